What follows belongs to an exercise in optimizing a design on an open flow for small area and a short achievable clock period; a production flow would make more cautious choices. Where RTL was checked, it was by simulation tests only, not by an equivalence proof against the original. The runs stand in the order in which they began. Some may have run side by side, so a run need not build on the results above it, and the first need not be the original design. Some runs may be left out. An edit can pass the tests and still lose a function that they never use. Function not checked in runs 2 to 4: the RTL went through the layout flow alone. Power is estimated from default activity; no workload was simulated.

==> design/flow/design.v <==
`timescale 1ns / 1ps
module adder_32(
    input [31:0] value1,
    input [31:0] value2,
    output reg [31:0] out_value
    );
    always @(*) begin
        out_value = value1 + value2;
    end
endmodule
module or2to1_1bit(
    input in1,
    input in2,
    output out
    );
    assign out = in1 | in2;
endmodule
module mux4to1_32(
    input [1:0] switch,
    input [31:0] input00,
    input [31:0] input01,
    input [31:0] input10,
    input [31:0] input11,
    output reg [31:0] out
    );
    always @(*) begin
        case(switch)
            2'b00: out = input00;
            2'b01: out = input01;
            2'b10: out = input10;
            2'b11: out = input11;
        endcase
        end
endmodule
module mux2to1_32(
    input switch,
    input [31:0] input0,
    input [31:0] input1,
    output reg [31:0] out
    );
    always @(*) begin
        if(switch) out = input1;
        else out = input0;
    end
endmodule
`timescale 1ns / 1ps
module program_counter(
    input [31:0] pc_in,
    input rst,
    input clk,
    output reg [31:0] pc_out  
    );
    always @(posedge clk) begin
        if(rst) pc_out <= 32'h00010000;  
        else pc_out <= pc_in;
    end
endmodule
`timescale 1ns / 1ps
module decoder_core(
    input [31:0] inst,
    output reg rd_e,
    output reg [4:0] rd,
    output reg rs1_e,
    output reg [4:0] rs1,
    output reg rs2_e,
    output reg [4:0] rs2,
    output reg imm_e,  
    output reg [31:0] imm,
    output reg pc_e,  
    output reg jump_e,  
    output reg [16:0] full_inst  
    );
    always @(*) begin
        case(inst[6:0])
            7'b0110011: begin  
                full_inst = {inst[31:25], inst[14:12], inst[6:0]};  
                rd_e = 1;
                rd = inst[11:7];
                rs1_e = 1;
                rs1 = inst[19:15];
                rs2_e = 1;
                rs2 = inst[24:20];
                imm_e = 0;
                imm = 32'b0;
                pc_e = 0;
                jump_e = 0;
            end
            7'b0010011,  
            7'b0000011,  
            7'b1110011,  
            7'b0001111: begin  
                full_inst = {7'b0, inst[14:12], inst[6:0]};  
                rd_e = 1;
                rd = inst[11:7];
                rs1_e = 1;
                rs1 = inst[19:15];
                rs2_e = 0;
                rs2 = 5'b0;
                imm_e = 1;
                imm = {{20{inst[31]}}, inst[31:20]};
                pc_e = 0;
                jump_e = 0;
            end
            7'b0100011: begin  
                full_inst = {7'b0, inst[14:12], inst[6:0]};  
                rd_e = 0;
                rd = 5'b0;
                rs1_e = 1;
                rs1 = inst[19:15];
                rs2_e = 1;
                rs2 = inst[24:20];
                imm_e = 1;
                imm = {{20{inst[31]}}, inst[31:25], inst[11:7]};
                pc_e = 0;
                jump_e = 0;
            end
            7'b1100011: begin  
                full_inst = {7'b0, inst[14:12], inst[6:0]};  
                rd_e = 0;
                rd = 5'b0;
                rs1_e = 1;
                rs1 = inst[19:15];
                rs2_e = 1;
                rs2 = inst[24:20];
                imm_e = 1;
                imm = {{20{inst[31]}}, inst[7], inst[30:25], inst[11:8], 1'b0};
                pc_e = 1;
                jump_e = 0;
            end
            7'b0110111 : begin  
                full_inst = {10'b0, inst[6:0]};  
                rd_e = 1;
                rd = inst[11:7];
                rs1_e = 1;
                rs1 = 5'b0;  
                rs2_e = 0;
                rs2 = 5'b0;
                imm_e = 1;
                imm = {inst[31:12], 12'b0};
                pc_e = 0;  
                jump_e = 0;
            end
            7'b0010111 : begin  
                full_inst = {10'b0, inst[6:0]};  
                rd_e = 1;
                rd = inst[11:7];
                rs1_e = 0;
                rs1 = 5'b0;
                rs2_e = 0;
                rs2 = 5'b0;
                imm_e = 1;
                imm = {inst[31:12], 12'b0};
                pc_e = 1;
                jump_e = 0;
            end
            7'b1101111: begin  
                full_inst = {10'b0, inst[6:0]};  
                rd_e = 1;
                rd = inst[11:7];
                rs1_e = 0;
                rs1 = 5'b0;
                rs2_e = 0;
                rs2 = 5'b0;
                imm_e = 1;
                imm = {{12{inst[31]}}, inst[19:12], inst[20], inst[30:21], 1'b0};
                pc_e = 1;
                jump_e = 1;
            end
             7'b1100111: begin  
                full_inst = {10'b0, inst[6:0]};  
                rd_e = 1;
                rd = inst[11:7];
                rs1_e = 1;
                rs1 = inst[19:15];
                rs2_e = 0;
                rs2 = 5'b0;
                imm_e = 1;
                imm = {{20{inst[31]}}, inst[31:20]};
                pc_e = 0;
                jump_e = 1;
            end
            default: begin  
                full_inst = 17'b0;
                rd_e = 0;
                rd = 5'b0;
                rs1_e = 0;
                rs1 = 5'b0;
                rs2_e = 0;
                rs2 = 5'b0;
                imm_e = 0;
                imm = 32'b0;
                pc_e = 0;
                jump_e = 0;
            end
        endcase
    end
endmodule
`timescale 1ns / 1ps
module register(
    input rd_e,
    input [4:0] rd,
    input [31:0] rd_v,
    input rs1_e,
    input [4:0] rs1,
    input rs2_e,
    input [4:0] rs2,
    input clk,
    output reg [31:0] rs1_v,
    output reg [31:0] rs2_v 
    );
    reg [31:0] registers[31:1];  
    always @(posedge clk) begin
        if (rd_e && (rd != 5'b0)) begin
            registers[rd] <= rd_v;
        end
    end
    always @(*) begin
        rs1_v = 32'b0;
        rs2_v = 32'b0;
        if (rs1_e && (rs1 != 5'b0)) rs1_v = registers[rs1];
        if (rs2_e && (rs2 != 5'b0)) rs2_v = registers[rs2];
    end
endmodule
`timescale 1ns / 1ps
module alu(
    input [16:0] full_op,
    input [31:0] in_value1,
    input [31:0] in_value2,
    output reg [31:0] out_value
    );
    always @(*) begin
        out_value = 32'b0;
        case(full_op[6:0])
            7'b0110011,  
            7'b0010011:  
                case(full_op[9:7])
                    3'b000:  
                        if(full_op[16:10]==7'b0000000) out_value = in_value1 + in_value2;
                        else if(full_op[6:0]==7'b0110011 && full_op[16:10]==7'b0100000) out_value = in_value1 - in_value2;
                    3'b001:  
                        if(full_op[16:10]==7'b0000000) out_value = in_value1 << in_value2[4:0];
                    3'b010:  
                        if(full_op[16:10]==7'b0000000) out_value = $signed(in_value1) < $signed(in_value2);
                    3'b011:  
                        if(full_op[16:10]==7'b0000000) out_value = in_value1 < in_value2;
                    3'b100:  
                        if(full_op[16:10]==7'b0000000) out_value = in_value1 ^ in_value2;
                    3'b101:  
                        if(full_op[16:10]==7'b0000000) out_value = in_value1 >> in_value2[4:0];
                        else if(full_op[16:10]==7'b0100000) out_value = $signed(in_value1) >>> in_value2[4:0];
                    3'b110:  
                        if(full_op[16:10]==7'b0000000) out_value = in_value1 | in_value2;
                    3'b111:  
                        if(full_op[16:10]==7'b0000000) out_value = in_value1 & in_value2;
                endcase
            7'b1101111,  
            7'b1100111,  
            7'b0110111,  
            7'b0010111,  
            7'b1100011: begin  
                out_value = in_value1 + in_value2;
            end
            default:
                out_value = 32'hdeadbeef;
        endcase
    end
endmodule
`timescale 1ns / 1ps
module branch(
    input [9:0] branch_inst,
    input [31:0] rs1_v,
    input [31:0] rs2_v,
    output reg branch_e
    );
    always @(*) begin
        case(branch_inst[6:0])
            7'b1100011: begin  
                case(branch_inst[9:7])
                    3'b000:  
                        branch_e = (rs1_v == rs2_v) ? 1 : 0;
                    3'b001:  
                        branch_e = (rs1_v == rs2_v) ? 0 : 1;
                    3'b100:  
                        branch_e = ($signed(rs1_v) < $signed(rs2_v)) ? 1 : 0;
                    3'b101:  
                        branch_e = ($signed(rs1_v) < $signed(rs2_v)) ? 0 : 1;
                    3'b110:  
                        branch_e = (rs1_v < rs2_v) ? 1 : 0;
                    3'b111:  
                        branch_e = (rs1_v < rs2_v) ? 0 : 1;
                    default:
                        branch_e = 0;
                endcase
            end
            default:
                branch_e = 0;
        endcase
    end
endmodule
`timescale 1ns / 1ps
module cpu(
        input clk,
        input reset,
        input [31:0] op_code,  
        output reg [31:0] im_addr  
    );
    wire branch_e, jump_e, jumpmux_e;
    wire [31:0] pc_in, pc_out, next_pc;
    wire rd_e, rs1_e, rs2_e, imm_e, pc_e;
    wire [4:0] rd, rs1, rs2;
    wire [16:0] full_inst;  
    wire [31:0] rd_v, rs1_v, rs2_v, imm;
    wire [31:0] value_1, value_2;
    wire [31:0] alu_out;
    or2to1_1bit _jumpsw(branch_e, jump_e, jumpmux_e);  
    mux2to1_32 _jumpmux(jumpmux_e, next_pc, alu_out, pc_in);  
    adder_32 _pcadd(32'd4, pc_out, next_pc);  
    program_counter _pc(pc_in, reset, clk, pc_out);  
    decoder_core _dc(op_code, rd_e, rd, rs1_e, rs1, rs2_e, rs2, imm_e, imm, pc_e, jump_e, full_inst);
    register _re(rd_e, rd, rd_v, rs1_e, rs1, rs2_e, rs2, clk, rs1_v, rs2_v);
    mux2to1_32 _pcsw(pc_e, rs1_v, pc_out, value_1);  
    mux2to1_32 _immsw(imm_e, rs2_v, imm, value_2);  
    alu _alu(full_inst, value_1, value_2, alu_out);
    branch _branch(full_inst[9:0], rs1_v, rs2_v, branch_e);
    mux4to1_32 _rdsw({1'b0, jump_e}, alu_out, next_pc, 32'b0, 32'b0, rd_v);  
    always @(posedge clk) begin
        im_addr <= pc_out;
    end
endmodule
==> design/flow/run.sh <==
#!/bin/bash
# synth_recipe.tcl (not shown) runs the flow's synth.tcl, then flattens the netlist and writes it again
# the make line also repeats each setting of config.mk as NAME=value (left out here)
make -C /OpenROAD-flow-scripts/flow DESIGN_CONFIG=/design/flow/config.mk WORK_HOME=/design/flow/orfs CLKGATE_MAP_FILE= SYNTH_SCRIPT=/design/flow/synth_recipe.tcl finish
==> design/flow/config.mk <==
export PLATFORM = sky130hd
export DESIGN_NAME = cpu
export DESIGN_NICKNAME = cpu
export VERILOG_FILES = /design/flow/design.v
export SDC_FILE = /design/flow/constraint.sdc
export NUM_CORES = 4
export LEC_CHECK = 0
export CAP_MARGIN = 20
export CORE_MARGIN = 2
export CORE_UTILIZATION = 40
export SLEW_MARGIN = 20
==> design/flow/constraint.sdc <==
create_clock -name core_clock -period 10.0 [get_ports {clk}]
set_input_delay 2.0000 -clock core_clock [delete_from_list [all_inputs] [get_ports {clk}]]
set_output_delay 2.0000 -clock core_clock [all_outputs]
set_load 0.01 [all_outputs]
==> results of run 1 <==
## worst min-delay path by stage
stage,endpoint,slack [ns],cells past startpoint
2_1_floorplan,im_addr[0]$_DFF_P_,0.36,0
3_3_place_gp,im_addr[21]$_DFF_P_,0.45,0
3_5_place_dp,im_addr[31]$_DFF_P_,0.44,0
4_1_cts,im_addr[31]$_DFF_P_,0.45,0
5_1_grt,im_addr[3]$_DFF_P_,0.46,0
6_report,im_addr[31]$_DFF_P_,0.45,0
## state kept, by name, summed over array words and instances, names as in the netlist
register,flops
im_addr,32
_pc.pc_out,32
_re.registers,992
## cell families after synthesis
kind of cell	Yosys count	synth area share
compound gates	1729	0.1917
simple gates	1919	0.1374
buf+inv	636	0.04423
flops	1056	0.4895
xor+xnor	70	0.009658
mux	572	0.1012
fa+ha+maj	132	0.02626
## power by group
group	switching, W	internal [W]	leakage [nW]
Sequential	0.0000120	0.00482	11.1
Clock	0.00195	0.00252	1.86
Combinational	0.000771	0.000317	12.7
Total	0.00273	0.00765	25.7
## area by class of cell
type	count	area share
Clock inverter	78	0.01203
Multi-Input combinational cell	4422	0.4176
Timing Repair Buffer	438	0.05435
Inverter	161	0.008395
Antenna cell	10	0.0003462
Sequential cell	1056	0.4298
Clock buffer	137	0.04154
Tap cell	2072	0.03587
## cell usage in the layout (no fill, tap or decap), types with 64 or more instances in the layout
master | netlist | layout
sky130_fd_sc_hd__nor2_1 | 416 | 375
sky130_fd_sc_hd__dfxtp_1 | 64 | 64
sky130_fd_sc_hd__a31oi_1 | 95 | 87
sky130_fd_sc_hd__o211ai_1 | 80 | 80
sky130_fd_sc_hd__nor4_1 | 67 | 67
sky130_fd_sc_hd__ha_1 | 130 | 130
sky130_fd_sc_hd__clkbuf_16 | 0 | 117
sky130_fd_sc_hd__inv_1 | 151 | 149
sky130_fd_sc_hd__a221oi_1 | 76 | 76
sky130_fd_sc_hd__a211oi_1 | 193 | 193
sky130_fd_sc_hd__a221o_1 | 79 | 79
sky130_fd_sc_hd__mux2i_1 | 394 | 392
sky130_fd_sc_hd__mux2_2 | 130 | 130
sky130_fd_sc_hd__o21ai_0 | 298 | 296
sky130_fd_sc_hd__edfxtp_1 | 992 | 992
sky130_fd_sc_hd__nor3_1 | 126 | 122
sky130_fd_sc_hd__nand3_1 | 238 | 233
sky130_fd_sc_hd__nor2b_1 | 67 | 67
sky130_fd_sc_hd__nand2_1 | 785 | 784
sky130_fd_sc_hd__a21oi_1 | 310 | 302
sky130_fd_sc_hd__buf_4 | 32 | 338
sky130_fd_sc_hd__o22ai_1 | 95 | 95
## layer usage
layer	vias up	share of wire
met5	-	0.00072
met4	24	0.083
met3	1325	0.14
met2	5057	0.41
met1	28850	0.37
li1	23700	-
## synthesized netlist by cell type, drive strengths merged, types with 12 or more instances
cell type	number
edfxtp	992
nand2	786
nor2	420
mux2i	398
o21ai	324
a21oi	315
clkbuf	265
nand3	239
buf	210
a211oi	200
inv	158
mux2	134
nor3	131
ha	130
a31oi	96
o22ai	95
o211ai	85
a221o	80
a221oi	79
nor4	69
nor2b	68
dfxtp	64
xnor2	50
a2111oi	40
and3	40
mux4	40
a21o	37
o221ai	37
o21a	34
nand4	31
o31ai	27
a22oi	26
a211o	23
and2	23
o21bai	23
nand2b	21
xor2	20
or2	18
or4	17
or3	16
o2111ai	15
o41ai	14
a32oi	12
## repair_timing
item	4_1_cts	5_1_grt
resized for setup	0	1
hold endpoints to repair	0	0
setup endpoints to repair	0	26
## stage by stage
stage / total power, W / setup TNS, ns
6_report: 0.01038 / 0
5_1_grt: 0.01057 / 0
3_5_place_dp: 0.005951 / -7.036
4_1_cts: 0.01033 / 0
2_1_floorplan: 0.005499 / 0
3_3_place_gp: 0.005953 / -9.273
## worst max-delay path: cells and delay by family
kind,cells,cell delay [ns]
compound gates,13,3.65
buf+inv,7,2.26
simple gates,6,1.76
fa+ha+maj,1,0.30
xor+xnor,1,0.12
mux,1,0.11
==> flow_summary.toml, run 1 <==
[yosys]
synth.avg_cell_area_um2 = 10.38
synth_async_sr_flop_share = 0
syn_inst = 6114
synth_seq_cells = 1056
synth-edff-count = 992
cell_accounting_for_the_most_synthesized_area = "sky130_fd_sc_hd__edfxtp_1"
dominantRegCellSynth = "sky130_fd_sc_hd__edfxtp_1"
synth_cell_type_count = 125
synthDominantCellAreaShare = 0.4693
synthesis.area_mm2 = 0.06348
synth_area_leaders = "sky130_fd_sc_hd__edfxtp_1, sky130_fd_sc_hd__mux2i_1, sky130_fd_sc_hd__nand2_1, sky130_fd_sc_hd__ha_1, sky130_fd_sc_hd__nor2_1"
synth_nets = 6280
ys.warnings.count = 9
synth_seq_area_share = 0.4895

[worst_setup_path]
critPathCaptureType = "register"
crit_path_start_kind = "primary input"
critPathKind = "primary input to register"
setup.reg_to_reg.worst_slack_ns = 3.03
cp_slowest_stage_delay_ns = 0.82
required_ns = 10.62
ff2ff_path_depth = 20
crit_arrival_ns = 10.31
reg2reg_from = "_re.registers[26][7]$_DFFE_PP_"
path_max_fanout = 40
most_frequent_cp_cell = "sky130_fd_sc_hd__buf_12"
crit_path_end = "_re.registers[4][31]$_DFFE_PP_"
r2r_end = "_re.registers[4][31]$_DFFE_PP_"
master_of_the_slowest_instance_on_the_critical_path = "sky130_fd_sc_hd__nor3_1"
timing.critical_path.from = "op_code[3]"

[pwr]
vdd_drop_max_mv = 0.1684
static-leakage-power_nw = 25.67
cellPowerDensity_mw_per_mm2 = 143.6

[clock_tree]
cts_buffers = 117
ctsLongestPathBuffers = 3
cts-htree-levels = 3
cts_root_buffer = "sky130_fd_sc_hd__clkbuf_16"
cts_tree = "yes"
clk_latency_ns = 0.79
post_cts.repair.setup_buffers = 0
clock-sinks = 1056
clk_pin_slew_ns = 0.06
cts_hold_buffers = 0

[cells_and_area]
n_fill_cell = 14520
final_util = 0.4575
syn2layout_area_growth_pct = 13.87
layoutNonFillerInstCount = 8374
postLayoutCellArea_mm2 = 0.07228
share_of_post_route_cells_with_drive_strength_above_1 = 0.1457
total_area_of_multi_input_combinational_cells_mm2 = 0.03019
regArea_mm2 = 0.03107
layout.nets = 6362

[die]
design.die.area_mm2 = 0.1619
core.rowCount = 146
chipWidth_um = 402.4
dieHeight_um = 402.4
count_of_boundary_i_o_pins = 66
core-area_mm2 = 0.1580
initial_core_util = 0.4017

[worst_hold_path]
min_from = "_pc.pc_out[31]$_SDFF_PP0_"
min_path_type = "register to register"

[placed_design]
place.gp.congestion = 1.090
detailed_place_hpwl_um = 213700
place_area_mm2 = 0.06836
portBuffers = 65
dp_slack_ns = -0.1955
dpl.cell_count = 8148

[route]
avgRoutedWirePerCell_um = 37.98
drt_first_pass_iters = 8
drt-initial-drc-count = 10350
post_drt_via_cell_ratio = 7.041
drt_drc_violations_left = 0
wl_um = 318100
ant_nets = 0
dr_total_vias = 58960

[global_route]
globalRouteMet1Util = 0.4918
busiest_layer = "met2"
grt_antenna_before_repair = 20
met2_use_gr = 0.5413
met3_track_usage_gr = 0.1231
grt_first_pass_wirelength_um = 436400
number_of_global_route_vias_before_repair = 55220
grtUsageTotal = 0.3807
globalRouteOverflowTotal = 0
grt_start_max_net_pins = 114

[timing]
final_setup_violation_count = 0
worstMarginPinSlew_ns = 1.251
final_min_period_over_clock_period = 0.9692
max_clock_freq_mhz = 103.2
final_period_minus_worst_setup_slack_ns = 9.692
timing.final.hold_violations = 0
rsz0062_at_grt = "false"
finalMaxSlewViolations = 0
maxSlewHeadroom = 0.1581
final_hold_slack_ns = 0.4477
setup_ws_final_ns = 0.3077
fin_worst_skew_ns = 0.04368

[flow_run]
cap_viol_max_count = 0

[outcome]
run_status = "complete, no violations"
==> run 2: changes to the inputs <==
==> design/flow/design.v (replaced) <==
module cpu(
        input clk,
        input reset,
        input [31:0] op_code,
        output reg [31:0] im_addr
    );
    wire [6:0] opc = op_code[6:0];
    wire [2:0] f3  = op_code[14:12];
    wire [6:0] f7  = op_code[31:25];
    wire [4:0] rd  = op_code[11:7];
    wire [4:0] rs1 = op_code[19:15];
    wire [4:0] rs2 = op_code[24:20];
    wire is_op    = opc == 7'b0110011;
    wire is_imm   = opc == 7'b0010011;
    wire is_lui   = opc == 7'b0110111;
    wire is_auipc = opc == 7'b0010111;
    wire is_jal   = opc == 7'b1101111;
    wire is_jalr  = opc == 7'b1100111;
    wire is_br    = opc == 7'b1100011;
    wire is_sys   = opc == 7'b0000011 || opc == 7'b1110011 || opc == 7'b0001111;
    wire f7_0  = f7 == 7'b0000000;
    wire f7_32 = f7 == 7'b0100000;
    wire arith = is_imm || (is_op && (f7_0 || (f7_32 && (f3 == 3'd0 || f3 == 3'd5))));
    wire rd_e  = is_op || is_imm || is_lui || is_auipc || is_jal || is_jalr || is_sys;
    wire we    = rd_e && rd != 5'd0;
    wire use2  = is_op || is_br;
    reg [31:0] imm;
    always @(*) begin
        if (is_imm || is_jalr)
            imm = {{20{op_code[31]}}, op_code[31:20]};
        else if (is_br)
            imm = {{20{op_code[31]}}, op_code[7], op_code[30:25], op_code[11:8], 1'b0};
        else if (is_jal)
            imm = {{12{op_code[31]}}, op_code[19:12], op_code[20], op_code[30:21], 1'b0};
        else
            imm = {op_code[31:12], 12'b0};
    end
    reg        rst_q;
    reg [31:0] imm_q;
    reg [31:1] s1_q, s2_q;      
    reg        f1_q, f2_q;      
    reg        imm2_q;          
    reg [4:0]  rd_q;
    reg        we_q;
    reg        add_q, sll_q, slt_q, sltu_q, xor_q, sr_q, or_q, and_q;
    reg        lui_q, auipc_q, link_q, dead_q, sub_q, sra_q;
    reg        jal_q, jalr_q, beq_q, blt_q, bltu_q, binv_q;
    reg [31:0] res_q;
    reg [4:0]  wrd_q;
    reg        wwe_q;
    wire fwd1 = we_q && rs1 == rd_q;
    wire fwd2 = we_q && rs2 == rd_q && use2;
    integer k;
    always @(posedge clk) begin
        rst_q  <= reset;
        imm_q  <= imm;
        for (k = 1; k < 32; k = k + 1) begin
            s1_q[k] <= rs1 == k && !fwd1;
            s2_q[k] <= rs2 == k && use2 && !fwd2;
        end
        f1_q   <= fwd1;
        f2_q   <= fwd2;
        imm2_q <= is_imm || is_jalr;
        rd_q   <= rd;
        we_q   <= we;
        add_q  <= arith && f3 == 3'd0;
        sll_q  <= arith && f3 == 3'd1;
        slt_q  <= arith && f3 == 3'd2;
        sltu_q <= arith && f3 == 3'd3;
        xor_q  <= arith && f3 == 3'd4;
        sr_q   <= arith && f3 == 3'd5;
        or_q   <= arith && f3 == 3'd6;
        and_q  <= arith && f3 == 3'd7;
        lui_q  <= is_lui;
        auipc_q <= is_auipc;
        link_q <= is_jal || is_jalr;
        dead_q <= is_sys;
        sub_q  <= (is_op && f7_32 && f3 == 3'd0) || (arith && (f3 == 3'd2 || f3 == 3'd3)) || is_br;
        sra_q  <= is_op && f7_32 && f3 == 3'd5;
        jal_q  <= is_jal;
        jalr_q <= is_jalr;
        beq_q  <= is_br && f3[2:1] == 2'b00;
        blt_q  <= is_br && f3[2:1] == 2'b10;
        bltu_q <= is_br && f3[2:1] == 2'b11;
        binv_q <= f3[0];
    end
    reg [31:0] rf [1:31];
    always @(posedge clk) begin
        if (wwe_q) rf[wrd_q] <= res_q;
    end
    reg [31:0] a, b;
    integer i;
    always @(*) begin
        a = {32{f1_q}} & res_q;
        b = ({32{f2_q}} & res_q) | ({32{imm2_q}} & imm_q);
        for (i = 1; i < 32; i = i + 1) begin
            a = a | ({32{s1_q[i]}} & rf[i]);
            b = b | ({32{s2_q[i]}} & rf[i]);
        end
    end
    wire [31:0] bx = b ^ {32{sub_q}};
    wire [32:0] sum = {1'b0, a} + {1'b0, bx} + {32'b0, sub_q};
    wire ltu = !sum[32];
    wire lt  = (a[31] ^ b[31]) ? a[31] : sum[31];
    wire eq  = a == b;
    reg [31:0] a_rev, shl;
    always @(*) for (i = 0; i < 32; i = i + 1) a_rev[i] = a[31 - i];
    wire [31:0] sh_in = sll_q ? a_rev : a;
    wire [31:0] shr = $signed({sra_q & a[31], sh_in}) >>> b[4:0];
    always @(*) for (i = 0; i < 32; i = i + 1) shl[i] = shr[31 - i];
    wire [31:0] pc4   = im_addr + 32'd4;
    wire [31:0] pcimm = im_addr + imm_q;
    wire [31:0] res =
          ({32{add_q}}   & sum[31:0])
        | ({32{slt_q}}   & {31'b0, lt})
        | ({32{sltu_q}}  & {31'b0, ltu})
        | ({32{xor_q}}   & (a ^ b))
        | ({32{or_q}}    & (a | b))
        | ({32{and_q}}   & (a & b))
        | ({32{sll_q}}   & shl)
        | ({32{sr_q}}    & shr)
        | ({32{lui_q}}   & imm_q)
        | ({32{auipc_q}} & pcimm)
        | ({32{link_q}}  & pc4)
        | ({32{dead_q}}  & 32'hdeadbeef);
    wire taken = (beq_q && (eq ^ binv_q)) || (blt_q && (lt ^ binv_q)) || (bltu_q && (ltu ^ binv_q));
    always @(posedge clk) begin
        res_q <= res;
        wrd_q <= rd_q;
        wwe_q <= we_q;
        if (rst_q)       im_addr <= 32'h00010000;
        else if (jalr_q) im_addr <= sum[31:0];
        else if (jal_q || taken) im_addr <= pcimm;
        else             im_addr <= pc4;
    end
endmodule
==> run 2 against run 1 <==
Area after synthesis decreased by 13%. Synthesized cell count decreased by 29%. Design area decreased by 13%. Non-clock buffer count decreased by 191. Critical path depth decreased by 9. Highest routed layer unchanged. First-iteration DRC count increased by 6.3%. Sequential power increased by 12%. Register-to-register slack got worse by 0.35 ns. Total power increased by 3.7%. Combinational power decreased by 23%. Largest cell class unchanged.
==> flow_summary.toml, run 2 <==
[route]
dr_total_vias = 48410
wl_um = 283500
drt-initial-drc-count = 11000
avgRoutedWirePerCell_um = 44.61
drt_drc_violations_left = 0
drt_first_pass_iters = 12
post_drt_via_cell_ratio = 7.619
ant_nets = 0

[timing]
timing.setup.tns_ns = 0
rsz0062_at_grt = "false"
max_clock_freq_mhz = 136.7
final_min_period_over_clock_period = 0.7316
finalMaxSlewViolations = 0
fin_worst_skew_ns = 0.1013
maxSlewHeadroom = 0.1048
final_period_minus_worst_setup_slack_ns = 7.316
setup_ws_final_ns = 2.684
final_setup_violation_count = 0
worstMarginPinSlew_ns = 1.343
timing.final.hold_violations = 0

[placed_design]
portBuffers = 65
place.gp.congestion = 0.9773
dp_slack_ns = 2.967
detailed_place_hpwl_um = 159500

[die]
chipWidth_um = 376.1
dieHeight_um = 376.1
core-area_mm2 = 0.1375
count_of_boundary_i_o_pins = 66
core.rowCount = 136
initial_core_util = 0.4027
design.die.area_mm2 = 0.1414

[pwr]
cell_internal_pwr_w = 0.008097
power_frac_clock = 0.419
cellPowerDensity_mw_per_mm2 = 171.5
switching_share = 0.2479
power.net_switching_w = 0.002670
p_seq_frac = 0.503
power.share.combinational = 0.078
static-leakage-power_nw = 21.16
vdd_drop_max_mv = 0.1742

[clock_tree]
clk_latency_ns = 0.80
clk_pin_slew_ns = 0.06
cts_root_buffer = "sky130_fd_sc_hd__clkbuf_16"
cts_buffers = 120
clock-sinks = 1186
post_cts_resize_count = 0
cts_hold_buffers = 0
cts_tree = "yes"
cts-htree-levels = 3
ctsLongestPathBuffers = 3
post_cts.repair.setup_buffers = 0

[yosys]
ys.warnings.count = 1
synthesis.area_mm2 = 0.05537
syn_inst = 4368
cell_accounting_for_the_most_synthesized_area = "sky130_fd_sc_hd__edfxtp_1"
synth_seq_cells = 1186
synth_area_leaders = "sky130_fd_sc_hd__edfxtp_1, sky130_fd_sc_hd__a22oi_1, sky130_fd_sc_hd__dfxtp_1, sky130_fd_sc_hd__ha_1, sky130_fd_sc_hd__a221oi_1"
yosysMostFrequentCell = "sky130_fd_sc_hd__edfxtp_1"
synth-edff-count = 992
synth_async_sr_flop_share = 0
synth_top_cells_by_count = "sky130_fd_sc_hd__edfxtp_1, sky130_fd_sc_hd__a22oi_1, sky130_fd_sc_hd__clkbuf_1"
synth.avg_cell_area_um2 = 12.68
dominantRegCellSynth = "sky130_fd_sc_hd__edfxtp_1"
synth_seq_area_share = 0.6081
synth_nets = 4531
synthDominantCellAreaShare = 0.5380
synth_cell_type_count = 84

[worst_setup_path]
cp_slowest_stage_delay_ns = 0.79
required_ns = 10.59
crit_arrival_ns = 7.90
cp.buffers_inverters = 3
critPathCaptureType = "register"
path_max_fanout = 40
crit_path_cell_trace = "buf_4 -> a221oi_1 -> nand3_1 -> nor3_1 -> nand3_1 -> inv_1 -> xnor2_1 -> ha_1 -> and2_1 -> a221oi_2 -> a311oi_1 -> a311oi_2 -> o2111ai_2 -> a311oi_2 -> o211a_1 -> o21bai_1 -> a311oi_4 -> buf_4 -> nor3_1 -> a2111oi_1"
critPathTopFamily = "compound AO/OA/AOI/OAI gates"
crit_path_start_kind = "register"
master_of_the_slowest_instance_on_the_critical_path = "sky130_fd_sc_hd__nand3_1"
critPathKind = "register to register"

[cells_and_area]
regArea_mm2 = 0.03376
layout.cells.most_common = "sky130_fd_sc_hd__edfxtp_1"
largest_register = "rf"
syn2layout_area_growth_pct = 13.40
largest_register_ffs = 992
n_fill_cell = 12390
share_of_post_route_cells_with_drive_strength_above_1 = 0.1167
total_area_of_multi_input_combinational_cells_mm2 = 0.02050
layout.nets = 4609
mostFrequentLayoutCells = "sky130_fd_sc_hd__edfxtp_1, sky130_fd_sc_hd__a22oi_1, sky130_fd_sc_hd__nand4_1"

[flow_run]
cap_viol_max_count = 0

[global_route]
grt_antenna_before_repair = 11
globalRouteOverflowTotal = 0
grt_start_max_net_pins = 41
grt_first_pass_wirelength_um = 377800
grtUsageTotal = 0.3886
number_of_global_route_vias_before_repair = 45170

[outcome]
run_status = "complete, no violations"

[worst_hold_path]
min_path_type = "register to register"
==> run 2: path summary, 6_finish.rpt <==
| kind | startpoint | to | slack (ns) | cells past startpoint |
|---|---|---|---|---|
| hold / removal | we_q$_DFF_P_ | wwe_q$_DFF_P_ | 0.36 | 0 |
| setup / recovery | s2_q[20]$_DFF_P_ | im_addr[11]$_SDFF_PP0_ | 2.68 | 20 |
| hold reg to reg | we_q$_DFF_P_ | wwe_q$_DFF_P_ | 0.36 | 0 |
| setup reg to reg | s2_q[20]$_DFF_P_ | im_addr[11]$_SDFF_PP0_ | 2.68 | 20 |
==> run 2: metrics by stage <==
stage | utilization | area, µm² | hold WS [ns] | std cells | power (W)
after floorplan | - | 55370 | 0.3363 | 4368 | 0.005917
after global placement | 0.4280 | 58850 | 0.4233 | 6118 | 0.006310
after detailed placement | 0.4280 | 58850 | 0.4094 | 6118 | 0.006310
after CTS | 0.4565 | 62770 | 0.3864 | 6344 | 0.01072
after global routing | 0.4566 | 62770 | 0.3974 | 6346 | 0.01098
final | 0.4567 | 62790 | 0.3638 | 6354 | 0.01077
==> run 2: kinds of logic after synthesis <==
| kind of cell | after synthesis | synth area share |
|---|---|---|
| xor+xnor | 129 | 0.02065 |
| buf+inv | 380 | 0.02644 |
| flops | 1186 | 0.6081 |
| mux | 83 | 0.02142 |
| simple gates | 955 | 0.08704 |
| compound gates | 1506 | 0.2069 |
| fa+ha+maj | 129 | 0.02942 |
==> run 2: area by class of cell <==
type                            count  share of cell area
Timing Repair Buffer              247             0.03212
Tap cell                         1794             0.03575
Antenna cell                       10           0.0003985
Inverter                           89            0.005320
Sequential cell                  1186              0.5376
Multi-Input combinational cell   2802              0.3265
Clock buffer                      167             0.05274
Clock inverter                     59            0.009624
==> run 2: power groups by stage <==
stage	clock network [W]	registers, W	logic [W]
2_1_floorplan	0	0.00548	0.000433
3_3_place_gp	0	0.00551	0.000797
3_5_place_dp	0	0.00551	0.000797
4_1_cts	0.00451	0.00541	0.000802
5_1_grt	0.00470	0.00541	0.000870
6_report	0.00451	0.00541	0.000843
==> run 2: worst register-to-register path: stages, from the launching register on <==
cell and delay [ns]:
sky130_fd_sc_hd__dfxtp_2 0.31, sky130_fd_sc_hd__buf_4 0.36, sky130_fd_sc_hd__a221oi_1 0.39, sky130_fd_sc_hd__nand3_1 0.15, sky130_fd_sc_hd__nor3_1 0.27, sky130_fd_sc_hd__nand3_1 0.79, sky130_fd_sc_hd__inv_1 0.76, sky130_fd_sc_hd__xnor2_1 0.13
sky130_fd_sc_hd__ha_1 0.36, sky130_fd_sc_hd__and2_1 0.20, sky130_fd_sc_hd__a221oi_2 0.41, sky130_fd_sc_hd__a311oi_1 0.19, sky130_fd_sc_hd__a311oi_2 0.47, sky130_fd_sc_hd__o2111ai_2 0.23, sky130_fd_sc_hd__a311oi_2 0.33, sky130_fd_sc_hd__o211a_1 0.18
sky130_fd_sc_hd__o21bai_1 0.10, sky130_fd_sc_hd__a311oi_4 0.53, sky130_fd_sc_hd__buf_4 0.48, sky130_fd_sc_hd__nor3_1 0.11, sky130_fd_sc_hd__a2111oi_1 0.36
==> run 2: metal layers <==
metal | vias up | wire (µm) | GRT usage
met5 | - | 223 | 0.005832
met4 | 18 | 23230 | 0.2432
met3 | 1543 | 49340 | 0.1828
met2 | 5309 | 115500 | 0.5535
met1 | 23380 | 95200 | 0.4730
li1 | 18160 | - | -
==> run 3: changes to the inputs <==
--- a/design/flow/config.mk
+++ b/design/flow/config.mk
@@ -8,4 +8,5 @@
 export CAP_MARGIN = 20
 export CORE_MARGIN = 2
 export CORE_UTILIZATION = 40
+export SETUP_SLACK_MARGIN = 5
 export SLEW_MARGIN = 20
==> run 3 against run 2 <==
Critical endpoint is now im_addr[24]$_SDFF_PP0_. Still clean on timing, DRC and antenna. Global-route usage up 1.2 points. Critical path depth up 2. Count of clock-buffer cells in the layout unchanged. Hold slack better by 0.0097 ns. Register-to-register slack better by 2.1 ns. Worst setup slack better by 2.1 ns. Critical path type unchanged. Total power up 0.82%. Clock skew up 0.0044 ns. Sequential cell count unchanged. Clock power about the same.
==> flow_summary.toml, run 3 <==
[clock_tree]
cts-htree-levels = 3
clk_pin_slew_ns = 0.06
clk_latency_ns = 0.81
cts_buffers = 120
clock-sinks = 1186
cts_root_buffer = "sky130_fd_sc_hd__clkbuf_16"
ctsLongestPathBuffers = 3
cts_tree = "yes"

[worst_setup_path]
reg2reg_from = "s1_q[24]$_DFF_P_"
r2r_end = "im_addr[24]$_SDFF_PP0_"
crit_arrival_ns = 5.82
crit_path_start_kind = "register"
ff2ff_path_depth = 22
critPathKind = "register to register"
master_of_the_slowest_instance_on_the_critical_path = "sky130_fd_sc_hd__nor4_1"
crit_path_cell_trace = "buf_6 -> a22oi_1 -> nand4_1 -> nor4_1 -> buf_4 -> inv_1 -> ha_1 -> and4_4 -> nand2_1 -> a311oi_2 -> a311oi_2 -> buf_4 -> o2111ai_4 -> a311oi_4 -> o211a_1 -> o21bai_2 -> a311oi_4 -> buf_6 -> buf_12 -> clkbuf_16 -> or2_2 -> a311oi_1"
cp_slowest_stage_delay_ns = 0.45
critPathCaptureType = "register"
setup.reg_to_reg.worst_slack_ns = 4.81
cp.buffers_inverters = 7
required_ns = 10.63
timing.critical_path.from = "s1_q[24]$_DFF_P_"
path_max_fanout = 32
critPathTopFamily = "compound AO/OA/AOI/OAI gates"

[cells_and_area]
layout.cells.most_common = "sky130_fd_sc_hd__edfxtp_1"
mostFrequentLayoutCells = "sky130_fd_sc_hd__edfxtp_1, sky130_fd_sc_hd__a22oi_1, sky130_fd_sc_hd__buf_4"
largest_register_ffs = 992
share_of_post_route_cells_with_drive_strength_above_1 = 0.1822
n_fill_cell = 12110
layoutNonFillerInstCount = 6543
syn2layout_area_growth_pct = 19.76
layout.nets = 4778
largest_register = "rf"

[pwr]
switching_share = 0.2500
vdd_drop_max_mv = 0.1786
cellPowerDensity_mw_per_mm2 = 163.7
cell_internal_pwr_w = 0.008141
static-leakage-power_nw = 22.60
power_frac_clock = 0.417
power.share.combinational = 0.085
p_seq_frac = 0.498
power.net_switching_w = 0.002714

[timing]
maxSlewHeadroom = 0.2147
timing.setup.tns_ns = 0
final_setup_violation_count = 0
final_hold_slack_ns = 0.3735
finalMaxSlewViolations = 0
timing.final.hold_violations = 0
final_period_minus_worst_setup_slack_ns = 5.193
final_min_period_over_clock_period = 0.5193
worstMarginPinSlew_ns = 1.178
fin_worst_skew_ns = 0.1058
rsz0062_at_grt = "true"
max_clock_freq_mhz = 192.6
setup_ws_final_ns = 4.807

[die]
count_of_boundary_i_o_pins = 66
initial_core_util = 0.4027
core.rowCount = 136
core-area_mm2 = 0.1375
dieHeight_um = 376.1
design.die.area_mm2 = 0.1414
chipWidth_um = 376.1

[global_route]
globalRouteOverflowTotal = 0
grtUsageTotal = 0.4008
grt_first_pass_wirelength_um = 388400
grt_start_max_net_pins = 39
number_of_global_route_vias_before_repair = 46030
grt_antenna_before_repair = 22

[worst_hold_path]
min_from = "rd_q[2]$_DFF_P_"
min_path_type = "register to register"
hold_end = "wrd_q[2]$_DFF_P_"
hold_path_depth = 0

[yosys]
synth_seq_area_share = 0.6081
synth_top_cells_by_count = "sky130_fd_sc_hd__edfxtp_1, sky130_fd_sc_hd__a22oi_1, sky130_fd_sc_hd__clkbuf_1"
synth_seq_cells = 1186
synth_async_sr_flop_share = 0
synth_cell_type_count = 84
synth-edff-count = 992
synth_nets = 4531
dominantRegCellSynth = "sky130_fd_sc_hd__edfxtp_1"
synth.avg_cell_area_um2 = 12.68
cell_accounting_for_the_most_synthesized_area = "sky130_fd_sc_hd__edfxtp_1"
syn_inst = 4368
ys.warnings.count = 1
synth_area_leaders = "sky130_fd_sc_hd__edfxtp_1, sky130_fd_sc_hd__a22oi_1, sky130_fd_sc_hd__dfxtp_1, sky130_fd_sc_hd__ha_1, sky130_fd_sc_hd__a221oi_1"
yosysMostFrequentCell = "sky130_fd_sc_hd__edfxtp_1"
synthDominantCellAreaShare = 0.5380
synthesis.area_mm2 = 0.05537

[flow_run]
cap_viol_max_count = 0

[placed_design]
place.gp.congestion = 0.9773
detailed_place_hpwl_um = 159500
dp_slack_ns = 2.967
portBuffers = 65
dpl.cell_count = 6118

[route]
drt_drc_violations_left = 0
avgRoutedWirePerCell_um = 45.11
drt_first_pass_iters = 14
wl_um = 295100
dr_total_vias = 50430
drt-initial-drc-count = 11740
post_drt_via_cell_ratio = 7.707
ant_nets = 0

[outcome]
run_status = "complete, no violations"
==> run 3: changes by cell type in the layout (fill, tap and decap cells not counted), moves of 19 or more <==
cell,change
sky130_fd_sc_hd__buf_4,+60
sky130_fd_sc_hd__a221oi_1,-21
sky130_fd_sc_hd__nor3_2,+23
sky130_fd_sc_hd__dfxtp_4,+21
sky130_fd_sc_hd__dfxtp_2,-19
sky130_fd_sc_hd__nor3_1,-24
sky130_fd_sc_hd__buf_6,+29
sky130_fd_sc_hd__diode_2,+20
sky130_fd_sc_hd__a221oi_2,+19
sky130_fd_sc_hd__nand2_2,+24
sky130_fd_sc_hd__buf_12,+46
sky130_fd_sc_hd__nand2_1,-29
==> run 3: worst max path at each step <==
stage                        endpoint  slack [ns]  cells after the start
2_1_floorplan  im_addr[11]$_SDFF_PP0_        5.21                     22
3_3_place_gp   im_addr[11]$_SDFF_PP0_        2.90                     20
3_5_place_dp   im_addr[11]$_SDFF_PP0_        2.97                     20
4_1_cts        im_addr[11]$_SDFF_PP0_        4.97                     23
5_1_grt        im_addr[11]$_SDFF_PP0_        4.77                     22
6_report       im_addr[24]$_SDFF_PP0_        4.81                     22
==> run 3: layer usage <==
layer	track usage	up-vias	wire length (µm)
met1	0.4789	24010	97470
met2	0.5624	5981	117400
li1	-	18550	-
met3	0.1957	1866	51420
met4	0.2799	26	28430
met5	0.007547	-	419
==> run 3: cell type report <==
class,instances,area [µm²],share of cell area
diodes,30,75.07,0.001132
clock buffers,167,3312,0.04994
clock inverters,59,604.3,0.009113
inverters,89,350.3,0.005283
multi-input cells,2803,21460,0.3236
flip-flops and latches,1186,33810,0.5099
well taps,1794,2245,0.03385
repair buffers,415,4456,0.06719
==> run 3: stage by stage <==
step                instance area (µm²)  power (W)  utilization
floorplan                         55370   0.005917            -
global route                      66250    0.01105       0.4818
detailed placement                58850   0.006310       0.4280
CTS                               65280    0.01077       0.4748
global placement                  58850   0.006310       0.4280
finish                            66310    0.01086       0.4823
==> run 3: what timing repair did <==
| action | in CTS | in global routing |
|---|---|---|
| gates resized for setup | 307 | 74 |
| hold buffers | 0 | 0 |
| pin swaps | 51 | 55 |
| setup endpoints to repair | 59 | 42 |
| setup buffers | 106 | 45 |
| cloned | 11 | 7 |
==> run 3: kinds of logic (layout without fill, tap and decap cells) <==
logic type	after synthesis	in the layout	share of synthesized area
AOI/OAI and AO/OA	1506	1506	0.2069
muxes	83	83	0.02142
xor gates and xnor gates	129	129	0.02065
adders and majority gates	129	129	0.02942
and+or+nand+nor	955	956	0.08704
other	0	30	0
DFF	1186	1186	0.6081
buffers and inverters	380	730	0.02644
==> run 3: worst reg2reg max path: stages, from the launching register on <==
cell                        delay (ns)
sky130_fd_sc_hd__dfxtp_2          0.32
sky130_fd_sc_hd__buf_6            0.27
sky130_fd_sc_hd__a22oi_1          0.46
sky130_fd_sc_hd__nand4_1          0.15
sky130_fd_sc_hd__nor4_1           0.45
sky130_fd_sc_hd__buf_4            0.27
sky130_fd_sc_hd__inv_1            0.09
sky130_fd_sc_hd__ha_1             0.32
sky130_fd_sc_hd__and4_4           0.29
sky130_fd_sc_hd__nand2_1          0.08
sky130_fd_sc_hd__a311oi_2         0.28
sky130_fd_sc_hd__a311oi_2         0.07
sky130_fd_sc_hd__buf_4            0.18
sky130_fd_sc_hd__o2111ai_4        0.23
sky130_fd_sc_hd__a311oi_4         0.15
sky130_fd_sc_hd__o211a_1          0.25
sky130_fd_sc_hd__o21bai_2         0.18
sky130_fd_sc_hd__a311oi_4         0.05
sky130_fd_sc_hd__buf_6            0.15
sky130_fd_sc_hd__buf_12           0.12
sky130_fd_sc_hd__clkbuf_16        0.15
sky130_fd_sc_hd__or2_2            0.26
sky130_fd_sc_hd__a311oi_1         0.25
==> run 3: power groups by stage <==
stage	registers (W)	clock network [W]	logic (W)
after CTS	0.00540	0.00451	0.000854
after detailed placement	0.00551	0	0.000797
after global routing	0.00540	0.00470	0.000951
after global placement	0.00551	0	0.000797
final	0.00540	0.00452	0.000927
after floorplan	0.00548	0	0.000433
==> run 4: changes to the inputs <==
==> design/flow/flow/run.sh (new file) <==
#!/bin/bash
# Standard ORFS layout, with repair_timing aiming for more setup slack than the
# period needs (the SDC and clock period are the standard flow's, unchanged).
set -euo pipefail
bash standard.sh SETUP_SLACK_MARGIN=6.5 finish > standard.log 2>&1
==> design/flow/standard.sh (new file) <==
#!/bin/bash
# synth_recipe.tcl (not shown) runs the flow's synth.tcl, then flattens the netlist and writes it again
# the make line also repeats each setting of config.mk as NAME=value (left out here)
make -C /OpenROAD-flow-scripts/flow DESIGN_CONFIG=/design/flow/config.mk WORK_HOME=/design/flow/orfs CLKGATE_MAP_FILE= SYNTH_SCRIPT=/design/flow/synth_recipe.tcl "${@:-finish}"
--- a/design/flow/config.mk
+++ b/design/flow/config.mk
@@ -8,5 +8,4 @@
 export CAP_MARGIN = 20
 export CORE_MARGIN = 2
 export CORE_UTILIZATION = 40
-export SETUP_SLACK_MARGIN = 5
 export SLEW_MARGIN = 20
removed: design/flow/run.sh
==> run 4 against run 3 <==
Wire length up 5.3%. Area after synthesis is the same. Combinational power is 14% higher. Register-to-register slack improved by 0.03 ns. Cell count increased by 2.6%. Total power grew 4.8%. Clock power grew 8.4%. Core utilization grew 3.1 points. Maximum frequency up 0.61%. Sequential power about the same. Critical path depth unchanged. Largest power group unchanged.
==> flow_summary.toml, run 4 <==
[pwr]
static-leakage-power_nw = 24.61
power.total_w = 0.01138
vdd_drop_max_mv = 0.1591
cellPowerDensity_mw_per_mm2 = 161.1

[yosys]
synthDominantCellAreaShare = 0.5380
synth-edff-count = 992
synth_cell_type_count = 84
synth_seq_cells = 1186
synth_seq_area_share = 0.6081
dominantRegCellSynth = "sky130_fd_sc_hd__edfxtp_1"
ys.warnings.count = 1
syn_inst = 4368
synth.avg_cell_area_um2 = 12.68
synthesis.area_mm2 = 0.05537
cell_accounting_for_the_most_synthesized_area = "sky130_fd_sc_hd__edfxtp_1"
synth_nets = 4531
synth_async_sr_flop_share = 0
synth_top_cells_by_count = "sky130_fd_sc_hd__edfxtp_1, sky130_fd_sc_hd__a22oi_1, sky130_fd_sc_hd__clkbuf_1"
synth_area_leaders = "sky130_fd_sc_hd__edfxtp_1, sky130_fd_sc_hd__a22oi_1, sky130_fd_sc_hd__dfxtp_1, sky130_fd_sc_hd__ha_1, sky130_fd_sc_hd__a221oi_1"
yosysMostFrequentCell = "sky130_fd_sc_hd__edfxtp_1"

[route]
drt_first_pass_iters = 14
drt-initial-drc-count = 12670
avgRoutedWirePerCell_um = 46.31
dr_wl_met2_um = 118900
ant_nets = 0
met3RoutedLength_um = 57270
m1WireLength_um = 99410
dr_total_vias = 52620
wl_um = 310900
post_drt_via_cell_ratio = 7.839
drt_drc_violations_left = 0
dr.max_layer_used = "met5"

[die]
initial_core_util = 0.4027
count_of_boundary_i_o_pins = 66
chipWidth_um = 376.1
design.die.area_mm2 = 0.1414
core.rowCount = 136
dieHeight_um = 376.1
core-area_mm2 = 0.1375

[worst_setup_path]
critPathCaptureType = "register"
cp_slowest_stage_delay_ns = 0.43
critPathTopFamily = "compound AO/OA/AOI/OAI gates"
crit_arrival_ns = 5.76
crit_path_cell_trace = "bufbuf_16 -> buf_4 -> a22oi_1 -> nand4_1 -> nor3_2 -> nand2_4 -> xnor2_4 -> ha_4 -> a21oi_4 -> o21bai_1 -> a21oi_1 -> o21ai_2 -> a211oi_2 -> nand2b_4 -> o21ai_4 -> xnor3_1 -> a311oi_4 -> buf_6 -> buf_12 -> buf_16 -> mux2i_1 -> a21oi_1"
setup.reg_to_reg.worst_slack_ns = 4.84
most_frequent_cp_cell = "sky130_fd_sc_hd__a21oi_1"
required_ns = 10.60
cp.buffers_inverters = 5
critPathKind = "register to register"
r2r_end = "im_addr[8]$_SDFF_PP0_"
path_max_fanout = 7
reg2reg_from = "s2_q[20]$_DFF_P_"
master_of_the_slowest_instance_on_the_critical_path = "sky130_fd_sc_hd__dfxtp_4"
crit_path_start_kind = "register"
ff2ff_path_depth = 22

[global_route]
grt_first_pass_wirelength_um = 410000
grt_start_max_net_pins = 34
globalRouteOverflowTotal = 0
grt_antenna_before_repair = 39
grtUsageTotal = 0.4241
number_of_global_route_vias_before_repair = 48420

[timing]
timing.final.hold_violations = 0
final_setup_violation_count = 0
timing.setup.tns_ns = 0
final_period_minus_worst_setup_slack_ns = 5.162
finalMaxSlewViolations = 0
setup_ws_final_ns = 4.838
worstMarginPinSlew_ns = 1.206
maxSlewHeadroom = 0.1961
final_min_period_over_clock_period = 0.5162
max_clock_freq_mhz = 193.7
rsz0062_at_grt = "true"
fin_worst_skew_ns = 0.09110

[worst_hold_path]
min_path_type = "register to register"
hold_end = "wwe_q$_DFF_P_"
min_from = "we_q$_DFF_P_"
hold_path_depth = 0

[clock_tree]
clk_latency_ns = 0.82
cts-htree-levels = 3
cts_root_buffer = "sky130_fd_sc_hd__clkbuf_16"
cts_tree = "yes"
clock-sinks = 1186
ctsLongestPathBuffers = 3
clk_pin_slew_ns = 0.07
cts_buffers = 120

[placed_design]
detailed_place_hpwl_um = 174000
portBuffers = 65
dp_slack_ns = 3.524
place.gp.congestion = 1.011

[cells_and_area]
largest_register = "rf"
layout.nets = 4943
largest_register_ffs = 992
layout.cells.most_common = "sky130_fd_sc_hd__edfxtp_1"
share_of_post_route_cells_with_drive_strength_above_1 = 0.2663
mostFrequentLayoutCells = "sky130_fd_sc_hd__edfxtp_1, sky130_fd_sc_hd__a22oi_1, sky130_fd_sc_hd__buf_4"
syn2layout_area_growth_pct = 27.58

[outcome]
run_status = "complete, no violations"

[flow_run]
cap_viol_max_count = 0
-- run 4: per-layer routing --
| layer | GRT usage | vias to the layer above |
|---|---|---|
| met3 | 0.2492 | 2251 |
| met2 | 0.5728 | 6253 |
| met5 | 0.04048 | - |
| met1 | 0.4831 | 25150 |
| li1 | - | 18900 |
| met4 | 0.3272 | 71 |
-- run 4: how the worst max path moves through the flow --
| stage | from | end | slack, ns | cells after the start |
|---|---|---|---|---|
| floorplan | rf[7][0]$_DFFE_PP_ | im_addr[2]$_SDFF_PP0_ | 5.37 | 22 |
| global placement | s1_q[28]$_DFF_P_ | im_addr[11]$_SDFF_PP0_ | 3.54 | 19 |
| detailed placement | s1_q[28]$_DFF_P_ | im_addr[11]$_SDFF_PP0_ | 3.52 | 19 |
| CTS | s2_q[20]$_DFF_P_ | im_addr[24]$_SDFF_PP0_ | 5.01 | 23 |
| global route | s2_q[20]$_DFF_P_ | im_addr[8]$_SDFF_PP0_ | 4.79 | 23 |
| finish | s2_q[20]$_DFF_P_ | im_addr[8]$_SDFF_PP0_ | 4.84 | 22 |
-- run 4: layout make-up --
| cell class | instances | area, µm² |
|---|---|---|
| Clock inverter | 75 | 1001 |
| Antenna cell | 34 | 85.08 |
| Fill cell | 11550 | 66850 |
| Inverter | 89 | 362.8 |
| Sequential cell | 1186 | 33950 |
| Multi-Input combinational cell | 2802 | 22920 |
| Tap cell | 1794 | 2245 |
| Timing Repair Buffer | 581 | 6808 |
| Clock buffer | 152 | 3276 |
-- run 4: through the flow --
stage / hold slack, ns / cell area (µm²) / util / cells
2_1_floorplan: 0.3363 / 55710 / - / 4368
3_3_place_gp: 0.3777 / 59060 / 0.4296 / 6122
3_5_place_dp: 0.3679 / 59060 / 0.4296 / 6122
4_1_cts: 0.3902 / 69310 / 0.5041 / 6630
5_1_grt: 0.3960 / 70590 / 0.5134 / 6692
6_report: 0.3918 / 70640 / 0.5138 / 6713
-- run 4: cell families after synthesis --
group                    Yosys count  share of synthesized area
AND/OR/NAND/NOR                  955                    0.08704
buffers and inverters            380                    0.02644
multiplexers                      83                    0.02142
adder cells (fa/ha/maj)          129                    0.02942
XOR/XNOR                         129                    0.02065
flip-flops                      1186                     0.6081
AO/OA/AOI/OAI                   1506                     0.2069
-- run 4: power breakdown --
| group | internal, W | total, W | leakage, nW | switching (W) |
|---|---|---|---|---|
| Clock | 0.00282 | 0.00490 | 2.06 | 0.00208 |
| Sequential | 0.00533 | 0.00542 | 11.0 | 0.0000907 |
| Combinational | 0.000407 | 0.00106 | 11.5 | 0.000653 |
-- run 4: what timing repair did --
action	4_1_cts	5_1_grt
gates resized for setup	692	174
pin swaps	98	98
endpoints found under the setup margin	156	98
cloned	30	2
buffers inserted	251	47
hold buffers	0	0
==> run 5: changes to the inputs <==
--- a/design/flow/design.v
+++ b/design/flow/design.v
@@ -24,43 +24,49 @@
     wire rd_e  = is_op || is_imm || is_lui || is_auipc || is_jal || is_jalr || is_sys;
     wire we    = rd_e && rd != 5'd0;
     wire use2  = is_op || is_br;
-    reg [31:0] imm;
+    wire imm2  = is_imm || is_jalr;
+    wire [31:0] imm_i = {{20{op_code[31]}}, op_code[31:20]};
+    reg [31:0] imm_p;
     always @(*) begin
-        if (is_imm || is_jalr)
-            imm = {{20{op_code[31]}}, op_code[31:20]};
-        else if (is_br)
-            imm = {{20{op_code[31]}}, op_code[7], op_code[30:25], op_code[11:8], 1'b0};
+        if (is_br)
+            imm_p = {{20{op_code[31]}}, op_code[7], op_code[30:25], op_code[11:8], 1'b0};
         else if (is_jal)
-            imm = {{12{op_code[31]}}, op_code[19:12], op_code[20], op_code[30:21], 1'b0};
+            imm_p = {{12{op_code[31]}}, op_code[19:12], op_code[20], op_code[30:21], 1'b0};
         else
-            imm = {op_code[31:12], 12'b0};
+            imm_p = {op_code[31:12], 12'b0};
     end
     reg        rst_q;
+    reg [31:0] a_q, b_q;        
+    reg        fa_q, fb_q;      
     reg [31:0] imm_q;
-    reg [31:1] s1_q, s2_q;      
-    reg        f1_q, f2_q;      
-    reg        imm2_q;          
     reg [4:0]  rd_q;
     reg        we_q;
     reg        add_q, sll_q, slt_q, sltu_q, xor_q, sr_q, or_q, and_q;
     reg        lui_q, auipc_q, link_q, dead_q, sub_q, sra_q;
     reg        jal_q, jalr_q, beq_q, blt_q, bltu_q, binv_q;
-    reg [31:0] res_q;
+    reg [31:0] res_q;           
     reg [4:0]  wrd_q;
     reg        wwe_q;
-    wire fwd1 = we_q && rs1 == rd_q;
-    wire fwd2 = we_q && rs2 == rd_q && use2;
-    integer k;
+    reg [31:0] rf [1:31];
+    wire ra_w = wwe_q && rs1 == wrd_q;
+    wire rb_w = wwe_q && rs2 == wrd_q;
+    reg [31:0] ra, rb;
+    integer i;
+    always @(*) begin
+        ra = {32{ra_w}} & res_q;
+        rb = ({32{use2 && rb_w}} & res_q) | ({32{imm2}} & imm_i);
+        for (i = 1; i < 32; i = i + 1) begin
+            ra = ra | ({32{rs1 == i && !ra_w}} & rf[i]);
+            rb = rb | ({32{rs2 == i && use2 && !rb_w}} & rf[i]);
+        end
+    end
     always @(posedge clk) begin
         rst_q  <= reset;
-        imm_q  <= imm;
-        for (k = 1; k < 32; k = k + 1) begin
-            s1_q[k] <= rs1 == k && !fwd1;
-            s2_q[k] <= rs2 == k && use2 && !fwd2;
-        end
-        f1_q   <= fwd1;
-        f2_q   <= fwd2;
-        imm2_q <= is_imm || is_jalr;
+        a_q    <= ra;
+        b_q    <= rb;
+        fa_q   <= we_q && rs1 == rd_q;
+        fb_q   <= we_q && rs2 == rd_q && use2;
+        imm_q  <= imm_p;
         rd_q   <= rd;
         we_q   <= we;
         add_q  <= arith && f3 == 3'd0;
@@ -75,7 +81,7 @@
         auipc_q <= is_auipc;
         link_q <= is_jal || is_jalr;
         dead_q <= is_sys;
-        sub_q  <= (is_op && f7_32 && f3 == 3'd0) || (arith && (f3 == 3'd2 || f3 == 3'd3)) || is_br;
+        sub_q  <= is_op && f7_32 && f3 == 3'd0;
         sra_q  <= is_op && f7_32 && f3 == 3'd5;
         jal_q  <= is_jal;
         jalr_q <= is_jalr;
@@ -84,24 +90,16 @@
         bltu_q <= is_br && f3[2:1] == 2'b11;
         binv_q <= f3[0];
     end
-    reg [31:0] rf [1:31];
     always @(posedge clk) begin
         if (wwe_q) rf[wrd_q] <= res_q;
     end
-    reg [31:0] a, b;
-    integer i;
-    always @(*) begin
-        a = {32{f1_q}} & res_q;
-        b = ({32{f2_q}} & res_q) | ({32{imm2_q}} & imm_q);
-        for (i = 1; i < 32; i = i + 1) begin
-            a = a | ({32{s1_q[i]}} & rf[i]);
-            b = b | ({32{s2_q[i]}} & rf[i]);
-        end
-    end
-    wire [31:0] bx = b ^ {32{sub_q}};
-    wire [32:0] sum = {1'b0, a} + {1'b0, bx} + {32'b0, sub_q};
-    wire ltu = !sum[32];
-    wire lt  = (a[31] ^ b[31]) ? a[31] : sum[31];
+    wire [31:0] a = fa_q ? res_q : a_q;
+    wire [31:0] b = fb_q ? res_q : b_q;
+    wire [31:0] bx  = b ^ {32{sub_q}};
+    wire [31:0] sum = a + bx + {31'b0, sub_q};
+    wire lt31 = a[30:0] < b[30:0];
+    wire ltu = (a[31] ^ b[31]) ? b[31] : lt31;
+    wire lt  = (a[31] ^ b[31]) ? a[31] : lt31;
     wire eq  = a == b;
     reg [31:0] a_rev, shl;
     always @(*) for (i = 0; i < 32; i = i + 1) a_rev[i] = a[31 - i];
@@ -111,7 +109,7 @@
     wire [31:0] pc4   = im_addr + 32'd4;
     wire [31:0] pcimm = im_addr + imm_q;
     wire [31:0] res =
-          ({32{add_q}}   & sum[31:0])
+          ({32{add_q}}   & sum)
         | ({32{slt_q}}   & {31'b0, lt})
         | ({32{sltu_q}}  & {31'b0, ltu})
         | ({32{xor_q}}   & (a ^ b))
@@ -129,7 +127,7 @@
         wrd_q <= rd_q;
         wwe_q <= we_q;
         if (rst_q)       im_addr <= 32'h00010000;
-        else if (jalr_q) im_addr <= sum[31:0];
+        else if (jalr_q) im_addr <= sum;
         else if (jal_q || taken) im_addr <= pcimm;
         else             im_addr <= pc4;
     end
==> design/flow/run.sh (new file) <==
#!/bin/bash
# synth_recipe.tcl (not shown) runs the flow's synth.tcl, then flattens the netlist and writes it again
# the make line also repeats each setting of config.mk as NAME=value (left out here)
make -C /OpenROAD-flow-scripts/flow DESIGN_CONFIG=/design/flow/config.mk WORK_HOME=/design/flow/orfs CLKGATE_MAP_FILE= SYNTH_SCRIPT=/design/flow/synth_recipe.tcl finish
--- a/design/flow/config.mk
+++ b/design/flow/config.mk
@@ -8,4 +8,8 @@
 export CAP_MARGIN = 20
 export CORE_MARGIN = 2
 export CORE_UTILIZATION = 40
+export CTS_BUF_LIST = sky130_fd_sc_hd__clkbuf_16
+export CTS_CLUSTER_DIAMETER = 80
+export CTS_CLUSTER_SIZE = 24
+export SETUP_SLACK_MARGIN = 5
 export SLEW_MARGIN = 20
removed: design/flow/flow/run.sh
removed: design/flow/standard.sh
==> run 5 against run 4 <==
Still clean. Critical path depth decreased by 12. Via count down 5.4%. Hold slack lost 0.010 ns. Critical path type is now primary input to register. Critical endpoint is now b_q[1]$_DFF_P_.
==> flow_summary.toml, run 5 <==
[route]
dr_total_vias = 49780
ant_nets = 0
drt_drc_violations_left = 0
post_drt_via_cell_ratio = 7.585
drt-initial-drc-count = 11980
wl_um = 276900
drt_first_pass_iters = 12
avgRoutedWirePerCell_um = 42.20

[placed_design]
portBuffers = 65
dp_slack_ns = 3.428
place.gp.congestion = 1.002
detailed_place_hpwl_um = 152700

[worst_setup_path]
crit_path_start_kind = "primary input"
critPathKind = "primary input to register"
path_max_fanout = 22
required_ns = 10.55
r2r_end = "res_q[16]$_DFF_P_"
cp_slowest_stage_delay_ns = 0.52
ff2ff_path_depth = 14
critPathCaptureType = "register"
reg2reg_from = "fb_q$_DFF_P_"
setup.reg_to_reg.worst_slack_ns = 5.07
critPathTopFamily = "simple AND/OR/NAND/NOR gates"
crit_arrival_ns = 5.58
crit_path_cell_trace = "clkdlybuf4s50_1 -> nand2_1 -> or2_2 -> nor4_2 -> nand3_1 -> nor2_4 -> buf_4 -> a22oi_1 -> nand4_1 -> or3_1"
cp.buffers_inverters = 2
master_of_the_slowest_instance_on_the_critical_path = "sky130_fd_sc_hd__buf_4"

[pwr]
cellPowerDensity_mw_per_mm2 = 150.6
static-leakage-power_nw = 21.47
vdd_drop_max_mv = 0.1540

[clock_tree]
cts_buffers = 60
cts_hold_buffers = 0
clk_latency_ns = 0.78
clk_pin_slew_ns = 0.09
clock-sinks = 1186
cts-htree-levels = 2
ctsLongestPathBuffers = 3
cts_tree = "yes"
cts_root_buffer = "sky130_fd_sc_hd__clkbuf_16"

[timing]
timing.final.hold_violations = 0
max_clock_freq_mhz = 198.8
finalMaxSlewViolations = 0
timing.setup.tns_ns = 0
worstMarginPinSlew_ns = 1.380
rsz0062_at_grt = "false"
maxSlewHeadroom = 0.07047
fin_worst_skew_ns = 0.08076
setup_ws_final_ns = 4.969
final_hold_slack_ns = 0.3814
final_setup_violation_count = 0
final_min_period_over_clock_period = 0.5031
final_period_minus_worst_setup_slack_ns = 5.031

[flow_run]
cap_viol_max_count = 0

[worst_hold_path]
hold_end = "wwe_q$_DFF_P_"
hold_path_depth = 0
min_from = "we_q$_DFF_P_"
min_path_type = "register to register"

[cells_and_area]
share_of_post_route_cells_with_drive_strength_above_1 = 0.1025
largest_register_ffs = 992
mostFrequentLayoutCells = "sky130_fd_sc_hd__edfxtp_1, sky130_fd_sc_hd__a22oi_1, sky130_fd_sc_hd__a221oi_1"
layout.nets = 4794
largest_register = "rf"
layout.cells.most_common = "sky130_fd_sc_hd__edfxtp_1"
syn2layout_area_growth_pct = 10.63
final_util = 0.4442

[die]
core-area_mm2 = 0.1431
initial_core_util = 0.4015
dieHeight_um = 383.1
core.rowCount = 139
count_of_boundary_i_o_pins = 66
design.die.area_mm2 = 0.1467
chipWidth_um = 383.1

[yosys]
synth_seq_area_share = 0.5859
synth_cell_type_count = 86
cell_accounting_for_the_most_synthesized_area = "sky130_fd_sc_hd__edfxtp_1"
synth_top_cells_by_count = "sky130_fd_sc_hd__edfxtp_1, sky130_fd_sc_hd__a22oi_1, sky130_fd_sc_hd__clkbuf_1"
synthesis.area_mm2 = 0.05747
synth.avg_cell_area_um2 = 12.48
synth_async_sr_flop_share = 0
ys.warnings.count = 1
synthDominantCellAreaShare = 0.5183
synth_nets = 4797
syn_inst = 4605
synth_area_leaders = "sky130_fd_sc_hd__edfxtp_1, sky130_fd_sc_hd__a22oi_1, sky130_fd_sc_hd__dfxtp_1, sky130_fd_sc_hd__a221oi_1, sky130_fd_sc_hd__ha_1"
synth_seq_cells = 1186
synth-edff-count = 992
yosysMostFrequentCell = "sky130_fd_sc_hd__edfxtp_1"
dominantRegCellSynth = "sky130_fd_sc_hd__edfxtp_1"

[global_route]
number_of_global_route_vias_before_repair = 45880
grt_first_pass_wirelength_um = 373600
globalRouteOverflowTotal = 0
grtUsageTotal = 0.3643
grt_start_max_net_pins = 43
grt_antenna_before_repair = 10

[outcome]
run_status = "complete, no violations"
==> run 5: cell types whose count changed after synthesis, moves of 26 or more <==
cell	change
sky130_fd_sc_hd__clkbuf_1	+27
sky130_fd_sc_hd__or4_1	+38
sky130_fd_sc_hd__a22oi_1	-101
sky130_fd_sc_hd__a21oi_1	+32
sky130_fd_sc_hd__a222oi_1	-33
sky130_fd_sc_hd__ha_1	+29
sky130_fd_sc_hd__nor4_1	-26
sky130_fd_sc_hd__or3_1	+40
sky130_fd_sc_hd__a221oi_1	+82
sky130_fd_sc_hd__mux2i_1	+46
sky130_fd_sc_hd__a22o_1	+64
==> run 5: worst reg2reg max path: stages (launching register included) <==
cell and delay, ns:
sky130_fd_sc_hd__dfxtp_2 0.34, sky130_fd_sc_hd__buf_8 0.33, sky130_fd_sc_hd__mux2i_4 0.32, sky130_fd_sc_hd__buf_4 0.37, sky130_fd_sc_hd__a2bb2oi_1 0.15, sky130_fd_sc_hd__o311a_1 0.18, sky130_fd_sc_hd__fa_1 0.47, sky130_fd_sc_hd__nor2b_1 0.25
sky130_fd_sc_hd__o2111ai_1 0.21, sky130_fd_sc_hd__a21oi_1 0.38, sky130_fd_sc_hd__o22ai_1 0.28, sky130_fd_sc_hd__o21ai_0 0.37, sky130_fd_sc_hd__xnor2_1 0.19, sky130_fd_sc_hd__a222oi_1 0.66, sky130_fd_sc_hd__o211ai_1 0.27
==> run 5: area by class of cell <==
cell class,count,area (µm²)
clock buffers,60,1501
flip-flops and latches,1186,33680
well taps,1903,2381
diodes,8,20.02
clock inverters,52,362.8
repair buffers,253,2287
multi-input cells,2988,22920
fillers,12960,79550
inverters,113,424.2
==> run 5: worst max path at each step <==
stage | startpoint | endpoint | cells after the start
detailed placement | op_code[16] | a_q[15]$_DFF_P_ | 12
global placement | op_code[16] | a_q[4]$_DFF_P_ | 12
global route | op_code[1] | b_q[1]$_DFF_P_ | 11
floorplan | op_code[17] | a_q[8]$_DFF_P_ | 12
CTS | op_code[18] | a_q[15]$_DFF_P_ | 12
finish | op_code[1] | b_q[1]$_DFF_P_ | 10
==> run 5: what timing repair did <==
item                                    in CTS  in global routing
setup buffers                               12                  9
endpoints found under the setup margin      95                 81
endpoints found under the hold margin        0                  0
pin swaps                                    6                  3
gates cloned                                 0                  1
gates resized for setup                     44                 29
==> run 5: cells by family after synthesis <==
kind of cell,synth area share
xor gates and xnor gates,0.02103
muxes,0.03588
DFF,0.5859
buffers and inverters,0.02939
AOI/OAI and AO/OA,0.2066
adders and majority gates,0.03466
and+or+nand+nor,0.08658
==> run 5: per-layer routing <==
metal	up-vias	share of wire	GRT usage
met3	1449	0.17	0.1603
met2	5329	0.40	0.5117
met4	10	0.086	0.2389
li1	18820	-	-
met5	-	0.00050	0.004960
met1	24170	0.34	0.4518
==> run 5: through the flow <==
step / total power (W) / cell area, µm² / instances
final: 0.009572 / 63580 / 6563
after global routing: 0.009796 / 63560 / 6555
after CTS: 0.009495 / 63380 / 6544
after detailed placement: 0.006755 / 61190 / 6420
after floorplan: 0.006257 / 57470 / 4605
after global placement: 0.006745 / 61190 / 6420
==> run 5: power breakdown <==
group	switching, W	total (W)	internal (W)
registers	0.000149	0.00552	0.00537
logic	0.000774	0.00121	0.000432
clock network	0.00171	0.00285	0.00113
==> run 6: changes to the inputs <==
--- a/design/flow/design.v
+++ b/design/flow/design.v
@@ -23,7 +23,6 @@
     wire arith = is_imm || (is_op && (f7_0 || (f7_32 && (f3 == 3'd0 || f3 == 3'd5))));
     wire rd_e  = is_op || is_imm || is_lui || is_auipc || is_jal || is_jalr || is_sys;
     wire we    = rd_e && rd != 5'd0;
-    wire use2  = is_op || is_br;
     wire imm2  = is_imm || is_jalr;
     wire [31:0] imm_i = {{20{op_code[31]}}, op_code[31:20]};
     reg [31:0] imm_p;
@@ -37,7 +36,6 @@
     end
     reg        rst_q;
     reg [31:0] a_q, b_q;        
-    reg        fa_q, fb_q;      
     reg [31:0] imm_q;
     reg [4:0]  rd_q;
     reg        we_q;
@@ -48,24 +46,27 @@
     reg [4:0]  wrd_q;
     reg        wwe_q;
     reg [31:0] rf [1:31];
+    reg [31:0] rf1, rf2;
+    integer i;
+    always @(*) begin
+        rf1 = 32'b0;
+        rf2 = 32'b0;
+        for (i = 1; i < 32; i = i + 1) begin
+            rf1 = rf1 | ({32{rs1 == i}} & rf[i]);
+            rf2 = rf2 | ({32{rs2 == i}} & rf[i]);
+        end
+    end
+    wire ra_x = we_q && rs1 == rd_q;
+    wire rb_x = we_q && rs2 == rd_q;
     wire ra_w = wwe_q && rs1 == wrd_q;
     wire rb_w = wwe_q && rs2 == wrd_q;
-    reg [31:0] ra, rb;
-    integer i;
-    always @(*) begin
-        ra = {32{ra_w}} & res_q;
-        rb = ({32{use2 && rb_w}} & res_q) | ({32{imm2}} & imm_i);
-        for (i = 1; i < 32; i = i + 1) begin
-            ra = ra | ({32{rs1 == i && !ra_w}} & rf[i]);
-            rb = rb | ({32{rs2 == i && use2 && !rb_w}} & rf[i]);
-        end
-    end
+    wire [31:0] res;
+    wire [31:0] ra = ra_x ? res : ra_w ? res_q : rf1;
+    wire [31:0] rb = imm2 ? imm_i : rb_x ? res : rb_w ? res_q : rf2;
     always @(posedge clk) begin
         rst_q  <= reset;
         a_q    <= ra;
         b_q    <= rb;
-        fa_q   <= we_q && rs1 == rd_q;
-        fb_q   <= we_q && rs2 == rd_q && use2;
         imm_q  <= imm_p;
         rd_q   <= rd;
         we_q   <= we;
@@ -93,8 +94,8 @@
     always @(posedge clk) begin
         if (wwe_q) rf[wrd_q] <= res_q;
     end
-    wire [31:0] a = fa_q ? res_q : a_q;
-    wire [31:0] b = fb_q ? res_q : b_q;
+    wire [31:0] a = a_q;
+    wire [31:0] b = b_q;
     wire [31:0] bx  = b ^ {32{sub_q}};
     wire [31:0] sum = a + bx + {31'b0, sub_q};
     wire lt31 = a[30:0] < b[30:0];
@@ -108,7 +109,7 @@
     always @(*) for (i = 0; i < 32; i = i + 1) shl[i] = shr[31 - i];
     wire [31:0] pc4   = im_addr + 32'd4;
     wire [31:0] pcimm = im_addr + imm_q;
-    wire [31:0] res =
+    assign res =
           ({32{add_q}}   & sum)
         | ({32{slt_q}}   & {31'b0, lt})
         | ({32{sltu_q}}  & {31'b0, ltu})
==> design/flow/flow/run.sh (new file) <==
#!/bin/bash
# The standard ORFS layout (standard.sh), with repair_timing asked for
# more setup slack than the clock period needs, so it keeps shortening the
# critical paths. The SDC, clock period and every other step are the standard flow's.
set -euo pipefail
bash standard.sh SETUP_SLACK_MARGIN=6.3 finish > standard.log 2>&1
==> design/flow/standard.sh (new file) <==
#!/bin/bash
# synth_recipe.tcl (not shown) runs the flow's synth.tcl, then flattens the netlist and writes it again
# the make line also repeats each setting of config.mk as NAME=value (left out here)
make -C /OpenROAD-flow-scripts/flow DESIGN_CONFIG=/design/flow/config.mk WORK_HOME=/design/flow/orfs CLKGATE_MAP_FILE= SYNTH_SCRIPT=/design/flow/synth_recipe.tcl "${@:-finish}"
--- a/design/flow/config.mk
+++ b/design/flow/config.mk
@@ -11,5 +11,4 @@
 export CTS_BUF_LIST = sky130_fd_sc_hd__clkbuf_16
 export CTS_CLUSTER_DIAMETER = 80
 export CTS_CLUSTER_SIZE = 24
-export SETUP_SLACK_MARGIN = 5
 export SLEW_MARGIN = 20
removed: design/flow/run.sh
==> run 6 against run 5 <==
Clock power grew 16%. Global-route usage grew 3.4 points. Area after synthesis grew 1.5%. Count of clock-buffer cells in the layout grew 14. Sequential cell count shrank 2. Cell count grew 8.9%. Total power grew 16%. Clock skew shrank 0.0060 ns. Wire length grew 11%. Sequential power grew 2%. Critical endpoint is now b_q[31]$_DFF_P_. Largest power group unchanged. Highest routed layer unchanged.
==> flow_summary.toml, run 6 <==
[outcome]
run_status = "complete, no violations"

[route]
wl_um = 306800
dr_total_vias = 53090
post_drt_via_cell_ratio = 7.431
drt_first_pass_iters = 13
avgRoutedWirePerCell_um = 42.95
drt_drc_violations_left = 0
drt-initial-drc-count = 12860
ant_nets = 0

[worst_setup_path]
crit_path_start_kind = "primary input"
critPathCaptureType = "register"
ff2ff_path_depth = 14
setup.reg_to_reg.worst_slack_ns = 6.26
crit_arrival_ns = 4.59
crit_path_end = "b_q[31]$_DFF_P_"
critPathKind = "primary input to register"
required_ns = 10.67
reg2reg_from = "sub_q$_DFF_P_"
path_max_fanout = 32
r2r_end = "b_q[15]$_DFF_P_"
timing.critical_path.from = "op_code[24]"

[die]
design.die.area_mm2 = 0.1490
dieHeight_um = 386.0
count_of_boundary_i_o_pins = 66
core-area_mm2 = 0.1452
core.rowCount = 140
chipWidth_um = 386.0
initial_core_util = 0.4019

[global_route]
globalRouteOverflowTotal = 0
grt_antenna_before_repair = 25
grtUsageTotal = 0.3987
grt_first_pass_wirelength_um = 408100
number_of_global_route_vias_before_repair = 48890
grt_start_max_net_pins = 66

[clock_tree]
ctsLongestPathBuffers = 3
clock-sinks = 1184
clk_latency_ns = 0.76
clk_pin_slew_ns = 0.09
cts_tree = "yes"
cts-htree-levels = 3
cts_root_buffer = "sky130_fd_sc_hd__clkbuf_16"
cts_hold_buffers = 0
cts_buffers = 71

[yosys]
synth.avg_cell_area_um2 = 11.59
synth_area_leaders = "sky130_fd_sc_hd__edfxtp_1, sky130_fd_sc_hd__a22oi_1, sky130_fd_sc_hd__dfxtp_1, sky130_fd_sc_hd__ha_1, sky130_fd_sc_hd__nand2_1"
synth_nets = 5226
dominantRegCellSynth = "sky130_fd_sc_hd__edfxtp_1"
synth_top_cells_by_count = "sky130_fd_sc_hd__edfxtp_1, sky130_fd_sc_hd__a22oi_1, sky130_fd_sc_hd__nand2_1"
yosysMostFrequentCell = "sky130_fd_sc_hd__edfxtp_1"
synth_seq_area_share = 0.5763
synth-edff-count = 992
synthesis.area_mm2 = 0.05836
synth_seq_cells = 1184
synth_cell_type_count = 86
synth_async_sr_flop_share = 0
cell_accounting_for_the_most_synthesized_area = "sky130_fd_sc_hd__edfxtp_1"
synthDominantCellAreaShare = 0.5105
syn_inst = 5034
ys.warnings.count = 1

[timing]
timing.setup.tns_ns = 0
finalMaxSlewViolations = 0
final_setup_violation_count = 0
fin_worst_skew_ns = 0.07479
max_clock_freq_mhz = 255.4
setup_ws_final_ns = 6.085
final_min_period_over_clock_period = 0.3915
worstMarginPinSlew_ns = 1.188
rsz0062_at_grt = "true"
timing.final.hold_violations = 0
maxSlewHeadroom = 0.2069
final_period_minus_worst_setup_slack_ns = 3.915

[cells_and_area]
n_fill_cell = 12910
syn2layout_area_growth_pct = 16.84
mostFrequentLayoutCells = "sky130_fd_sc_hd__edfxtp_1, sky130_fd_sc_hd__a22oi_1, sky130_fd_sc_hd__nand2_1"
layout.nets = 5347
final_util = 0.4695
share_of_post_route_cells_with_drive_strength_above_1 = 0.1608
layoutNonFillerInstCount = 7144
postLayoutCellArea_mm2 = 0.06818
largest_register_ffs = 992
layout.cells.most_common = "sky130_fd_sc_hd__edfxtp_1"
regArea_mm2 = 0.03378
largest_register = "rf"
total_area_of_multi_input_combinational_cells_mm2 = 0.02469

[pwr]
vdd_drop_max_mv = 0.1148
static-leakage-power_nw = 24.41
cellPowerDensity_mw_per_mm2 = 163.0

[placed_design]
portBuffers = 65
detailed_place_hpwl_um = 172400
place.gp.congestion = 1.064
place_area_mm2 = 0.06202
dp_slack_ns = 3.996
dpl.cell_count = 6828

[worst_hold_path]
min_path_type = "register to register"

[flow_run]
cap_viol_max_count = 0
[run 6: cell count changes in the layout (fill, tap and decap cells not counted), moves of 72 or more]
cell | previous run | this run
sky130_fd_sc_hd__a221oi_1 | 232 | 56
sky130_fd_sc_hd__a22o_1 | 187 | 47
sky130_fd_sc_hd__a22oi_1 | 675 | 843
sky130_fd_sc_hd__dfxtp_1 | 190 | 118
sky130_fd_sc_hd__nand2_1 | 208 | 506
sky130_fd_sc_hd__nand4_1 | 201 | 84
sky130_fd_sc_hd__nor2_1 | 141 | 231
[run 6: cell type report]
cell class	count	share of cell area
clock buffer	74	0.02716
inverter	124	0.007193
multi-input combinational	3387	0.3621
timing repair buffer	387	0.06448
sequential	1184	0.4954
antenna	17	0.0006239
clock inverter	54	0.007836
tap	1917	0.03518
[run 6: worst max-delay path: stages]
cell and delay (ns):
sky130_fd_sc_hd__buf_4 0.17, sky130_fd_sc_hd__or2_4 0.33, sky130_fd_sc_hd__buf_4 0.16, sky130_fd_sc_hd__nor2_4 0.10, sky130_fd_sc_hd__buf_6 0.46, sky130_fd_sc_hd__a22oi_1 0.21, sky130_fd_sc_hd__nand4_1 0.16, sky130_fd_sc_hd__nor3_1 0.06
sky130_fd_sc_hd__a31oi_1 0.45, sky130_fd_sc_hd__o221a_2 0.29
[run 6: power by group]
| group | internal [W] | total, W | switching [W] |
|---|---|---|---|
| Combinational | 0.000783 | 0.00217 | 0.00138 |
| Sequential | 0.00538 | 0.00563 | 0.000241 |
| Clock | 0.00147 | 0.00332 | 0.00185 |
[run 6: logic make-up after synthesis]
group | synth area share
AOI/OAI and AO/OA | 0.2062
xor gates and xnor gates | 0.02071
adders and majority gates | 0.03413
buffers and inverters | 0.03253
DFF | 0.5763
muxes | 0.02515
and+or+nand+nor | 0.1050
[run 6: metal layers]
metal | vias up | global-route usage | part of all wire
li1 | 20170 | - | -
met1 | 25290 | 0.4683 | 0.33
met2 | 5788 | 0.5704 | 0.41
met3 | 1797 | 0.1749 | 0.16
met4 | 37 | 0.3053 | 0.10
met5 | - | 0.005198 | 0.0025
[run 6: how the worst min path moves through the flow]
stage | endpoint | cells past startpoint | start
finish | wrd_q[2]$_DFF_P_ | 0 | rd_q[2]$_DFF_P_
global route | wrd_q[3]$_DFF_P_ | 0 | rd_q[3]$_DFF_P_
CTS | wrd_q[3]$_DFF_P_ | 0 | rd_q[3]$_DFF_P_
detailed placement | wwe_q$_DFF_P_ | 0 | we_q$_DFF_P_
global placement | wwe_q$_DFF_P_ | 0 | we_q$_DFF_P_
floorplan | wwe_q$_DFF_P_ | 0 | we_q$_DFF_P_
[run 6: stage by stage]
stage	hold WS, ns	total power [W]
after floorplan	0.3552	0.006697
after global placement	0.3871	0.007473
after detailed placement	0.3785	0.007474
after CTS	0.4044	0.01086
after global routing	0.4150	0.01132
final	0.4054	0.01111
[run 6: repair_timing]
item / CTS / global route
gates cloned: 11 / 5
pin swaps: 68 / 37
gates resized for setup: 394 / 154
endpoints found under the setup margin: 163 / 125
buffers inserted: 120 / 35
==> run 7: changes to the inputs <==
--- a/design/flow/design.v
+++ b/design/flow/design.v
@@ -39,7 +39,8 @@
     reg [31:0] imm_q;
     reg [4:0]  rd_q;
     reg        we_q;
-    reg        add_q, sll_q, slt_q, sltu_q, xor_q, sr_q, or_q, and_q;
+    reg        add_q, sll_q, slt_q, sltu_q, sr_q;
+    reg [3:0]  lg_q;            
     reg        lui_q, auipc_q, link_q, dead_q, sub_q, sra_q;
     reg        jal_q, jalr_q, beq_q, blt_q, bltu_q, binv_q;
     reg [31:0] res_q;           
@@ -74,10 +75,11 @@
         sll_q  <= arith && f3 == 3'd1;
         slt_q  <= arith && f3 == 3'd2;
         sltu_q <= arith && f3 == 3'd3;
-        xor_q  <= arith && f3 == 3'd4;
         sr_q   <= arith && f3 == 3'd5;
-        or_q   <= arith && f3 == 3'd6;
-        and_q  <= arith && f3 == 3'd7;
+        lg_q   <= !(arith && f3[2] && f3 != 3'd5) ? 4'b0000 :
+                  f3[1:0] == 2'b00 ? 4'b0110 :      
+                  f3[1:0] == 2'b10 ? 4'b1110 :      
+                                     4'b1000;       
         lui_q  <= is_lui;
         auipc_q <= is_auipc;
         link_q <= is_jal || is_jalr;
@@ -102,26 +104,23 @@
     wire ltu = (a[31] ^ b[31]) ? b[31] : lt31;
     wire lt  = (a[31] ^ b[31]) ? a[31] : lt31;
     wire eq  = a == b;
-    reg [31:0] a_rev, shl;
-    always @(*) for (i = 0; i < 32; i = i + 1) a_rev[i] = a[31 - i];
-    wire [31:0] sh_in = sll_q ? a_rev : a;
-    wire [31:0] shr = $signed({sra_q & a[31], sh_in}) >>> b[4:0];
-    always @(*) for (i = 0; i < 32; i = i + 1) shl[i] = shr[31 - i];
+    wire [31:0] shl = a << b[4:0];
+    wire [31:0] shr = $signed({sra_q & a[31], a}) >>> b[4:0];
     wire [31:0] pc4   = im_addr + 32'd4;
     wire [31:0] pcimm = im_addr + imm_q;
-    assign res =
-          ({32{add_q}}   & sum)
-        | ({32{slt_q}}   & {31'b0, lt})
-        | ({32{sltu_q}}  & {31'b0, ltu})
-        | ({32{xor_q}}   & (a ^ b))
-        | ({32{or_q}}    & (a | b))
-        | ({32{and_q}}   & (a & b))
-        | ({32{sll_q}}   & shl)
-        | ({32{sr_q}}    & shr)
-        | ({32{lui_q}}   & imm_q)
+    wire [31:0] early =
+          ({32{lui_q}}   & imm_q)
         | ({32{auipc_q}} & pcimm)
         | ({32{link_q}}  & pc4)
         | ({32{dead_q}}  & 32'hdeadbeef);
+    reg [31:0] lg;
+    always @(*)
+        for (i = 0; i < 32; i = i + 1)
+            lg[i] = (lg_q[3] & a[i] & b[i]) | (lg_q[2] & a[i] & !b[i])
+                  | (lg_q[1] & !a[i] & b[i]) | (lg_q[0] & !a[i] & !b[i]);
+    wire [31:0] sh = ({32{sll_q}} & shl) | ({32{sr_q}} & shr);
+    wire cmp = (slt_q & lt) | (sltu_q & ltu);
+    assign res = ({32{add_q}} & sum) | lg | sh | early | {31'b0, cmp};
     wire taken = (beq_q && (eq ^ binv_q)) || (blt_q && (lt ^ binv_q)) || (bltu_q && (ltu ^ binv_q));
     always @(posedge clk) begin
         res_q <= res;
--- a/design/flow/config.mk
+++ b/design/flow/config.mk
@@ -7,7 +7,7 @@
 export LEC_CHECK = 0
 export CAP_MARGIN = 20
 export CORE_MARGIN = 2
-export CORE_UTILIZATION = 40
+export CORE_UTILIZATION = 55
 export CTS_BUF_LIST = sky130_fd_sc_hd__clkbuf_16
 export CTS_CLUSTER_DIAMETER = 80
 export CTS_CLUSTER_SIZE = 24
==> run 7 against run 6 <==
Wire length decreased by 2.8%. First-iteration DRC count increased by 8.3%. Synthesized cell count decreased by 3.1%. Highest routed layer unchanged. Clock power decreased by 12%. Hold slack got worse by 0.0063 ns. Global-route usage increased by 13 points. Sequential power increased by 2%.
==> flow_summary.toml, run 7 <==
[outcome]
run_status = "complete, no violations"

[pwr]
cell_internal_pwr_w = 0.007415
static-leakage-power_nw = 23.50
cellPowerDensity_mw_per_mm2 = 158.9
switching_share = 0.3066
power.share.combinational = 0.189
vdd_drop_max_mv = 0.1780
power.net_switching_w = 0.003279
p_seq_frac = 0.537
power_frac_clock = 0.274
power.total_w = 0.01069

[worst_setup_path]
path_max_fanout = 13
crit_path_cell_trace = "buf_6 -> or3b_4 -> nor2_4 -> buf_12 -> buf_12 -> buf_4 -> a22oi_1 -> nand3_1 -> nor3_1 -> a31oi_2 -> o21ai_0 -> a21oi_1"
crit_path_start_kind = "primary input"
cp_slowest_stage_delay_ns = 0.48
reg2reg_from = "b_q[0]$_DFF_P_"
most_frequent_cp_cell = "sky130_fd_sc_hd__buf_12"
critPathKind = "primary input to register"
master_of_the_slowest_instance_on_the_critical_path = "sky130_fd_sc_hd__or3b_4"
critPathCaptureType = "register"
timing.critical_path.from = "op_code[22]"
crit_arrival_ns = 4.62
required_ns = 10.69

[yosys]
synthDominantCellAreaShare = 0.5105
synth_area_leaders = "sky130_fd_sc_hd__edfxtp_1, sky130_fd_sc_hd__a22oi_1, sky130_fd_sc_hd__dfxtp_1, sky130_fd_sc_hd__a221oi_1, sky130_fd_sc_hd__a22o_1"
cell_accounting_for_the_most_synthesized_area = "sky130_fd_sc_hd__edfxtp_1"
synth_cell_type_count = 97
syn_inst = 4879
synth_seq_area_share = 0.5761
synth_top_cells_by_count = "sky130_fd_sc_hd__edfxtp_1, sky130_fd_sc_hd__a22oi_1, sky130_fd_sc_hd__nor2_1"
yosysMostFrequentCell = "sky130_fd_sc_hd__edfxtp_1"
synth_async_sr_flop_share = 0
synth.avg_cell_area_um2 = 11.96
synth-edff-count = 992
synth_nets = 5008
dominantRegCellSynth = "sky130_fd_sc_hd__edfxtp_1"
synthesis.area_mm2 = 0.05835
ys.warnings.count = 1
synth_seq_cells = 1183

[cells_and_area]
layout.cells.most_common = "sky130_fd_sc_hd__edfxtp_1"
final_util = 0.6395
n_fill_cell = 7939
syn2layout_area_growth_pct = 15.36
layout.nets = 5121
largest_register = "rf"
largest_register_ffs = 992
mostFrequentLayoutCells = "sky130_fd_sc_hd__edfxtp_1, sky130_fd_sc_hd__a22oi_1, sky130_fd_sc_hd__nand2_1"
share_of_post_route_cells_with_drive_strength_above_1 = 0.1695
postLayoutCellArea_mm2 = 0.06731

[flow_run]
cap_viol_max_count = 0

[timing]
rsz0062_at_grt = "true"
final_min_period_over_clock_period = 0.3928
timing.final.hold_violations = 0
setup_ws_final_ns = 6.072
worstMarginPinSlew_ns = 1.276
finalMaxSlewViolations = 0
maxSlewHeadroom = 0.1479
max_clock_freq_mhz = 254.6
final_setup_violation_count = 0
fin_worst_skew_ns = 0.06302
timing.setup.tns_ns = 0
final_period_minus_worst_setup_slack_ns = 3.928

[die]
initial_core_util = 0.5543
dieHeight_um = 329.7
design.die.area_mm2 = 0.1087
chipWidth_um = 329.7
core.rowCount = 119
core-area_mm2 = 0.1053
count_of_boundary_i_o_pins = 66

[route]
post_drt_via_cell_ratio = 8.337
ant_nets = 0
dr_total_vias = 53830
drt_drc_violations_left = 0
drt-initial-drc-count = 13930
wl_um = 298300
avgRoutedWirePerCell_um = 46.20
drt_first_pass_iters = 14

[clock_tree]
cts_tree = "yes"
clk_pin_slew_ns = 0.10
clock-sinks = 1183
cts_root_buffer = "sky130_fd_sc_hd__clkbuf_16"
ctsLongestPathBuffers = 3
cts-htree-levels = 2
clk_latency_ns = 0.78
cts_buffers = 61

[global_route]
grt_first_pass_wirelength_um = 393600
globalRouteOverflowTotal = 0
grt_start_max_net_pins = 59
number_of_global_route_vias_before_repair = 48920
grt_antenna_before_repair = 17
grtUsageTotal = 0.5287

[placed_design]
place_area_mm2 = 0.06116
portBuffers = 65
detailed_place_hpwl_um = 162000
dp_slack_ns = 3.941
place.gp.congestion = 1.017

[worst_hold_path]
min_path_type = "register to register"
min_from = "rd_q[3]$_DFF_P_"
-- run 7: cell families (layout without fill, tap and decap cells) --
group / count (synthesis) / after routing / synth area share
fa+ha+maj: 95 / 95 / 0.02063
buf+inv: 474 / 638 / 0.03266
flops: 1183 / 1183 / 0.5761
mux: 159 / 159 / 0.04231
compound gates: 1658 / 1658 / 0.2126
simple gates: 1179 / 1181 / 0.09607
xor+xnor: 131 / 131 / 0.01966
other cells: 0 / 21 / 0
-- run 7: worst paths after layout --
check	depth (start not counted)	to	slack (ns)
max reg2reg	10	b_q[3]$_DFF_P_	6.23
max	12	b_q[29]$_DFF_P_	6.07
min reg2reg	0	wrd_q[3]$_DFF_P_	0.40
min	0	wrd_q[3]$_DFF_P_	0.40
-- run 7: layout make-up --
class                           count  area, µm²  share of cell area
Antenna cell                       21      52.55           0.0007807
Clock buffer                       63       1577             0.02342
Timing Repair Buffer              435       4965             0.07376
Clock inverter                     53      384.1            0.005706
Sequential cell                  1183      33710              0.5007
Tap cell                         1391       1740             0.02586
Multi-Input combinational cell   3224      24560              0.3648
Inverter                           87      330.3            0.004907
-- run 7: routing by layer --
layer,vias to the layer above,track usage,share of wire
met1,25200,0.6211,0.31
met5,-,0.02043,0.0016
met2,6411,0.7393,0.39
met4,21,0.4379,0.12
li1,19980,-,-
met3,2218,0.2396,0.18
-- run 7: power groups by stage --
stage,Combinational (W),Clock (W),Sequential [W]
finish,0.00202,0.00293,0.00575
global route,0.00208,0.00305,0.00575
CTS,0.00182,0.00288,0.00572
detailed placement,0.00170,0,0.00584
global placement,0.00170,0,0.00584
floorplan,0.00117,0,0.00567
-- run 7: through the flow --
stage | cells | hold slack (ns)
2_1_floorplan | 4879 | 0.3552
3_3_place_gp | 6108 | 0.3975
3_5_place_dp | 6108 | 0.3896
4_1_cts | 6358 | 0.4011
5_1_grt | 6439 | 0.4226
6_report | 6457 | 0.3992
-- run 7: worst max-delay path: cells and delay by family --
family	cells	cell delay, ns
AO/OA/AOI/OAI	4	0.78
AND/OR/NAND/NOR	4	1.14
buffers and inverters	4	0.68
-- run 7: repair_timing --
action	CTS	global route
cloned	9	9
setup endpoints to repair	149	91
pin swaps	66	63
hold buffers	0	0
hold endpoints to repair	0	0
buffers inserted	125	67
resized for setup	338	182
==> run 8: changes to the inputs <==
--- a/design/flow/design.v
+++ b/design/flow/design.v
@@ -43,9 +43,6 @@
     reg [3:0]  lg_q;            
     reg        lui_q, auipc_q, link_q, dead_q, sub_q, sra_q;
     reg        jal_q, jalr_q, beq_q, blt_q, bltu_q, binv_q;
-    reg [31:0] res_q;           
-    reg [4:0]  wrd_q;
-    reg        wwe_q;
     reg [31:0] rf [1:31];
     reg [31:0] rf1, rf2;
     integer i;
@@ -59,11 +56,9 @@
     end
     wire ra_x = we_q && rs1 == rd_q;
     wire rb_x = we_q && rs2 == rd_q;
-    wire ra_w = wwe_q && rs1 == wrd_q;
-    wire rb_w = wwe_q && rs2 == wrd_q;
     wire [31:0] res;
-    wire [31:0] ra = ra_x ? res : ra_w ? res_q : rf1;
-    wire [31:0] rb = imm2 ? imm_i : rb_x ? res : rb_w ? res_q : rf2;
+    wire [31:0] ra = ra_x ? res : rf1;
+    wire [31:0] rb = imm2 ? imm_i : rb_x ? res : rf2;
     always @(posedge clk) begin
         rst_q  <= reset;
         a_q    <= ra;
@@ -94,7 +89,7 @@
         binv_q <= f3[0];
     end
     always @(posedge clk) begin
-        if (wwe_q) rf[wrd_q] <= res_q;
+        if (we_q) rf[rd_q] <= res;
     end
     wire [31:0] a = a_q;
     wire [31:0] b = b_q;
@@ -123,9 +118,6 @@
     assign res = ({32{add_q}} & sum) | lg | sh | early | {31'b0, cmp};
     wire taken = (beq_q && (eq ^ binv_q)) || (blt_q && (lt ^ binv_q)) || (bltu_q && (ltu ^ binv_q));
     always @(posedge clk) begin
-        res_q <= res;
-        wrd_q <= rd_q;
-        wwe_q <= we_q;
         if (rst_q)       im_addr <= 32'h00010000;
         else if (jalr_q) im_addr <= sum;
         else if (jal_q || taken) im_addr <= pcimm;
--- a/design/flow/config.mk
+++ b/design/flow/config.mk
@@ -11,4 +11,5 @@
 export CTS_BUF_LIST = sky130_fd_sc_hd__clkbuf_16
 export CTS_CLUSTER_DIAMETER = 80
 export CTS_CLUSTER_SIZE = 24
+export PLACE_DENSITY = 0.75
 export SLEW_MARGIN = 20
==> run 8 against run 7 <==
Cell count decreased by 2.8%. Critical endpoint is now b_q[2]$_DFF_P_. Die area is 2.9% lower. Combinational power up 8%. Still clean. Sequential power decreased by 5.4%. Wire length decreased by 5.9%. Register-to-register slack worse by 0.06 ns. Area after synthesis decreased by 3.0%.
==> flow_summary.toml, run 8 <==
[outcome]
run_status = "complete, no violations"

[global_route]
grt_antenna_before_repair = 12
number_of_global_route_vias_before_repair = 48410
grt_start_max_net_pins = 83
grtUsageTotal = 0.5085
globalRouteOverflowTotal = 0
grt_first_pass_wirelength_um = 375900

[pwr]
static-leakage-power_nw = 22.96
vdd_drop_max_mv = 0.1812
cellPowerDensity_mw_per_mm2 = 158.9

[cells_and_area]
largest_register_ffs = 992
share_of_post_route_cells_with_drive_strength_above_1 = 0.1693
layout.nets = 4972
final_util = 0.6401
largest_register = "rf"
layout.cells.most_common = "sky130_fd_sc_hd__edfxtp_1"
mostFrequentLayoutCells = "sky130_fd_sc_hd__edfxtp_1, sky130_fd_sc_hd__a22oi_1, sky130_fd_sc_hd__nand2_1"
syn2layout_area_growth_pct = 15.18

[worst_setup_path]
cp_slowest_stage_delay_ns = 0.54
crit_path_start_kind = "primary input"
master_of_the_slowest_instance_on_the_critical_path = "sky130_fd_sc_hd__buf_4"
critPathTopFamily = "simple AND/OR/NAND/NOR gates"
ff2ff_path_depth = 8
cp.buffers_inverters = 3
crit_path_cell_trace = "clkbuf_4 -> nand3b_1 -> buf_4 -> nor2_4 -> buf_4 -> a22oi_1 -> nand2_1 -> nor4_1 -> and3_1 -> nand3_1 -> o21ai_0 -> o21ai_0"
required_ns = 10.65
crit_arrival_ns = 4.53
critPathCaptureType = "register"
critPathKind = "primary input to register"
reg2reg_from = "im_addr[7]$_SDFF_PP0_"
timing.critical_path.from = "op_code[23]"
total_stage_count_of_the_critical_path = 12
path_max_fanout = 19

[yosys]
synth_top_cells_by_count = "sky130_fd_sc_hd__edfxtp_1, sky130_fd_sc_hd__a22oi_1, sky130_fd_sc_hd__nand2_1"
synthesis.area_mm2 = 0.05662
synth_seq_cells = 1145
ys.warnings.count = 1
synth.avg_cell_area_um2 = 11.99
dominantRegCellSynth = "sky130_fd_sc_hd__edfxtp_1"
synth_cell_type_count = 95
synth-edff-count = 992
synth_nets = 4853
synth_seq_area_share = 0.5802
cell_accounting_for_the_most_synthesized_area = "sky130_fd_sc_hd__edfxtp_1"
synth_area_leaders = "sky130_fd_sc_hd__edfxtp_1, sky130_fd_sc_hd__a22oi_1, sky130_fd_sc_hd__dfxtp_1, sky130_fd_sc_hd__nand2_1, sky130_fd_sc_hd__a221oi_1"
synthDominantCellAreaShare = 0.5261
synth_async_sr_flop_share = 0
syn_inst = 4724
yosysMostFrequentCell = "sky130_fd_sc_hd__edfxtp_1"

[die]
core.rowCount = 117
design.die.area_mm2 = 0.1055
count_of_boundary_i_o_pins = 66
core-area_mm2 = 0.1019
chipWidth_um = 324.9
dieHeight_um = 324.9
initial_core_util = 0.5557

[clock_tree]
cts_root_buffer = "sky130_fd_sc_hd__clkbuf_16"
clk_pin_slew_ns = 0.10
cts_tree = "yes"
cts-htree-levels = 2
clock-sinks = 1145
ctsLongestPathBuffers = 3
cts_buffers = 58
clk_latency_ns = 0.76

[placed_design]
place.gp.congestion = 1.044
detailed_place_hpwl_um = 146800
portBuffers = 65

[worst_hold_path]
hold_path_depth = 2
min_path_type = "register to register"
min_from = "im_addr[0]$_SDFFE_PP0P_"

[timing]
maxSlewHeadroom = 0.1458
timing.final.hold_violations = 0
final_setup_violation_count = 0
fin_worst_skew_ns = 0.03453
final_period_minus_worst_setup_slack_ns = 3.881
finalMaxSlewViolations = 0
rsz0062_at_grt = "true"
max_clock_freq_mhz = 257.7
final_min_period_over_clock_period = 0.3881
worstMarginPinSlew_ns = 1.272
timing.setup.tns_ns = 0

[route]
drt-initial-drc-count = 15800
avgRoutedWirePerCell_um = 44.76
drt_first_pass_iters = 22
post_drt_via_cell_ratio = 8.440
wl_um = 280800
dr_total_vias = 52940
drt_drc_violations_left = 0
ant_nets = 0

[flow_run]
cap_viol_max_count = 0
==> run 8: changes by cell type in the layout (fill, tap and decap cells not counted), sizes merged, moves of 17 or more <==
| cell | delta |
|---|---|
| nand2 | +59 |
| buf | -43 |
| inv | -43 |
| dfxtp | -38 |
| nand3 | -36 |
| mux2i | +29 |
| mux4 | -27 |
| nor2 | -26 |
| nor3 | -23 |
| o22ai | -23 |
| a211oi | -19 |
| clkinvlp | +18 |
| nand4 | -17 |
==> run 8: report_power, final <==
part / switching, W / internal, W
sequential: 0.000160 / 0.00528
clock: 0.00162 / 0.00113
combinational: 0.00140 / 0.000780
total: 0.00317 / 0.00719
==> run 8: cells by family after synthesis <==
group	count (synthesis)	share of synthesized area
AO/OA/AOI/OAI	1602	0.2119
adder cells (fa/ha/maj)	95	0.02126
AND/OR/NAND/NOR	1165	0.09756
buffers and inverters	414	0.02921
XOR/XNOR	127	0.01965
flip-flops	1145	0.5802
multiplexers	176	0.04017
==> run 8: repair_timing <==
action,in CTS,in global routing
hold buffers,0,0
gates cloned,19,9
pin swaps,58,37
setup endpoints to repair,1025,655
buffers inserted,126,36
gates resized for setup,346,156
==> run 8: layer usage <==
metal	share of wire	track usage	up-vias
met2	0.38	0.6755	6744
li1	-	-	19340
met4	0.12	0.4100	26
met5	0.0037	0.05661	-
met3	0.20	0.2987	2381
met1	0.30	0.5837	24450
==> run 8: worst paths after layout <==
kind,to,slack [ns]
worst min register to register,im_addr[0]$_SDFFE_PP0P_,0.55
worst max register to register,b_q[22]$_DFF_P_,6.17
worst min-delay path,im_addr[0]$_SDFFE_PP0P_,0.55
worst max-delay path,b_q[2]$_DFF_P_,6.12
==> run 8: final cells by class <==
cell class	instances	area (µm²)
antenna	14	35.03
multi-input combinational	3175	23980
timing repair buffer	391	4373
clock buffer	59	1476
sequential	1145	32950
tap	1368	1712
inverter	62	265.3
timing repair inverter	10	75.07
clock inverter	49	346.6
fill	7531	36670
==> run 8: worst min-delay path: cells and delay by family, from the launching register on <==
| kind | cells | cell delay (ns) |
|---|---|---|
| AO/OA/AOI/OAI | 1 | 0.05 |
| AND/OR/NAND/NOR | 1 | 0.11 |
| flip-flops | 1 | 0.35 |
==> run 8: per-stage QoR <==
| stage | total power (W) | setup slack [ns] | cell area (µm²) | hold slack (ns) | cells |
|---|---|---|---|---|---|
| floorplan | 0.006614 | 6.273 | 56970 | 0.5217 | 4724 |
| global placement | 0.007244 | 3.947 | 59510 | 0.5208 | 5959 |
| detailed placement | 0.007258 | 4.161 | 59520 | 0.5344 | 5960 |
| CTS | 0.01003 | 6.217 | 64120 | 0.5489 | 6213 |
| global route | 0.01052 | 6.118 | 65190 | 0.5963 | 6262 |
| finish | 0.01036 | 6.119 | 65220 | 0.5507 | 6273 |
==> run 9: changes to the inputs <==
==> design/flow/flow/run.sh (replaced) <==
#!/bin/bash
# The standard ORFS layout (standard.sh), with repair_timing asked for
# more setup slack than the clock period needs, so it keeps shortening the
# critical paths. The SDC, clock period and every other step are the standard flow's.
set -euo pipefail
bash standard.sh SETUP_SLACK_MARGIN=6.45 finish > standard.log 2>&1
==> run 9 against run 8 <==
Sequential cell count is the same. Clock power grew 3%. Core utilization is 1.4 points higher. Count of clock-buffer cells in the layout rose by 1. Design area increased by 2.2%. Combinational power rose by 13%. Still clean on timing, DRC and antenna. Global-route usage rose by 0.54 points. Register-to-register slack lost 0.06 ns.
==> flow_summary.toml, run 9 <==
[outcome]
run_status = "complete, no violations"

[die]
design.die.area_mm2 = 0.1055
core-area_mm2 = 0.1019
initial_core_util = 0.5557
core.rowCount = 117
dieHeight_um = 324.9
chipWidth_um = 324.9
count_of_boundary_i_o_pins = 66

[global_route]
globalRouteOverflowTotal = 0
grt_start_max_net_pins = 65
grt_antenna_before_repair = 12
grt_first_pass_wirelength_um = 379600
number_of_global_route_vias_before_repair = 48580
grtUsageTotal = 0.5139

[yosys]
synth_cell_type_count = 95
synth-edff-count = 992
yosysMostFrequentCell = "sky130_fd_sc_hd__edfxtp_1"
synthesis.area_mm2 = 0.05662
dominantRegCellSynth = "sky130_fd_sc_hd__edfxtp_1"
synth_nets = 4853
synth_async_sr_flop_share = 0
synth.avg_cell_area_um2 = 11.99
synth_seq_cells = 1145
synthDominantCellAreaShare = 0.5261
ys.warnings.count = 1
cell_accounting_for_the_most_synthesized_area = "sky130_fd_sc_hd__edfxtp_1"
synth_top_cells_by_count = "sky130_fd_sc_hd__edfxtp_1, sky130_fd_sc_hd__a22oi_1, sky130_fd_sc_hd__nand2_1"
synth_area_leaders = "sky130_fd_sc_hd__edfxtp_1, sky130_fd_sc_hd__a22oi_1, sky130_fd_sc_hd__dfxtp_1, sky130_fd_sc_hd__nand2_1, sky130_fd_sc_hd__a221oi_1"
syn_inst = 4724
synth_seq_area_share = 0.5802

[route]
post_drt_via_cell_ratio = 8.533
drt-initial-drc-count = 16200
drt_first_pass_iters = 28
drt_drc_violations_left = 0
wl_um = 287400
ant_nets = 0
avgRoutedWirePerCell_um = 45.35
dr_total_vias = 54070

[clock_tree]
cts_tree = "yes"
cts-htree-levels = 2
clk_latency_ns = 0.80
cts_buffers = 59
clock-sinks = 1145
cts_root_buffer = "sky130_fd_sc_hd__clkbuf_16"
clk_pin_slew_ns = 0.10
ctsLongestPathBuffers = 3

[timing]
final_setup_violation_count = 0
worstMarginPinSlew_ns = 1.316
timing.final.hold_violations = 0
final_period_minus_worst_setup_slack_ns = 3.889
final_hold_slack_ns = 0.5245
max_clock_freq_mhz = 257.1
final_min_period_over_clock_period = 0.3889
timing.setup.tns_ns = 0
setup_ws_final_ns = 6.111
fin_worst_skew_ns = 0.08132
finalMaxSlewViolations = 0
rsz0062_at_grt = "true"
maxSlewHeadroom = 0.1166

[cells_and_area]
share_of_post_route_cells_with_drive_strength_above_1 = 0.1899
mostFrequentLayoutCells = "sky130_fd_sc_hd__edfxtp_1, sky130_fd_sc_hd__a22oi_1, sky130_fd_sc_hd__nand2_1"
layout.cells.most_common = "sky130_fd_sc_hd__edfxtp_1"
largest_register_ffs = 992
layout.nets = 5031
n_fill_cell = 7369
syn2layout_area_growth_pct = 17.75
layoutNonFillerInstCount = 6336
largest_register = "rf"

[flow_run]
cap_viol_max_count = 0

[worst_hold_path]
min_path_type = "register to register"
hold_path_depth = 2

[placed_design]
detailed_place_hpwl_um = 146600
place.gp.congestion = 1.045
dpl.cell_count = 5948
portBuffers = 65
dp_slack_ns = 4.112

[worst_setup_path]
ff2ff_path_depth = 12
path_max_fanout = 33
crit_arrival_ns = 4.51
required_ns = 10.62
critPathKind = "register to register"
crit_path_start_kind = "register"
critPathCaptureType = "register"

[pwr]
cellPowerDensity_mw_per_mm2 = 161.3
vdd_drop_max_mv = 0.1584
static-leakage-power_nw = 23.45
-- run 9: cell counts after synthesis --
No cell type changed its count.
-- run 9: stage by stage --
| stage | cell area, µm² | power (W) | utilization |
|---|---|---|---|
| final | 66670 | 0.01075 | 0.6543 |
| after global routing | 66630 | 0.01089 | 0.6540 |
| after CTS | 64520 | 0.01026 | 0.6333 |
| after detailed placement | 59490 | 0.007265 | 0.5839 |
| after global placement | 59470 | 0.007254 | 0.5837 |
| after floorplan | 57600 | 0.006631 | - |
-- run 9: timing repair --
| action | 4_1_cts | 5_1_grt |
|---|---|---|
| setup endpoints to repair | 1155 | 771 |
| buffers inserted | 145 | 62 |
| pin swaps | 70 | 63 |
| hold buffers | 0 | 0 |
| gates resized for setup | 418 | 258 |
| gates cloned | 32 | 22 |
-- run 9: path summary, 6_finish.rpt --
path / to / start / slack, ns
worst max-delay path: a_q[28]$_DFF_P_ / a_q[3]$_DFF_P_ / 6.11
worst min-delay path: im_addr[0]$_SDFFE_PP0P_ / im_addr[0]$_SDFFE_PP0P_ / 0.52
worst max register to register: a_q[28]$_DFF_P_ / a_q[3]$_DFF_P_ / 6.11
worst min register to register: im_addr[0]$_SDFFE_PP0P_ / im_addr[0]$_SDFFE_PP0P_ / 0.52
-- run 9: logic make-up after synthesis --
kind of cell,Yosys count,share of synthesized area
xor gates and xnor gates,127,0.01965
DFF,1145,0.5802
buffers and inverters,414,0.02921
AOI/OAI and AO/OA,1602,0.2119
muxes,176,0.04017
and+or+nand+nor,1165,0.09756
adders and majority gates,95,0.02126
-- run 9: final cells by class --
cell class	count	area, µm²	share of cell area
Multi-Input combinational cell	3183	24480	0.3673
Clock inverter	50	410.4	0.006156
Sequential cell	1145	32960	0.4944
Clock buffer	60	1501	0.02252
Timing Repair Buffer	440	5204	0.07805
Timing Repair inverter	11	82.58	0.001239
Tap cell	1368	1712	0.02567
Inverter	62	267.8	0.004016
Antenna cell	17	42.54	0.0006381
-- run 9: critical path, stage by stage (launching register included) --
cell and delay (ns):
sky130_fd_sc_hd__dfxtp_1 0.85, sky130_fd_sc_hd__ha_1 0.42, sky130_fd_sc_hd__o21a_1 0.20, sky130_fd_sc_hd__o31a_1 0.16, sky130_fd_sc_hd__o21ai_4 0.34, sky130_fd_sc_hd__nand4bb_4 0.18, sky130_fd_sc_hd__and3_4 0.25, sky130_fd_sc_hd__buf_12 0.14
sky130_fd_sc_hd__a21o_1 0.21, sky130_fd_sc_hd__mux2i_1 0.13, sky130_fd_sc_hd__a221o_1 0.36, sky130_fd_sc_hd__buf_12 0.20, sky130_fd_sc_hd__o21a_1 0.26
-- run 9: layer usage --
metal / vias up / track usage / wire length, µm
li1: 19490 / - / -
met4: 43 / 0.4054 / 35270
met5: - / 0.06839 / 1633
met2: 7003 / 0.6840 / 108000
met1: 25020 / 0.5896 / 85350
met3: 2517 / 0.3045 / 57080
-- run 9: power breakdown --
part | total, W | internal, W | switching [W] | leakage (nW)
Sequential | 0.00548 | 0.00528 | 0.000195 | 10.3
Clock | 0.00282 | 0.00116 | 0.00165 | 1.05
Combinational | 0.00246 | 0.000940 | 0.00152 | 12.1
Total | 0.0108 | 0.00739 | 0.00337 | 23.5
==> run 10: changes to the inputs <==
--- a/design/flow/design.v
+++ b/design/flow/design.v
@@ -95,10 +95,23 @@
     wire [31:0] b = b_q;
     wire [31:0] bx  = b ^ {32{sub_q}};
     wire [31:0] sum = a + bx + {31'b0, sub_q};
-    wire lt31 = a[30:0] < b[30:0];
+    reg [30:0] cl, ce;
+    reg        lt31, eq31;
+    integer w;
+    always @(*) begin
+        cl = ~a[30:0] & b[30:0];
+        ce = ~(a[30:0] ^ b[30:0]);
+        for (w = 1; w < 31; w = w * 2)
+            for (i = 0; i + w < 31; i = i + 2 * w) begin
+                cl[i] = cl[i + w] | (ce[i + w] & cl[i]);
+                ce[i] = ce[i + w] & ce[i];
+            end
+        lt31 = cl[0];
+        eq31 = ce[0];
+    end
     wire ltu = (a[31] ^ b[31]) ? b[31] : lt31;
     wire lt  = (a[31] ^ b[31]) ? a[31] : lt31;
-    wire eq  = a == b;
+    wire eq  = !(a[31] ^ b[31]) & eq31;
     wire [31:0] shl = a << b[4:0];
     wire [31:0] shr = $signed({sra_q & a[31], a}) >>> b[4:0];
     wire [31:0] pc4   = im_addr + 32'd4;
==> run 10 against run 9 <==
Largest power group unchanged. Non-clock buffer count fell by 46. Still clean. Wire length is 0.69% lower. Critical endpoint is now a_q[11]$_DFF_P_. Maximum frequency increased by 6.7%. Sequential share of layout area increased by 0.38 points. Largest cell class unchanged. Count of clock-buffer cells in the layout unchanged. Cell count decreased by 0.71%. Clock skew is 0.034 ns lower.
==> flow_summary.toml, run 10 <==
[yosys]
synth-edff-count = 992
synthDominantCellAreaShare = 0.5213
cell_accounting_for_the_most_synthesized_area = "sky130_fd_sc_hd__edfxtp_1"
synth_nets = 4859
ys.warnings.count = 1
dominantRegCellSynth = "sky130_fd_sc_hd__edfxtp_1"
synth_seq_cells = 1145
synth_area_leaders = "sky130_fd_sc_hd__edfxtp_1, sky130_fd_sc_hd__a22oi_1, sky130_fd_sc_hd__dfxtp_1, sky130_fd_sc_hd__a221oi_1, sky130_fd_sc_hd__a22o_1"
synth_cell_type_count = 89
yosysMostFrequentCell = "sky130_fd_sc_hd__edfxtp_1"
synth_async_sr_flop_share = 0
synthesis.area_mm2 = 0.05714
synth_seq_area_share = 0.5749
synth_top_cells_by_count = "sky130_fd_sc_hd__edfxtp_1, sky130_fd_sc_hd__a22oi_1, sky130_fd_sc_hd__clkbuf_1"
syn_inst = 4730
synth.avg_cell_area_um2 = 12.08

[flow_run]
cap_viol_max_count = 0

[die]
chipWidth_um = 326.3
count_of_boundary_i_o_pins = 66
core.rowCount = 118
initial_core_util = 0.5529
core-area_mm2 = 0.1033
dieHeight_um = 326.3
design.die.area_mm2 = 0.1065

[placed_design]
detailed_place_hpwl_um = 151600
place.gp.congestion = 1.022
dp_slack_ns = 4.519
portBuffers = 65
place_area_mm2 = 0.06021

[timing]
final_hold_slack_ns = 0.5656
max_clock_freq_mhz = 274.3
final_setup_violation_count = 0
fin_worst_skew_ns = 0.04774
rsz0062_at_grt = "true"
final_period_minus_worst_setup_slack_ns = 3.645
timing.setup.tns_ns = 0
worstMarginPinSlew_ns = 1.140
timing.final.hold_violations = 0
final_min_period_over_clock_period = 0.3645
finalMaxSlewViolations = 0
setup_ws_final_ns = 6.355
maxSlewHeadroom = 0.2398

[clock_tree]
clk_pin_slew_ns = 0.10
cts_root_buffer = "sky130_fd_sc_hd__clkbuf_16"
cts-htree-levels = 2
ctsLongestPathBuffers = 3
cts_tree = "yes"
clk_latency_ns = 0.79
clock-sinks = 1145
cts_buffers = 59

[global_route]
grt_antenna_before_repair = 12
grt_first_pass_wirelength_um = 377800
grtUsageTotal = 0.5099
grt_start_max_net_pins = 57
globalRouteOverflowTotal = 0
number_of_global_route_vias_before_repair = 48530

[route]
drt_first_pass_iters = 22
drt-initial-drc-count = 15060
dr_total_vias = 53540
post_drt_via_cell_ratio = 8.510
drt_drc_violations_left = 0
avgRoutedWirePerCell_um = 45.36
ant_nets = 0
wl_um = 285400

[pwr]
vdd_drop_max_mv = 0.1921
cellPowerDensity_mw_per_mm2 = 169.9
static-leakage-power_nw = 22.83
power.total_w = 0.01125

[cells_and_area]
mostFrequentLayoutCells = "sky130_fd_sc_hd__edfxtp_1, sky130_fd_sc_hd__a22oi_1, sky130_fd_sc_hd__nand2_1"
postLayoutCellArea_mm2 = 0.06622
layout.nets = 4976
largest_register = "rf"
n_fill_cell = 7713
layout.cells.most_common = "sky130_fd_sc_hd__edfxtp_1"
syn2layout_area_growth_pct = 15.88
share_of_post_route_cells_with_drive_strength_above_1 = 0.1930
largest_register_ffs = 992

[worst_setup_path]
critPathKind = "primary input to register"
crit_arrival_ns = 4.26
cp.buffers_inverters = 2
crit_path_start_kind = "primary input"
master_of_the_slowest_instance_on_the_critical_path = "sky130_fd_sc_hd__nor3_4"
critPathTopFamily = "simple AND/OR/NAND/NOR gates"
critPathCaptureType = "register"
cp_slowest_stage_delay_ns = 0.40
path_max_fanout = 32
crit_path_cell_trace = "clkbuf_4 -> or3b_4 -> nor2_4 -> buf_6 -> a22o_1 -> a221oi_1 -> nand4_1 -> nor3_4 -> a21oi_1"
required_ns = 10.62

[outcome]
run_status = "complete, no violations"

[worst_hold_path]
min_path_type = "register to register"
[run 10: worst paths after layout]
path | end | slack (ns) | from | cells after the start
max | a_q[11]$_DFF_P_ | 6.35 | op_code[17] | 9
min reg2reg | im_addr[0]$_SDFFE_PP0P_ | 0.57 | im_addr[0]$_SDFFE_PP0P_ | 2
max reg2reg | b_q[27]$_DFF_P_ | 6.42 | sll_q$_DFF_P_ | 8
min | im_addr[0]$_SDFFE_PP0P_ | 0.57 | im_addr[0]$_SDFFE_PP0P_ | 2
[run 10: final cells by class]
class,instances,area (µm²),area share
clock inverters,51,385.4,0.005820
multi-input cells,3153,25000,0.3775
flip-flops and latches,1145,33000,0.4983
inverters,81,322.8,0.004875
well taps,1380,1727,0.02608
repair buffers,394,4155,0.06275
clock buffers,60,1501,0.02267
repair inverters,13,97.59,0.001474
diodes,14,35.03,0.0005291
[run 10: per-stage QoR]
step | util | cells
3_5_place_dp | 0.5826 | 5959
6_report | 0.6407 | 6291
2_1_floorplan | - | 4730
4_1_cts | 0.6238 | 6195
3_3_place_gp | 0.5826 | 5959
5_1_grt | 0.6405 | 6281
[run 10: worst min-delay path: cells and delay by family, from the launching register on]
family             cells  cell delay, ns
and+or+nand+nor        1            0.11
AOI/OAI and AO/OA      1            0.05
DFF                    1            0.37
[run 10: timing repair]
item                       in CTS  in global routing
buffers inserted              114                 61
resized for setup             392                204
pin swaps                      54                 55
setup endpoints to repair    1090                678
hold buffers                    0                  0
cloned                         11                 21
[run 10: logic make-up (layout without fill, tap and decap cells)]
logic type	count (synthesis)	in the layout	share of synthesized area
buf+inv	444	599	0.03087
other cells	0	14	0
simple gates	1122	1130	0.09483
fa+ha+maj	95	95	0.02106
mux	191	191	0.04758
flops	1145	1145	0.5749
xor+xnor	116	116	0.01778
compound gates	1617	1621	0.2130
[run 10: routing by layer]
layer	track usage	vias up	routed length, µm
met4	0.4095	20	34800
met3	0.2831	2390	54660
met2	0.6967	6643	110700
met5	0.01908	-	512
li1	-	19520	-
met1	0.5843	24960	84710
[run 10: power by group]
group / internal, W / total [W] / switching (W) / leakage, nW
Clock: 0.00114 / 0.00280 / 0.00167 / 1.04
Combinational: 0.00107 / 0.00286 / 0.00180 / 11.4
Sequential: 0.00532 / 0.00558 / 0.000262 / 10.4
==> run 11: changes to the inputs <==
--- a/design/flow/design.v
+++ b/design/flow/design.v
@@ -95,23 +95,10 @@
     wire [31:0] b = b_q;
     wire [31:0] bx  = b ^ {32{sub_q}};
     wire [31:0] sum = a + bx + {31'b0, sub_q};
-    reg [30:0] cl, ce;
-    reg        lt31, eq31;
-    integer w;
-    always @(*) begin
-        cl = ~a[30:0] & b[30:0];
-        ce = ~(a[30:0] ^ b[30:0]);
-        for (w = 1; w < 31; w = w * 2)
-            for (i = 0; i + w < 31; i = i + 2 * w) begin
-                cl[i] = cl[i + w] | (ce[i + w] & cl[i]);
-                ce[i] = ce[i + w] & ce[i];
-            end
-        lt31 = cl[0];
-        eq31 = ce[0];
-    end
+    wire lt31 = a[30:0] < b[30:0];
     wire ltu = (a[31] ^ b[31]) ? b[31] : lt31;
     wire lt  = (a[31] ^ b[31]) ? a[31] : lt31;
-    wire eq  = !(a[31] ^ b[31]) & eq31;
+    wire eq  = a == b;
     wire [31:0] shl = a << b[4:0];
     wire [31:0] shr = $signed({sra_q & a[31], a}) >>> b[4:0];
     wire [31:0] pc4   = im_addr + 32'd4;
--- a/design/flow/config.mk
+++ b/design/flow/config.mk
@@ -7,9 +7,9 @@
 export LEC_CHECK = 0
 export CAP_MARGIN = 20
 export CORE_MARGIN = 2
-export CORE_UTILIZATION = 55
+export CORE_UTILIZATION = 50
 export CTS_BUF_LIST = sky130_fd_sc_hd__clkbuf_16
 export CTS_CLUSTER_DIAMETER = 80
 export CTS_CLUSTER_SIZE = 24
-export PLACE_DENSITY = 0.75
+export PLACE_DENSITY = 0.65
 export SLEW_MARGIN = 20
==> run 11 against run 10 <==
Still clean. Hold slack lost 0.0061 ns. Global-route usage shrank 1.7 points. Maximum frequency shrank 4.6%. Sequential power shrank 2%. Area after synthesis shrank 0.92%. Core utilization shrank 5.0 points. Highest routed layer unchanged.
==> flow_summary.toml, run 11 <==
[outcome]
run_status = "complete, no violations"

[global_route]
grt_antenna_before_repair = 11
grt_start_max_net_pins = 65
grtUsageTotal = 0.4926
globalRouteOverflowTotal = 0
grt_first_pass_wirelength_um = 394600
number_of_global_route_vias_before_repair = 48430

[clock_tree]
cts_root_buffer = "sky130_fd_sc_hd__clkbuf_16"
clk_pin_slew_ns = 0.10
cts_tree = "yes"
cts-htree-levels = 3
clock-sinks = 1145
cts_buffers = 67
clk_latency_ns = 0.71
ctsLongestPathBuffers = 3

[worst_setup_path]
path_max_fanout = 8
setup.reg_to_reg.worst_slack_ns = 6.18
required_ns = 10.45
r2r_end = "rf[1][31]$_DFFE_PP_"
crit_path_start_kind = "register"
ff2ff_path_depth = 9
reg2reg_from = "b_q[31]$_DFF_P_"
critPathCaptureType = "register"
critPathKind = "register to register"
crit_arrival_ns = 4.27

[flow_run]
cap_viol_max_count = 0

[timing]
finalMaxSlewViolations = 0
max_clock_freq_mhz = 261.9
fin_worst_skew_ns = 0.07408
rsz0062_at_grt = "true"
final_period_minus_worst_setup_slack_ns = 3.819
timing.final.hold_violations = 0
maxSlewHeadroom = 0.1888
final_min_period_over_clock_period = 0.3819
final_setup_violation_count = 0
timing.setup.tns_ns = 0
worstMarginPinSlew_ns = 1.217

[die]
design.die.area_mm2 = 0.1160
count_of_boundary_i_o_pins = 66
core.rowCount = 123
dieHeight_um = 340.5
initial_core_util = 0.5040
core-area_mm2 = 0.1123
chipWidth_um = 340.5

[route]
post_drt_via_cell_ratio = 8.192
wl_um = 300100
dr_wl_met2_um = 118600
avgRoutedWirePerCell_um = 46.46
ant_nets = 0
met3RoutedLength_um = 54560
drt_first_pass_iters = 22
drt-initial-drc-count = 13870
dr.max_layer_used = "met5"
dr_total_vias = 52910
m1WireLength_um = 93040
drt_drc_violations_left = 0

[placed_design]
place.gp.congestion = 1.001
place_area_mm2 = 0.05982
detailed_place_hpwl_um = 162800
portBuffers = 65
dpl.cell_count = 6099

[yosys]
synthDominantCellAreaShare = 0.5261
synth_top_cells_by_count = "sky130_fd_sc_hd__edfxtp_1, sky130_fd_sc_hd__a22oi_1, sky130_fd_sc_hd__nand2_1"
synth_seq_cells = 1145
synth_seq_area_share = 0.5802
synth-edff-count = 992
dominantRegCellSynth = "sky130_fd_sc_hd__edfxtp_1"
synth_nets = 4853
yosysMostFrequentCell = "sky130_fd_sc_hd__edfxtp_1"
syn_inst = 4724
synth_cell_type_count = 95
cell_accounting_for_the_most_synthesized_area = "sky130_fd_sc_hd__edfxtp_1"
ys.warnings.count = 1
synth_async_sr_flop_share = 0
synth.avg_cell_area_um2 = 11.99
synth_area_leaders = "sky130_fd_sc_hd__edfxtp_1, sky130_fd_sc_hd__a22oi_1, sky130_fd_sc_hd__dfxtp_1, sky130_fd_sc_hd__nand2_1, sky130_fd_sc_hd__a221oi_1"
synthesis.area_mm2 = 0.05662

[cells_and_area]
layout.nets = 5026
syn2layout_area_growth_pct = 17.30
layout.cells.most_common = "sky130_fd_sc_hd__edfxtp_1"
mostFrequentLayoutCells = "sky130_fd_sc_hd__edfxtp_1, sky130_fd_sc_hd__a22oi_1, sky130_fd_sc_hd__nand2_1"
postLayoutCellArea_mm2 = 0.06642
layoutNonFillerInstCount = 6459
largest_register = "rf"
share_of_post_route_cells_with_drive_strength_above_1 = 0.1899
largest_register_ffs = 992
final_util = 0.5912

[worst_hold_path]
hold_end = "im_addr[0]$_SDFFE_PP0P_"
min_from = "im_addr[0]$_SDFFE_PP0P_"
min_path_type = "register to register"
hold_path_depth = 2

[pwr]
static-leakage-power_nw = 23.28
vdd_drop_max_mv = 0.1495
cellPowerDensity_mw_per_mm2 = 163.7
## run 11: cell types whose count changed after synthesis, sizes merged, moves of 22 or more
cell	before	now
inv	81	59
buf	60	85
mux4	60	36
a22oi	554	639
clkbuf	303	267
nand2	296	354
a22o	179	137
a221oi	190	152
## run 11: worst max path at each step
stage	from	slack, ns	cells past startpoint	endpoint
6_report	b_q[31]$_DFF_P_	6.18	9	rf[1][31]$_DFFE_PP_
3_5_place_dp	op_code[22]	4.09	11	b_q[1]$_DFF_P_
5_1_grt	sub_q$_DFF_P_	6.27	16	im_addr[24]$_SDFF_PP0_
4_1_cts	b_q[4]$_DFF_P_	6.31	14	rf[4][0]$_DFFE_PP_
2_1_floorplan	op_code[23]	6.35	8	b_q[14]$_DFF_P_
3_3_place_gp	op_code[20]	4.09	10	b_q[20]$_DFF_P_
## run 11: where the power goes
part | internal, W | switching (W) | leakage (nW)
Sequential | 0.00528 | 0.000199 | 10.3
Clock | 0.00144 | 0.00173 | 1.19
Combinational | 0.000826 | 0.00139 | 11.8
Total | 0.00755 | 0.00332 | 23.3
## run 11: kinds of logic after synthesis
kind of cell               synth area share
DFF                                  0.5802
buffers and inverters               0.02921
muxes                               0.04017
xor gates and xnor gates            0.01965
and+or+nand+nor                     0.09756
AOI/OAI and AO/OA                    0.2119
adders and majority gates           0.02126
## run 11: layer usage
| metal | up-vias | GRT usage |
|---|---|---|
| li1 | 19430 | - |
| met5 | - | 0.01471 |
| met3 | 2115 | 0.2530 |
| met4 | 21 | 0.3779 |
| met1 | 25070 | 0.5753 |
| met2 | 6277 | 0.6835 |
## run 11: final cells by class
| type | count | area [µm²] |
|---|---|---|
| Fill cell | 8925 | 45930 |
| Sequential cell | 1145 | 32960 |
| Multi-Input combinational cell | 3171 | 24090 |
| Timing Repair Buffer | 438 | 4858 |
| Tap cell | 1500 | 1877 |
| Clock buffer | 71 | 1777 |
| Clock inverter | 51 | 467.9 |
| Inverter | 62 | 271.5 |
| Timing Repair inverter | 12 | 90.09 |
| Antenna cell | 9 | 22.52 |
## run 11: worst max-delay path, stage by stage, from the launching register on
cell                        delay, ns
sky130_fd_sc_hd__dfxtp_1         0.90
sky130_fd_sc_hd__xor2_1          0.34
sky130_fd_sc_hd__xnor2_2         0.66
sky130_fd_sc_hd__or2_2           0.24
sky130_fd_sc_hd__o21ai_0         0.20
sky130_fd_sc_hd__a2111oi_4       0.49
sky130_fd_sc_hd__buf_4           0.19
sky130_fd_sc_hd__o211ai_4        0.07
sky130_fd_sc_hd__buf_12          0.19
sky130_fd_sc_hd__bufbuf_16       0.28
## run 11: timing repair
item                                    4_1_cts  5_1_grt
pin swaps                                    55       43
resized for setup                           430      198
gates cloned                                 20       14
buffers inserted                            133       62
hold buffers                                  0        0
endpoints found under the setup margin     1125      643
## run 11: stage by stage
| step | hold slack (ns) | total power, W | setup WS (ns) |
|---|---|---|---|
| finish | 0.5595 | 0.01087 | 6.181 |
| global route | 0.5810 | 0.01105 | 6.273 |
| CTS | 0.5587 | 0.01057 | 6.306 |
| detailed placement | 0.5265 | 0.007317 | 4.090 |
| global placement | 0.5122 | 0.007311 | 4.088 |
| floorplan | 0.5217 | 0.006631 | 6.351 |

[re-timing with driven ports]
Ports are ideal in the flow. The routed layouts listed here were re-timed in OpenROAD.
Step 1: set_driving_cell puts a clkbuf_16 on clk and a buf_2 on each other input, an assumption about the parent block.
Step 2 also shifts input and output timing later by t, the mid clock arrival at the registers, as if the neighbouring blocks saw the same clock.
Slacks: no drivers / after step 1 / after step 2; pairs: no drivers / after step 1.
run	t, ns	setup slack, ns	clock arrival spread, ns	worst register clock-pin slew, ns	worst slew at a driven data input, ns
run 1	0.856	0.308 / 0.369 / -0.487	0.044 / 0.044	0.07 / 0.07	0.05
run 2	0.830	2.684 / 2.684 / 2.684	0.102 / 0.102	0.07 / 0.07	0.08
run 3	0.838	4.807 / 4.807 / 4.807	0.106 / 0.106	0.07 / 0.07	0.07
run 4	0.848	4.838 / 4.838 / 4.838	0.091 / 0.092	0.07 / 0.07	0.08
run 5	0.825	4.969 / 5.025 / 4.200	0.084 / 0.084	0.11 / 0.11	0.05
run 6	0.803	6.085 / 6.011 / 5.208	0.079 / 0.079	0.10 / 0.10	0.27
run 7	0.826	6.072 / 6.089 / 5.264	0.066 / 0.065	0.11 / 0.11	0.09
run 8	0.815	6.119 / 6.168 / 5.353	0.037 / 0.036	0.10 / 0.10	0.05
run 9	0.829	6.111 / 6.111 / 5.436	0.082 / 0.082	0.10 / 0.10	0.04
run 10	0.841	6.355 / 6.373 / 5.568	0.054 / 0.053	0.10 / 0.10	0.04
run 11	0.746	6.181 / 6.181 / 5.628	0.074 / 0.075	0.11 / 0.11	0.11
With both steps, setup timing fails in run 1, where it was met with ideal ports. The setup slack of run 6, which loses most, moves by -0.074 ns with the drivers and by -0.877 ns with both steps.
